This design comes from an exercise in tuning for small area and a short achievable clock period on the open sky130 flow, not from production work. Only simulation tests tie the RTL to the original design; equivalence was not proved. The runs stand in the order in which they began. Some may have run side by side, so a run need not build on the results above it, and the first need not be the original design. The series may have gaps, and a smaller design here may also do less where the tests do not look. No activity file was given, so power comes from the tool's default toggle rates.

<file path="design/flow/config.mk">
export PLATFORM = sky130hd
export DESIGN_NAME = Processor
export DESIGN_NICKNAME = Processor
export VERILOG_FILES = /design/flow/design.v
export SDC_FILE = /design/flow/constraint.sdc
export NUM_CORES = 4
export LEC_CHECK = 0
export CAP_MARGIN = 20
export CORE_MARGIN = 2
export CORE_UTILIZATION = 40
export PLACE_DENSITY = 0.6
export SLEW_MARGIN = 20
</file>
<file path="design/flow/constraint.sdc">
create_clock -name core_clock -period 12.0 [get_ports {clock}]
set_input_delay 2.4000 -clock core_clock [delete_from_list [all_inputs] [get_ports {clock}]]
set_output_delay 2.4000 -clock core_clock [all_outputs]
set_load 0.01 [all_outputs]
</file>
<file path="design/flow/design.v">
module ArithmeticLogicUnit (
	input clock,
	input [5:0] funct,
	input [31:0] RSvalue,  
	input [31:0] RTvalue,  
	input [31:0] immediate,  
	output reg [31:0] RDvalue  
);
	localparam [5:0] ADD = 6'd0, ADDI = 6'd1, SUB = 6'd2, SUBI = 6'd3, AND = 6'd4, ANDI = 6'd5,
							OR = 6'd6, ORI = 6'd7, XOR = 6'd8, NOR = 6'd9, NOT = 6'd10,
							SLT = 6'd11, SLE = 6'd12, SGT = 6'd13, SGE = 6'd14, EQ = 6'd15,
							NEQ = 6'd16, MULT = 6'd17, DIV = 6'd18;
	always@ (*) begin
		case (funct)
			ADD: RDvalue = RSvalue + RTvalue;  
			ADDI: RDvalue = RSvalue + immediate;  
			SUB: RDvalue = RSvalue - RTvalue;  
			SUBI: RDvalue = RSvalue - immediate;  
			AND: RDvalue = RSvalue & RTvalue;  
			ANDI: RDvalue = RSvalue & immediate;  
			OR: RDvalue = RSvalue | RTvalue;  
			ORI: RDvalue = RSvalue | immediate;  
			XOR: RDvalue = RSvalue ^ RTvalue;  
			NOR: RDvalue = ~(RSvalue | RTvalue);  
			NOT: RDvalue = ~RSvalue;  
			SLT: begin  
				if (RSvalue < RTvalue) RDvalue = 32'd1;
				else RDvalue = 32'd0;
			end
			SLE: begin  
				if (RSvalue <= RTvalue) RDvalue = 32'd1;
				else RDvalue = 32'd0;
			end
			SGT: begin  
				if (RSvalue > RTvalue) RDvalue = 32'd1;
				else RDvalue = 32'd0;
			end
			SGE: begin  
				if (RSvalue >= RTvalue) RDvalue = 32'd1;
				else RDvalue = 32'd0;
			end
			EQ: begin  
				if (RSvalue == RTvalue) RDvalue = 32'd1;
				else RDvalue = 32'd0;
			end
			NEQ: begin  
				if (RSvalue != RTvalue) RDvalue = 32'd1;
				else RDvalue = 32'd0;
			end
			default: RDvalue = 32'd0;
		endcase
	end	
endmodule
module RegisterFile (
	input clock,
	input reset,
	input flagRF,  
	input [4:0] addrRW,  
	input [4:0] addrRD,  
	input [4:0] addrRS,  
	input [4:0] addrRT,  
	input [31:0] data,   
	output [31:0] readRW,   
	output [31:0] readRD,   
	output [31:0] readRS,   
	output [31:0] readRT,   
	output [31:0] regOUT,   
	output [31:0] regDest,  
	output [31:0] regData   
);
	reg [31:0] registers[31:0];  
	assign readRW = (addrRW == 5'd0) ? 32'd0 : registers[addrRW];
	assign readRD = (addrRD == 5'd0) ? 32'd0 : registers[addrRD];
	assign readRS = (addrRS == 5'd0) ? 32'd0 : registers[addrRS];
	assign readRT = (addrRT == 5'd0) ? 32'd0 : registers[addrRT];
	assign regOUT = registers[6];
	assign regDest = registers[1];
	assign regData = registers[2];
	always@ (posedge clock) begin
		if (flagRF == 1) begin  
			if(addrRW != 5'd0)
				registers[addrRW] <= data;
		end
	end	
endmodule
module ProgramCounter
#(parameter ADDR_WIDTH=12)
(
	input clock,
	input reset,
	input [2:0] flagPC,
	input [(ADDR_WIDTH-1):0] newAddress,
	output reg [(ADDR_WIDTH-1):0] address
);
	localparam [2:0] INCREASE = 3'd1, JUMP = 3'd2, DELAY = 3'd3;
	wire [31:0] delay;
	reg [31:0] count;
	assign delay = 32'd750000;
	always@ (posedge clock) begin
		if (reset == 1) begin 	 
			address <= 12'd0;
			count <= 32'd0;
		end
		else begin
			case(flagPC)
				INCREASE: address <= address + 12'd1;
				JUMP: address <= newAddress;
				DELAY: begin
					if(count < delay) count <= count + 32'd1;
					else begin
						count <= 32'd0;
						address <= address + 12'd1;
					end		
				end
			endcase	
		end
	end
endmodule
module ControlUnit (
	input reset,  
	input interruption,  
	input flagJB,  
	input flagCS,  
	input [5:0] opcode,  
	output reg LED,  
	output reg flagMI,  
	output reg flagMD,  
	output reg flagJR,  
	output reg flagLSR,  
	output reg flagRF,  
	output reg flagAddrRF,  
	output reg flagHALT,  
	output reg flagExecProc,  
	output reg flagHD,  
	output reg flagNumProg,  
	output reg [1:0] flagBQ,  
	output reg [1:0] flagSetValue,  
	output reg [2:0] flagPC,  
	output reg [2:0] flagMuxRF,  
	output reg flagSend,  
	output reg flagSOControl,  
	output reg flagReceive
);
	localparam [5:0] ALU = 6'd0, LW = 6'd1, LI = 6'd2, LR = 6'd3, SW = 6'd4, SR = 6'd5,
							BEQ = 6'd6, BNQ = 6'd7, JMP = 6'd8, JR = 6'd9, NOP = 6'd10,
							HLT = 6'd11, IN = 6'd12, OUT = 6'd13, DELAY = 6'd14,
							HD_TRANSFER_MI = 6'd15, SAVE_RF_HD = 6'd16, REC_RF_HD = 6'd17,
							SAVE_RF_HD_IND = 6'd18, REC_RF_HD_IND = 6'd19, SET_MULTIPROG = 6'd20,
							SET_QUANTUM = 6'd21, SET_ADDR_CS = 6'd22, SET_NUM_PROG = 6'd23,
							EXEC_PROCESS = 6'd24, GET_PC_PROCESS = 6'd25,
							SEND = 6'd26, RECEIVE = 6'd27, SEND_SO = 6'd28, RECEIVE_SO = 6'd29;
	always@(*) begin
		if((reset == 1) || (interruption == 1) || (flagCS == 1))
			flagSOControl = 0;
		else if((opcode == SEND) || (opcode == RECEIVE))
			flagSOControl = 1;
		else
			flagSOControl = 0;
	end
	always@(*) begin
		if((reset == 1) || (interruption == 1) || (flagCS == 1))
			flagSend = 0;
		else if(opcode == SEND_SO)
			flagSend = 1;
		else
			flagSend = 0;
	end
	always@(*) begin
		if((reset == 1) || (interruption == 1) || (flagCS == 1))
			flagReceive = 0;
		else if(opcode == RECEIVE_SO)
			flagReceive = 1;
		else
			flagReceive = 0;
	end
	always@(*) begin
		if((reset == 1) || (interruption == 1) || (flagCS == 1))
			flagMI = 0;
		else if(opcode == HD_TRANSFER_MI)
			flagMI = 1;
		else
			flagMI = 0;
	end
	always@(*) begin
		if((reset == 1) || (interruption == 1) || (flagCS == 1))
			flagHD = 0;
		else if((opcode == SAVE_RF_HD) || (opcode == SAVE_RF_HD_IND))
			flagHD = 1;
		else
			flagHD = 0;
	end
	always@(*) begin
		if((reset == 1) || (interruption == 1) || (flagCS == 1))
			flagHALT = 0;
		else if(opcode == HLT)
			flagHALT = 1;
		else
			flagHALT = 0;
	end
	always@(*) begin
		if((reset == 1) || (interruption == 1) || (flagCS == 1))
			flagExecProc = 0;
		else if(opcode == EXEC_PROCESS)
			flagExecProc = 1;
		else
			flagExecProc = 0;
	end
	always@(*) begin
		if((reset == 1) || (interruption == 1) || (flagCS == 1))
			flagSetValue = 2'd0;
		else if(opcode == SET_QUANTUM)
			flagSetValue = 2'd1;
		else if(opcode == SET_MULTIPROG)
			flagSetValue = 2'd2;
		else if(opcode == SET_ADDR_CS)
			flagSetValue = 2'd3;
		else
			flagSetValue = 2'd0;
	end
	always@(*) begin
		if((reset == 1) || (interruption == 1) || (flagCS == 1))
			flagNumProg = 0;
		else if(opcode == SET_NUM_PROG)
			flagNumProg = 1;
		else
			flagNumProg = 0;
	end
	always@ (*) begin
		if((reset == 1) || (interruption == 1)) begin
			LED = 0;
			flagMD = 0;
			flagJR = 0;
			flagLSR = 0;
			flagRF = 0;
			flagAddrRF = 0;
			flagPC = 3'd0;
			flagBQ = 2'd0;
			flagMuxRF = 3'd0;
		end
		else if(flagCS == 1) begin
			LED = 0;
			flagMD = 0;
			flagJR = 0;
			flagLSR = 0;
			flagRF = 0;
			flagAddrRF = 0;
			flagPC = 3'd2;
			flagBQ = 2'd0;
			flagMuxRF = 3'd0;
		end
		else begin
			case (opcode)
				ALU: begin  
					LED = 0;
					flagMD = 0;
					flagJR = 0;
					flagLSR = 0;
					flagRF = 1;
					flagAddrRF = 0;
					flagPC = 3'd1;
					flagBQ = 2'd0;
					flagMuxRF = 3'd1;
				end
				LW: begin  
					LED = 0;
					flagMD = 0;
					flagJR = 0;
					flagLSR = 0;
					flagRF = 1;
					flagAddrRF = 0;
					flagPC = 3'd1;
					flagBQ = 2'd0;
					flagMuxRF = 3'd2;
				end
				LI: begin  
					LED = 0;
					flagMD = 0;
					flagJR = 0;
					flagLSR = 0;
					flagRF = 1;
					flagAddrRF = 0;
					flagPC = 3'd1;
					flagBQ = 2'd0;
					flagMuxRF = 3'd4;
				end
				LR: begin  
					LED = 0;
					flagMD = 0;
					flagJR = 0;
					flagLSR = 1;
					flagRF = 1;
					flagAddrRF = 0;
					flagPC = 3'd1;
					flagBQ = 2'd0;
					flagMuxRF = 3'd2;
				end
				SW: begin  
					LED = 0;
					flagMD = 1;
					flagJR = 0;
					flagLSR = 0;
					flagRF = 0;
					flagAddrRF = 0;
					flagPC = 3'd1;
					flagBQ = 2'd0;
					flagMuxRF = 3'd0;
				end
				SR: begin  
					LED = 0;
					flagMD = 1;
					flagJR = 0;
					flagLSR = 1;
					flagRF = 0;
					flagAddrRF = 0;
					flagPC = 3'd1;
					flagBQ = 2'd0;
					flagMuxRF = 3'd0;
				end
				BEQ: begin  
					LED = 0;
					flagMD = 0;
					flagJR = 0;
					flagLSR = 0;
					flagRF = 0;
					flagAddrRF = 0;
					flagBQ = 2'd1;
					flagMuxRF = 3'd0;
					if(flagJB == 1)
						flagPC = 3'd2;
					else flagPC = 3'd1;
				end
				BNQ: begin  
					LED = 0;
					flagMD = 0;
					flagJR = 0;
					flagLSR = 0;
					flagRF = 0;
					flagAddrRF = 0;
					flagBQ = 2'd2;
					flagMuxRF = 3'd0;
					if(flagJB == 1)
						flagPC = 3'd2;
					else flagPC = 3'd1;
				end
				JMP: begin  
					LED = 0;
					flagMD = 0;
					flagJR = 0;
					flagLSR = 0;
					flagRF = 0;
					flagAddrRF = 0;
					flagPC = 3'd2;
					flagBQ = 2'd0;
					flagMuxRF = 3'd0;
				end
				JR: begin  
					LED = 0;
					flagMD = 0;
					flagJR = 1;
					flagLSR = 0;
					flagRF = 0;
					flagAddrRF = 0;
					flagPC = 3'd2;
					flagBQ = 2'd0;
					flagMuxRF = 3'd0;
				end
				NOP: begin  
					LED = 0;
					flagMD = 0;
					flagJR = 0;
					flagLSR = 0;
					flagRF = 0;
					flagAddrRF = 0;
					flagPC = 3'd1;
					flagBQ = 2'd0;
					flagMuxRF = 3'd0;
				end
				HLT: begin  
					LED = 1;
					flagMD = 0;
					flagJR = 0;
					flagLSR = 0;
					flagRF = 0;
					flagAddrRF = 0;
					flagPC = 3'd2;
					flagBQ = 2'd0;
					flagMuxRF = 3'd0;
				end
				IN: begin  
					LED = 1;
					flagMD = 0;
					flagJR = 0;
					flagLSR = 0;
					flagRF = 1;
					flagAddrRF = 0;
					flagPC = 3'd1;
					flagBQ = 2'd0;
					flagMuxRF = 3'd3;
				end
				OUT: begin  
					LED = 0;
					flagMD = 0;
					flagJR = 0;
					flagLSR = 0;
					flagRF = 0;
					flagAddrRF = 0;
					flagPC = 3'd1;
					flagBQ = 2'd0;
					flagMuxRF = 3'd0;
				end
				DELAY: begin
					LED = 0;
					flagMD = 0;
					flagJR = 0;
					flagLSR = 0;
					flagRF = 0;
					flagAddrRF = 0;
					flagPC = 3'd3;
					flagBQ = 2'd0;
					flagMuxRF = 3'd0;
				end
				HD_TRANSFER_MI: begin
					LED = 0;
					flagMD = 0;
					flagJR = 0;
					flagLSR = 0;
					flagRF = 0;
					flagAddrRF = 0;
					flagPC = 3'd1;
					flagBQ = 2'd0;
					flagMuxRF = 3'd0;
				end
				SAVE_RF_HD: begin
					LED = 0;
					flagMD = 0;
					flagJR = 0;
					flagLSR = 0;
					flagRF = 0;
					flagAddrRF = 0;
					flagPC = 3'd1;
					flagBQ = 2'd0;
					flagMuxRF = 3'd0;
				end
				REC_RF_HD: begin
					LED = 0;
					flagMD = 0;
					flagJR = 0;
					flagLSR = 0;
					flagRF = 1;
					flagAddrRF = 0;
					flagPC = 3'd1;
					flagBQ = 2'd0;
					flagMuxRF = 3'd6;
				end
				SAVE_RF_HD_IND: begin
					LED = 0;
					flagMD = 0;
					flagJR = 0;
					flagLSR = 0;
					flagRF = 0;
					flagAddrRF = 1;
					flagPC = 3'd1;
					flagBQ = 2'd0;
					flagMuxRF = 3'd0;
				end
				REC_RF_HD_IND: begin
					LED = 0;
					flagMD = 0;
					flagJR = 0;
					flagLSR = 0;
					flagRF = 1;
					flagAddrRF = 1;
					flagPC = 3'd1;
					flagBQ = 2'd0;
					flagMuxRF = 3'd6;
				end
				SET_MULTIPROG: begin
					LED = 0;
					flagMD = 0;
					flagJR = 0;
					flagLSR = 0;
					flagRF = 0;
					flagAddrRF = 0;
					flagPC = 3'd1;
					flagBQ = 2'd0;
					flagMuxRF = 3'd0;
				end
				SET_QUANTUM: begin
					LED = 0;
					flagMD = 0;
					flagJR = 0;
					flagLSR = 0;
					flagRF = 0;
					flagAddrRF = 0;
					flagPC = 3'd1;
					flagBQ = 2'd0;
					flagMuxRF = 3'd0;
				end
				SET_ADDR_CS: begin
					LED = 0;
					flagMD = 0;
					flagJR = 0;
					flagLSR = 0;
					flagRF = 0;
					flagAddrRF = 0;
					flagPC = 3'd1;
					flagBQ = 2'd0;
					flagMuxRF = 3'd0;
				end
				SET_NUM_PROG: begin
					LED = 0;
					flagMD = 0;
					flagJR = 0;
					flagLSR = 0;
					flagRF = 0;
					flagAddrRF = 0;
					flagPC = 3'd1;
					flagBQ = 2'd0;
					flagMuxRF = 3'd0;
				end
				EXEC_PROCESS: begin
					LED = 0;
					flagMD = 0;
					flagJR = 1;
					flagLSR = 0;
					flagRF = 0;
					flagAddrRF = 0;
					flagPC = 3'd2;
					flagBQ = 2'd0;
					flagMuxRF = 3'd0;
				end
				GET_PC_PROCESS: begin
					LED = 0;
					flagMD = 0;
					flagJR = 0;
					flagLSR = 0;
					flagRF = 1;
					flagAddrRF = 0;
					flagPC = 3'd1;
					flagBQ = 2'd0;
					flagMuxRF = 3'd5;
				end
				SEND: begin
					LED = 0;
					flagMD = 0;
					flagJR = 0;
					flagLSR = 0;
					flagRF = 0;
					flagAddrRF = 0;
					flagPC = 3'd0;
					flagBQ = 2'd0;
					flagMuxRF = 3'd0;
				end
				RECEIVE: begin
					LED = 0;
					flagMD = 0;
					flagJR = 0;
					flagLSR = 0;
					flagRF = 0;
					flagAddrRF = 0;
					flagPC = 3'd0;
					flagBQ = 2'd0;
					flagMuxRF = 3'd0;
				end
				SEND_SO: begin
					LED = 0;
					flagMD = 0;
					flagJR = 0;
					flagLSR = 0;
					flagRF = 0;
					flagAddrRF = 0;
					flagPC = 3'd1;
					flagBQ = 2'd0;
					flagMuxRF = 3'd0;
				end
				RECEIVE_SO: begin
					LED = 0;
					flagMD = 0;
					flagJR = 0;
					flagLSR = 0;
					flagRF = 1;
					flagAddrRF = 0;
					flagPC = 3'd1;
					flagBQ = 2'd0;
					flagMuxRF = 3'd7;
				end
				default: begin
					LED = 0;
					flagMD = 0;
					flagJR = 0;
					flagLSR = 0;
					flagRF = 0;
					flagAddrRF = 0;
					flagPC = 3'd0;
					flagBQ = 2'd0;
					flagMuxRF = 3'd0;
				end
			endcase
		end
	end
endmodule
module Datapath (
	input reset,
	input clock,
	input flagJR,  
	input flagLSR,  
	input flagRF,  
	input flagAddrRF,  
	input flagHALT,  
	input flagExecProc,  
	input [1:0] flagBQ,  
	input [1:0] flagSetValue,  
	input [2:0] flagPC,  
	input [2:0] flagMuxRF,  
	input [31:0] dataReadMD,  
	input [31:0] instruction,  
	input [31:0] IN,  
	input [31:0] dataHD,
	output reg flagJB,  
	output reg flagCS,  
	output reg [1:0] flagShift,  
	output [5:0] opcode,  
	output [11:0] addressMI,  
	output reg [11:0] addressMD,  
	output [15:0] outTest,  
	output [31:0] RWvalue,  
	output [31:0] RDvalue,
	output [31:0] RSvalue,
	output [31:0] RTvalue,
	output [31:0] OUT_LCD,  
	input [31:0] netDataArduino,
	output [31:0] netDest,
	output [31:0] netData
);
	wire [4:0] RD, RS, RT, addrRW;  
	wire [5:0] funct;  
	wire [9:0] imed_op;  
	wire [20:0] imed_load;  
	wire [31:0] resultALU;  
	reg multProg;  
	reg [11:0] newAddress;  
	reg [11:0] addrCS;  
	reg [11:0] processPC;  
	reg [31:0] quantum;  
	reg [31:0] imed_op_ext;  
	reg [31:0] imed_load_ext;  
	reg [31:0] data;  
	reg [31:0] contQ;  
	RegisterFile RegisterFile1 (
		.clock(clock),
		.reset(reset),
		.flagRF(flagRF),
		.addrRW(addrRW),
		.addrRD(RD),
		.addrRS(RS),
		.addrRT(RT),
		.data(data),
		.readRW(RWvalue),
		.readRD(RDvalue),
		.readRS(RSvalue),
		.readRT(RTvalue),
		.regOUT(OUT_LCD),
		.regDest(netDest),
		.regData(netData)
	);
	ProgramCounter ProgramCounter1 (
		.clock(clock),
		.reset(reset),
		.flagPC(flagPC),
		.newAddress(newAddress),
		.address(addressMI)
	);
	ArithmeticLogicUnit ArithmeticLogicUni1 (
		.clock(clock),
		.funct(funct),
		.RDvalue(resultALU),
		.RSvalue (RSvalue),
		.RTvalue(RTvalue),
		.immediate(imed_op_ext)
	);
	assign outTest = {10'd0, opcode};
	assign addrRW = (flagAddrRF == 1)? RDvalue[4:0] : RD;
	assign opcode = instruction [31:26];  
	assign RD = instruction [25:21];  
	assign RS = instruction [20:16];  
	assign RT = instruction [15:11];  
	assign funct = instruction [5:0];  
	assign imed_op = instruction [15:6];  
	assign imed_load = instruction[20:0];  
	always@ (posedge clock) begin
		if (reset == 1) begin 	 
			quantum <= 32'd500000;
			multProg <= 0;
			addrCS <= 12'd0;
			processPC <= 12'd0;
		end
		else begin
			if(flagSetValue == 2'd1)  
				quantum <= RDvalue;
			else if(flagSetValue == 2'd2)  
				multProg <= imed_load_ext[0];
			else if(flagSetValue == 2'd3)  
				addrCS <= RDvalue[11:0];
			if((flagCS == 1) || (flagHALT == 1))
				processPC <= addressMI;
		end
	end
	always@(*) begin
		if((flagHALT == 1) || (flagCS == 1))  
			flagShift = 2'd1;
		else if(flagExecProc == 1)  
			flagShift = 2'd2;
		else  
			flagShift = 2'd0;
	end
	always@ (posedge clock) begin
		if(reset == 1)
			contQ <= 32'd0;
		else if((multProg == 1) && (flagCS == 0)) begin  
			if((flagHALT == 1) || (flagPC == 3'd3))  
				contQ <= 32'd0;
			else if(contQ < quantum)  
				contQ <= contQ + 32'd1;
			else contQ <= 32'd0;
		end
		else contQ <= 32'd0;
	end
	always@(*) begin
		if(contQ == quantum)  
			flagCS = 1;  
		else flagCS = 0;
	end
	always@ (*) begin
		if(imed_op[9] == 1) imed_op_ext = {20'hfffff, 2'b11, imed_op};
		else imed_op_ext = {22'd0, imed_op};
		if(imed_load[20] == 1) imed_load_ext = {11'b11111111111, imed_load};
		else imed_load_ext = {11'd0, imed_load};
	end
	always@ (*) begin
		if (flagHALT == 1) begin  
			if(multProg == 1) newAddress = addrCS;
			else newAddress = 12'd0;
		end
		else if(flagCS == 1)  
			newAddress = addrCS;
		else if (flagJR == 1)  
			newAddress = RDvalue [11:0];
		else  
			newAddress = instruction [11:0];
	end
	always@ (*) begin	
		if(flagBQ == 2'd1) begin  
			if(RDvalue == RSvalue)
				flagJB = 1;  
			else flagJB = 0;  
		end
		else if (flagBQ == 2'd2) begin  
			if(RDvalue != RSvalue) 
				flagJB = 1;  
			else flagJB = 0;  
		end
		else flagJB = 0;  
	end
	always@ (*) begin
		if(flagLSR == 1)  
			addressMD = RSvalue [11:0];  
		else addressMD = instruction [11:0];  
	end
	always@ (*) begin
		if(flagMuxRF == 3'd1) data = resultALU;  
		else if(flagMuxRF == 3'd2) data = dataReadMD;  
		else if(flagMuxRF == 3'd3) data = IN;  
		else if(flagMuxRF == 3'd4) data = imed_load_ext;  
		else if(flagMuxRF == 3'd5) data = {20'd0, processPC};  
		else if(flagMuxRF == 3'd6) data = dataHD;
		else if(flagMuxRF == 3'd7) data = netDataArduino;
		else data = 32'd0;
	end
endmodule
module Processor (
	input reset,  
	input clock,  
	input interruption,  
	input [31:0] dataReadMD,  
	input [31:0] instruction,  
	input [31:0] IN_Data,  
	input [31:0] dataHD,  
	output flagMI,  
	output LED,  
	output flagMD,  
	output flagHALT,  
	output flagHD,  
	output flagNumProg,  
	output flagSend,
	output [1:0] flagShift,  
	output [11:0] addressMD,  
	output [11:0] addressMI,  
	output [15:0] outTest,  
	output [31:0] RWvalue,  
	output [31:0] RDvalue,
	output [31:0] RSvalue,
	output [31:0] RTvalue,
	output [31:0] outLCD,  
	input [31:0] netDataArduino,
	output flagSOControl,
	output flagReceive,
	output reg [1:0] addrSOControl,
	output [31:0] netDest,
	output [31:0] netData
);
	wire flagJR, flagLSR, flagRF, flagJB, flagAddrRF, flagSO;
	wire flagExecProc;
	wire flagCS;
	wire [1:0] flagBQ;
	wire [1:0] flagSetValue;
	wire [2:0] flagPC, flagMuxRF;
	wire [5:0] opcode;  
	Datapath Datapath1 (
		.reset(reset),
		.clock(clock),
		.flagJR(flagJR),
		.flagLSR(flagLSR),
		.flagRF(flagRF),
		.flagAddrRF(flagAddrRF),
		.flagHALT(flagHALT),
		.flagExecProc(flagExecProc),
		.flagBQ(flagBQ),
		.flagSetValue(flagSetValue),
		.flagPC(flagPC),
		.flagMuxRF(flagMuxRF),
		.dataReadMD(dataReadMD),
		.instruction(instruction),
		.IN(IN_Data),
		.dataHD(dataHD),
		.flagJB(flagJB),
		.flagCS(flagCS),
		.flagShift(flagShift),
		.opcode(opcode),
		.addressMI(addressMI),
		.addressMD(addressMD),
		.outTest(outTest),
		.RWvalue(RWvalue),
		.RDvalue(RDvalue),
		.RSvalue(RSvalue),
		.RTvalue(RTvalue),
		.OUT_LCD(outLCD),
		.netDataArduino(netDataArduino),
		.netDest(netDest),
		.netData(netData)
	);
	ControlUnit ControlUnit1 (
		.reset(reset),
		.interruption(interruption),
		.flagJB(flagJB),
		.flagCS(flagCS),
		.opcode(opcode),  
		.LED(LED),
		.flagMI(flagMI),
		.flagMD(flagMD),
		.flagJR(flagJR),
		.flagLSR(flagLSR),
		.flagRF(flagRF),
		.flagAddrRF(flagAddrRF),
		.flagHALT(flagHALT),
		.flagExecProc(flagExecProc),
		.flagHD(flagHD),
		.flagNumProg(flagNumProg),
		.flagBQ(flagBQ),
		.flagSetValue(flagSetValue),
		.flagPC(flagPC),
		.flagMuxRF(flagMuxRF),
		.flagSend(flagSend),
		.flagSOControl(flagSOControl),
		.flagReceive(flagReceive)
	);
	always@(posedge clock) begin
		if(reset == 1)
			addrSOControl <= 2'd0;
		else if(opcode == 6'd26) 
			addrSOControl <= 2'd0;  
		else if(opcode == 6'd27) 
			addrSOControl <= 2'd1;  
	end
endmodule
</file>
<file path="design/flow/run.sh">
#!/bin/bash
# synth_recipe.tcl (not shown) runs the flow's synth.tcl, then flattens the netlist and writes it again
# the make line also repeats each setting of config.mk as NAME=value (left out here)
make -C /OpenROAD-flow-scripts/flow DESIGN_CONFIG=/design/flow/config.mk WORK_HOME=/design/flow/orfs CLKGATE_MAP_FILE= SYNTH_SCRIPT=/design/flow/synth_recipe.tcl finish
</file>
==> results of run 1 <==
## tightest hold or removal path: cells and delay by family (launching register included)
family	cells	cell delay (ps)
AO/OA/AOI/OAI	1	50
flip-flops	1	310
AND/OR/NAND/NOR	1	50
## power groups by stage
stage | clock network, mW | registers (mW) | logic (mW)
2_1_floorplan | 0 | 4.42 | 1.11
3_3_place_gp | 0 | 4.42 | 1.95
3_5_place_dp | 0 | 4.42 | 1.95
4_1_cts | 4.05 | 4.34 | 1.96
5_1_grt | 4.20 | 4.33 | 2.08
6_report | 4.06 | 4.34 | 2.04
## per-stage QoR
step / cell area (sq um) / utilization / total power [mW]
finish: 93000 / 0.466 / 10.4
detailed placement: 88700 / 0.444 / 6.37
floorplan: 80500 / - / 5.53
CTS: 92900 / 0.465 / 10.4
global route: 92900 / 0.465 / 10.6
global placement: 88600 / 0.444 / 6.37
## flip-flops by register name, indices dropped and copies added, names as in the netlist
signal / flops
addrSOControl: 1
Datapath1.processPC: 12
Datapath1.quantum: 32
Datapath1.ProgramCounter1.address: 12
Datapath1.contQ: 32
Datapath1.RegisterFile1.registers: 1024
Datapath1.multProg: 1
Datapath1.addrCS: 12
Datapath1.ProgramCounter1.count: 32
## per-layer routing
layer,GRT usage,up-vias
met3,0.163,1727
li1,-,28400
met1,0.448,35300
met5,0,-
met2,0.535,6590
met4,0.287,26
## cell type report
class | count | area (sq um)
diodes | 26 | 65.1
flip-flops and latches | 1158 | 33400
repair buffers | 785 | 7310
clock buffers | 161 | 3550
inverters | 149 | 566
well taps | 2656 | 3320
fillers | 17900 | 107000
clock inverters | 72 | 631
multi-input cells | 5265 | 44100
## worst paths after layout
kind,slack (ps),end,from,cells after the start
worst max-delay path,690,RWvalue[20],instruction[24],16
worst min-delay path,450,Datapath1.processPC[5]$_SDFFE_PP0N_,Datapath1.processPC[5]$_SDFFE_PP0N_,2
worst max register to register,4250,Datapath1.RegisterFile1.registers[7][29]$_DFFE_PP_,Datapath1.RegisterFile1.registers[6][8]$_DFFE_PP_,22
worst min register to register,450,Datapath1.processPC[5]$_SDFFE_PP0N_,Datapath1.processPC[5]$_SDFFE_PP0N_,2
## Yosys cell counts, types with 16 or more instances
cell type	number	area [sq um]
mux2_2	71	800
nor3_1	68	340
xor2_1	62	543
clkbuf_1	339	1270
ha_1	142	1780
o22ai_1	57	357
o21ai_0	188	941
edfxtp_1	1024	30700
nor2b_1	44	275
mux2i_1	224	2240
buf_6	38	428
nand2_1	1313	4930
or3_1	16	100
a31oi_1	60	375
a21oi_1	450	2250
a21o_1	27	203
a211oi_1	58	435
buf_2	129	646
nor2_1	352	1320
or4_1	35	263
inv_1	142	533
nor4_1	50	313
o2111ai_1	21	184
nand4_1	39	244
o21bai_1	27	203
buf_1	55	206
a22oi_1	95	713
mux4_2	750	16900
buf_4	48	360
xnor2_1	91	797
a221oi_1	77	674
nand2b_1	26	163
and3_1	83	519
dfxtp_1	134	2680
o221ai_1	36	315
o211ai_1	52	390
nand3_1	450	2250
a22o_1	30	263
## logic make-up after synthesis
family | Yosys count | synth area share
DFF | 1158 | 0.416
xor gates and xnor gates | 153 | 0.0167
other | 1 | 0.0000467
and+or+nand+nor | 2552 | 0.142
buffers and inverters | 768 | 0.0455
adders and majority gates | 144 | 0.0226
AOI/OAI and AO/OA | 1327 | 0.108
muxes | 1046 | 0.249
==> impl_metrics.toml, run 1 <==
[power]
p_clk_frac = 0.389
comb_power_share = 0.196
ir_worst_vdd_mv = 0.126
power_density_mw_per_mm2 = 112
p_sw_frac = 0.299
p_switching_mw = 3.11
p_leak_nw = 33.3
seqPwrFrac = 0.416
intPower_mw = 7.32

[yosys]
syn_inst = 7149
synth.distinct_cells = 100
ys.warnings.count = 6
synthFlopType = "edfxtp_1"
async_reset_ff_frac = 0
ys_seq_area_frac = 0.416
avgSynthCellArea_sq_um = 11.2
synthesis.area_sq_mm = 0.0803
synth_edf_count = 1024
synth_seq_cells = 1158

[routing]
drt_iter0_markers = 11800
num_vias = 72100
antenna_left = 0
wl_met1_mm = 129
met3_wirelength_mm = 65.4
drc = 0
viasPerCell = 7.02
wl_per_cell_microns = 38.4
wl_mm = 395
dr.pass1.iters = 8
route.met2.wl_mm = 162
highest_layer = "met5"

[floorplan]
fp-row-count = 164
coreArea_sq_mm = 0.200
start_util = 0.402
die_y_microns = 452
io_pins = 440
die_width_microns = 452
dieArea_sq_mm = 0.204

[sta]
rsz0062_at_grt = "false"
fin_crit_ps = 11310
slew_headroom = 0.158
slew_violations = 0
maxClockFrequency_ghz = 0.0884
fin_tns_setup_ps = 0
timing.final.ws_setup_ps = 688
min_period_over_period = 0.943
hold_ws_ps = 450
worst_pin_slew_ps = 1260
finalClockSkew_ps = 49.8
setup_violations = 0
finalHoldViolations = 0

[critical_path]
crit_path_max_incr_delay_ps = 810
path_buf_inv = 6
cp_max_fo = 81
required_ps = 9600
crit_arrival_ps = 8910
critPathTopFamily = "buffers and inverters"
start_kind = "input port"
cp-end-kind = "primary output"
path_class = "in -> out"
crit_path_frequent_cell = "buf_4"
crit_path_cell_trace = "clkdlybuf4s50_1 > or4_1 > nor2_1 > buf_4 > nor2_4 > a22o_1 > mux2_8 > buf_12 > buf_4 > nand2_1 > nand3_1 > a21oi_1 > or4_1 > nor4_1 > buf_4 > clkdlybuf4s50_1"
cp_slowest_cell = "clkdlybuf4s50_1"

[global_routing]
grt_pass1_vias = 67700
grt_use_total = 0.376
grt_overflow_total = 0
antenna_found_initial = 29
grt_start_max_net_pins = 178
grt_pass1_wl_mm = 541

[clock_tree]
cts_resized = 0
clockRootBuffer = "clkbuf_16"
max-clock-path-buffers = 3
postCtsSetupBuffers = 0
cts_hold_buf = 0
clock-sinks = 1158
clk_latency_ps = 840
h-tree-depth = 4
tritoncts = "done"
numCtsBuffers = 131
clk_pin_slew_ps = 60

[run_status]
status = "no timing/DRC/antenna violations"

[placement]
gp_congestion = 0.996
numPortBuffers = 428
pre_cts_ws_ps = 888
hpwl_mm = 267
placedCellCount = 10000

[final_layout]
final-instance-count-excl-fill = 10300
final_nets = 7797
area_delta_synth_final_pct = 15.8
layout.cells.most_common = "nand2_1"
drive_above_1_share = 0.204
final_cell_mix = "nand2_1 (1311), edfxtp_1 (1024), mux4_2 (750)"

[flow_run]
drv_cap = 0

[hold_path]
worst_hold_path_type = "reg -> reg"
==> inputs of run 2 (changes only) <==
==> design/flow/design.v (replaced) <==
module ArithmeticLogicUnit (
	input [5:0] funct,
	input [31:0] RSvalue,
	input [31:0] RTvalue,
	input [31:0] immediate,
	output reg [31:0] result
);
	wire useImm = (funct == 6'd1) | (funct == 6'd3) | (funct == 6'd5) | (funct == 6'd7);
	wire isSub = (funct == 6'd2) | (funct == 6'd3) | (funct == 6'd11) | (funct == 6'd12) |
	             (funct == 6'd13) | (funct == 6'd14);
	wire [31:0] B = useImm ? immediate : RTvalue;
	wire [31:0] b = B ^ {32{isSub}};
	wire [31:0] a = RSvalue;
	wire [31:0] g0, p0, carry, sum;
	AluAnd32 gen (.x(a), .z(b), .y(g0));
	AluXor32 prop (.x(a), .z(b), .y(p0));
	AluCarry cla (.g(g0), .p(p0), .cin(isSub), .c(carry));
	AluXor32 add (.x(p0), .z({carry[30:0], isSub}), .y(sum));
	wire ge = carry[31];
	wire eqST = (RSvalue == RTvalue);
	always @(*) begin
		case (funct)
			6'd0, 6'd1, 6'd2, 6'd3: result = sum;
			6'd4, 6'd5: result = g0;
			6'd6, 6'd7: result = g0 | p0;
			6'd8:  result = p0;
			6'd9:  result = ~(g0 | p0);
			6'd10: result = ~a;
			6'd11: result = {31'd0, ~ge};
			6'd12: result = {31'd0, ~ge | eqST};
			6'd13: result = {31'd0, ge & ~eqST};
			6'd14: result = {31'd0, ge};
			6'd15: result = {31'd0, eqST};
			6'd16: result = {31'd0, ~eqST};
			default: result = 32'd0;
		endcase
	end
endmodule
module AluAnd32 (input [31:0] x, input [31:0] z, output [31:0] y);
	assign y = x & z;
endmodule
module AluXor32 (input [31:0] x, input [31:0] z, output [31:0] y);
	assign y = x ^ z;
endmodule
module AluCarry (
	input [31:0] g,
	input [31:0] p,
	input cin,
	output [31:0] c
);
	wire [31:0] G [0:5];
	wire [31:0] P [0:5];
	assign G[0] = {g[31:1], g[0] | (p[0] & cin)};
	assign P[0] = p;
	genvar l, i;
	generate
		for (l = 0; l < 5; l = l + 1) begin : LVL
			for (i = 0; i < 32; i = i + 1) begin : BIT
				if (i >= (1 << l)) begin : C
					assign G[l+1][i] = G[l][i] | (P[l][i] & G[l][i - (1 << l)]);
					assign P[l+1][i] = P[l][i] & P[l][i - (1 << l)];
				end else begin : N
					assign G[l+1][i] = G[l][i];
					assign P[l+1][i] = P[l][i];
				end
			end
		end
	endgenerate
	assign c = G[5];
endmodule
module RegisterFile (
	input [30:0] sel,
	input [31*32-1:0] regs,
	output [31:0] value
);
	genvar b, g;
	generate
		for (b = 0; b < 32; b = b + 1) begin : BIT
			wire [10:0] n;
			for (g = 0; g < 10; g = g + 1) begin : GRP
				Aoi222 aoi (
					.a1(sel[3*g]),     .b1(regs[(3*g)*32 + b]),
					.a2(sel[3*g + 1]), .b2(regs[(3*g + 1)*32 + b]),
					.a3(sel[3*g + 2]), .b3(regs[(3*g + 2)*32 + b]),
					.y(n[g]));
			end
			wire [2:0] m;
			Nand2 last (.a(sel[30]), .b(regs[30*32 + b]), .y(n[10]));
			And4 m0 (.a(n[0]), .b(n[1]), .c(n[2]), .d(n[3]), .y(m[0]));
			And4 m1 (.a(n[4]), .b(n[5]), .c(n[6]), .d(n[7]), .y(m[1]));
			And3 m2 (.a(n[8]), .b(n[9]), .c(n[10]), .y(m[2]));
			Nand3 fin (.a(m[0]), .b(m[1]), .c(m[2]), .y(value[b]));
		end
	endgenerate
endmodule
module RfReadFast #(parameter W = 32) (
	input [30:0] sel,
	input [31*W-1:0] regs,
	output [W-1:0] value
);
	genvar b, k;
	generate
		for (b = 0; b < W; b = b + 1) begin : BIT
			wire [15:0] n;
			wire [3:0] m;
			wire [1:0] o;
			for (k = 0; k < 15; k = k + 1) begin : P
				Aoi22 aoi (
					.a1(sel[2*k]),     .b1(regs[(2*k)*W + b]),
					.a2(sel[2*k + 1]), .b2(regs[(2*k + 1)*W + b]),
					.y(n[k]));
			end
			Nand2 last (.a(sel[30]), .b(regs[30*W + b]), .y(n[15]));
			for (k = 0; k < 4; k = k + 1) begin : Q
				Nand4 nd (.a(n[4*k]), .b(n[4*k + 1]), .c(n[4*k + 2]), .d(n[4*k + 3]), .y(m[k]));
			end
			Nor2 o0 (.a(m[0]), .b(m[1]), .y(o[0]));
			Nor2 o1 (.a(m[2]), .b(m[3]), .y(o[1]));
			Nand2 fin (.a(o[0]), .b(o[1]), .y(value[b]));
		end
	endgenerate
endmodule
module RfDecode (
	input [4:0] addr,
	output [30:0] sel
);
	wire [3:0] lo;
	wire [7:0] hi;
	genvar j;
	generate
		for (j = 0; j < 4; j = j + 1) begin : LO
			assign lo[j] = (addr[1:0] == j);
		end
		for (j = 0; j < 8; j = j + 1) begin : HI
			assign hi[j] = (addr[4:2] == j);
		end
		for (j = 1; j < 32; j = j + 1) begin : SEL
			assign sel[j-1] = hi[j >> 2] & lo[j & 3];
		end
	endgenerate
endmodule
module Aoi222 (input a1, b1, a2, b2, a3, b3, output y);
	assign y = ~((a1 & b1) | (a2 & b2) | (a3 & b3));
endmodule
module Aoi22 (input a1, b1, a2, b2, output y);
	assign y = ~((a1 & b1) | (a2 & b2));
endmodule
module Nand4 (input a, b, c, d, output y);
	assign y = ~(a & b & c & d);
endmodule
module Nor2 (input a, b, output y);
	assign y = ~(a | b);
endmodule
module Nand2 (input a, b, output y);
	assign y = ~(a & b);
endmodule
module Nand3 (input a, b, c, output y);
	assign y = ~(a & b & c);
endmodule
module And4 (input a, b, c, d, output y);
	assign y = a & b & c & d;
endmodule
module And3 (input a, b, c, output y);
	assign y = a & b & c;
endmodule
module Processor (
	input reset,
	input clock,
	input interruption,
	input [31:0] dataReadMD,
	input [31:0] instruction,
	input [31:0] IN_Data,
	input [31:0] dataHD,
	output flagMI,
	output LED,
	output flagMD,
	output flagHALT,
	output flagHD,
	output flagNumProg,
	output flagSend,
	output [1:0] flagShift,
	output [11:0] addressMD,
	output [11:0] addressMI,
	output [15:0] outTest,
	output [31:0] RWvalue,
	output [31:0] RDvalue,
	output [31:0] RSvalue,
	output [31:0] RTvalue,
	output [31:0] outLCD,
	input [31:0] netDataArduino,
	output flagSOControl,
	output flagReceive,
	output reg [1:0] addrSOControl,
	output [31:0] netDest,
	output [31:0] netData
);
	wire [5:0] opcode = instruction[31:26];
	wire [4:0] RD = instruction[25:21];
	wire [4:0] RS = instruction[20:16];
	wire [4:0] RT = instruction[15:11];
	wire [5:0] funct = instruction[5:0];
	reg [11:0] pc;
	reg [19:0] count;
	reg [31:0] quantum;
	reg [31:0] contQ;
	reg multProg;
	reg [11:0] addrCS;
	reg [11:0] processPC;
	wire flagCS = (contQ == quantum);
	wire en = ~reset & ~interruption & ~flagCS;
	wire op_alu  = opcode == 6'd0;
	wire op_lw   = opcode == 6'd1;
	wire op_li   = opcode == 6'd2;
	wire op_lr   = opcode == 6'd3;
	wire op_sw   = opcode == 6'd4;
	wire op_sr   = opcode == 6'd5;
	wire op_beq  = opcode == 6'd6;
	wire op_bnq  = opcode == 6'd7;
	wire op_jmp  = opcode == 6'd8;
	wire op_jr   = opcode == 6'd9;
	wire op_hlt  = opcode == 6'd11;
	wire op_in   = opcode == 6'd12;
	wire op_dly  = opcode == 6'd14;
	wire op_hdmi = opcode == 6'd15;
	wire op_svhd = opcode == 6'd16;
	wire op_rchd = opcode == 6'd17;
	wire op_svhi = opcode == 6'd18;
	wire op_rchi = opcode == 6'd19;
	wire op_smp  = opcode == 6'd20;
	wire op_sq   = opcode == 6'd21;
	wire op_scs  = opcode == 6'd22;
	wire op_snp  = opcode == 6'd23;
	wire op_exec = opcode == 6'd24;
	wire op_gpc  = opcode == 6'd25;
	wire op_send = opcode == 6'd26;
	wire op_recv = opcode == 6'd27;
	wire op_sso  = opcode == 6'd28;
	wire op_rso  = opcode == 6'd29;
	assign flagMI        = en & op_hdmi;
	assign flagHD        = en & (op_svhd | op_svhi);
	assign flagHALT      = en & op_hlt;
	assign flagNumProg   = en & op_snp;
	assign flagSOControl = en & (op_send | op_recv);
	assign flagSend      = en & op_sso;
	assign flagReceive   = en & op_rso;
	assign LED           = en & (op_hlt | op_in);
	assign flagMD        = en & (op_sw | op_sr);
	wire flagExecProc    = en & op_exec;
	wire flagJR          = op_jr | op_exec;
	wire flagLSR         = en & (op_lr | op_sr);
	wire flagAddrRF      = en & (op_svhi | op_rchi);
	wire flagRF          = en & (op_alu | op_lw | op_li | op_lr | op_in | op_rchd |
	                             op_rchi | op_gpc | op_rso);
	assign flagShift = {flagExecProc, flagHALT | flagCS};
	assign outTest = {10'd0, opcode};
	assign addressMI = pc;
	wire [32*32-1:0] rfv;
	assign rfv[31:0] = 32'd0;
	wire [4:0] rdLow;
	wire [30:0] selA;
	wire [31*5-1:0] lowBits;
	genvar ga;
	generate
		for (ga = 1; ga < 32; ga = ga + 1) begin : LOWB
			assign lowBits[(ga-1)*5 +: 5] = rfv[ga*32 +: 5];
		end
	endgenerate
	RfDecode decA (.addr(RD), .sel(selA));
	RfReadFast #(.W(5)) readA (.sel(selA), .regs(lowBits), .value(rdLow));
	wire [4:0] addrRW = flagAddrRF ? rdLow : RD;
	reg [31:0] wdata;
	wire [31:0] wen;
	genvar gi;
	generate
		for (gi = 1; gi < 32; gi = gi + 1) begin : R
			reg [31:0] q;
			assign wen[gi] = flagRF & (addrRW == gi);
			always @(posedge clock)
				if (wen[gi]) q <= wdata;
			assign rfv[gi*32 +: 32] = q;
		end
	endgenerate
	assign wen[0] = 1'b0;
	wire [30:0] selD, selS, selT, selW;
	RfDecode decD (.addr(RD), .sel(selD));
	RfDecode decS (.addr(RS), .sel(selS));
	RfDecode decT (.addr(RT), .sel(selT));
	RfDecode decW (.addr(rdLow), .sel(selW));
	RegisterFile readD (.sel(selD), .regs(rfv[32*32-1:32]), .value(RDvalue));
	RegisterFile readS (.sel(selS), .regs(rfv[32*32-1:32]), .value(RSvalue));
	RegisterFile readT (.sel(selT), .regs(rfv[32*32-1:32]), .value(RTvalue));
	wire [31:0] rdInd;
	RfReadFast #(.W(32)) readW (.sel(selW), .regs(rfv[32*32-1:32]), .value(rdInd));
	assign RWvalue = flagAddrRF ? rdInd : RDvalue;
	assign outLCD  = rfv[6*32 +: 32];
	assign netDest = rfv[1*32 +: 32];
	assign netData = rfv[2*32 +: 32];
	assign addressMD = flagLSR ? RSvalue[11:0] : instruction[11:0];
	wire [31:0] imm = {{22{instruction[15]}}, instruction[15:6]};
	wire [31:0] aluR;
	ArithmeticLogicUnit alu (.funct(funct), .RSvalue(RSvalue), .RTvalue(RTvalue),
		.immediate(imm), .result(aluR));
	always @(*) begin
		case (opcode)
			6'd0: wdata = aluR;
			6'd1, 6'd3: wdata = dataReadMD;
			6'd12: wdata = IN_Data;
			6'd2: wdata = {{11{instruction[20]}}, instruction[20:0]};
			6'd25: wdata = {20'd0, processPC};
			6'd17, 6'd19: wdata = dataHD;
			default: wdata = netDataArduino;
		endcase
	end
	always @(posedge clock) begin
		if (reset) begin
			quantum <= 32'd500000;
			multProg <= 1'b0;
			addrCS <= 12'd0;
			processPC <= 12'd0;
		end else begin
			if (en & op_sq) quantum <= RDvalue;
			if (en & op_smp) multProg <= instruction[0];
			if (en & op_scs) addrCS <= RDvalue[11:0];
			if (flagCS | flagHALT) processPC <= pc;
		end
	end
	wire kill = reset | interruption;
	always @(posedge clock) begin
		if (reset)
			contQ <= 32'd0;
		else if (multProg & ~flagCS & ~(~interruption & (op_hlt | op_dly)) & (contQ < quantum))
			contQ <= contQ + 32'd1;
		else
			contQ <= 32'd0;
	end
	wire eqDS = (RDvalue == RSvalue);
	wire taken = (op_beq & eqDS) | (op_bnq & ~eqDS);
	wire pcJump = flagCS | op_jmp | op_jr | op_hlt | op_exec | taken;
	wire pcInc = op_alu | op_lw | op_li | op_lr | op_sw | op_sr | (opcode == 6'd10) |
	             op_in | (opcode == 6'd13) | op_hdmi | op_svhd | op_rchd | op_svhi | op_rchi |
	             op_smp | op_sq | op_scs | op_snp | op_gpc | op_sso | op_rso |
	             ((op_beq | op_bnq) & ~taken);
	reg [11:0] newAddress;
	always @(*) begin
		if (flagCS) newAddress = addrCS;
		else if (op_hlt) newAddress = multProg ? addrCS : 12'd0;
		else if (flagJR) newAddress = RDvalue[11:0];
		else newAddress = instruction[11:0];
	end
	wire dlyDone = (count == 20'd750000);
	always @(posedge clock) begin
		if (reset) begin
			pc <= 12'd0;
			count <= 20'd0;
		end else if (~interruption) begin
			if (pcJump) pc <= newAddress;
			else if (pcInc | (op_dly & dlyDone)) pc <= pc + 12'd1;
			if (~flagCS & op_dly) count <= dlyDone ? 20'd0 : count + 20'd1;
		end
	end
	always @(posedge clock) begin
		if (reset)
			addrSOControl <= 2'd0;
		else if (op_send)
			addrSOControl <= 2'd0;
		else if (op_recv)
			addrSOControl <= 2'd1;
	end
endmodule
==> design/flow/flow/run.sh (new file) <==
#!/bin/bash
# Layout flow: the standard ORFS flow (standard synthesis unchanged), with
# port buffers built from sky130_fd_sc_hd__buf_2 instead of the default choice,
# and sizing allowed to change a cell's footprint. The make output is logged
# to flow_make.log here; each ORFS step keeps its own log under orfs/logs/.
set -euo pipefail
bash standard.sh MATCH_CELL_FOOTPRINT=0 \
  "BUFFER_PORTS_ARGS=-buffer_cell sky130_fd_sc_hd__buf_2" \
  finish > flow_make.log 2>&1
==> design/flow/standard.sh (new file) <==
#!/bin/bash
# synth_recipe.tcl (not shown) runs the flow's synth.tcl, then flattens the netlist and writes it again
# the make line also repeats each setting of config.mk as NAME=value (left out here)
make -C /OpenROAD-flow-scripts/flow DESIGN_CONFIG=/design/flow/config.mk WORK_HOME=/design/flow/orfs CLKGATE_MAP_FILE= SYNTH_SCRIPT=/design/flow/synth_recipe.tcl "${@:-finish}"
--- a/design/flow/config.mk
+++ b/design/flow/config.mk
@@ -8,5 +8,11 @@
 export CAP_MARGIN = 20
+export CELL_PAD_IN_SITES_DETAIL_PLACEMENT = 1
+export CELL_PAD_IN_SITES_GLOBAL_PLACEMENT = 1
 export CORE_MARGIN = 2
-export CORE_UTILIZATION = 40
-export PLACE_DENSITY = 0.6
+export CORE_UTILIZATION = 30
+export CTS_BUF_LIST = sky130_fd_sc_hd__clkbuf_8
+export PLACE_DENSITY = 0.45
+export SETUP_SLACK_MARGIN = 4
 export SLEW_MARGIN = 20
+export SYNTH_HIERARCHICAL = 1
+export SYNTH_MINIMUM_KEEP_SIZE = 0
removed: design/flow/run.sh
==> impl_metrics.toml, run 2 <==
[routing]
drc = 0
dr.pass1.iters = 15
num_vias = 67700
wl_per_cell_microns = 46.6
viasPerCell = 7.18
wl_mm = 439
antenna_left = 0
drt_iter0_markers = 16000

[global_routing]
grt_start_max_net_pins = 52
grt_overflow_total = 0
grt_use_total = 0.384
grt_pass1_vias = 63700
grt_pass1_wl_mm = 576
antenna_found_initial = 32

[placement]
hpwl_mm = 303
gp_congestion = 0.993
numPortBuffers = 428
pre_cts_ws_ps = 1870

[critical_path]
cp_max_fo = 32
crit_arrival_ps = 5970
path_class = "in -> out"
cp-end-kind = "primary output"
start_kind = "input port"
required_ps = 9600

[clock_tree]
numCtsBuffers = 207
tritoncts = "done"
clock-sinks = 1114
clk_pin_slew_ps = 60
h-tree-depth = 4
clockRootBuffer = "clkbuf_8"
cts_hold_buf = 0
max-clock-path-buffers = 3
clk_latency_ps = 1020

[final_layout]
final_cell_mix = "edfxtp_1 (992), a222oi_1 (970), a22oi_2 (555)"
register_area_sq_mm = 0.0322
final_nets = 6611
area_delta_synth_final_pct = 30.3
nFillCells = 22700
largest_register = "R.q"
largest_reg_flops = 992
reg_top3 = "R.q: 992 flops, contQ: 32 flops, quantum: 32 flops"
multi_input_area_sq_mm = 0.0343
layout.cells.most_common = "edfxtp_1"
drive_above_1_share = 0.374

[yosys]
ys.warnings.count = 9
synth.distinct_cells = 80
avgSynthCellArea_sq_um = 12.4
synthesis.area_sq_mm = 0.0645
async_reset_ff_frac = 0
netlist_top_cells_area = "edfxtp_1 (46%), a222oi_1 (15%), a22oi_2 (11%), dfxtp_1 (3.8%), and4_1 (2.6%)"
synthFlopType = "edfxtp_1"
synth.top_cell.area_share = 0.462
ys_seq_area_frac = 0.500
synth.most_common_cell = "edfxtp_1"
synth_top_cells_by_count = "edfxtp_1 (992), a222oi_1 (970), a22oi_2 (555)"
syn_inst = 5193
synth_edf_count = 992
synth_seq_cells = 1114
yosysTopAreaCell = "edfxtp_1"

[floorplan]
start_util = 0.301
dieArea_sq_mm = 0.219
die_width_microns = 468
io_pins = 440
fp-row-count = 170
coreArea_sq_mm = 0.214
die_y_microns = 468

[sta]
min_period_over_period = 0.698
fin_tns_setup_ps = 0
worst_pin_slew_ps = 1160
maxClockFrequency_ghz = 0.119
finalHoldViolations = 0
setup_violations = 0
fin_crit_ps = 8370
slew_violations = 0
slew_headroom = 0.224
timing.final.ws_setup_ps = 3630
finalClockSkew_ps = 57.9
rsz0062_at_grt = "true"

[hold_path]
worst_hold_path_type = "reg -> reg"

[power]
p_leak_nw = 26.8
power_density_mw_per_mm2 = 129
ir_worst_vdd_mv = 0.119

[run_status]
status = "no timing/DRC/antenna violations"

[flow_run]
drv_cap = 0
[run 2: cell types whose count changed after synthesis, moves of 297 or more]
| cell | before | now |
|---|---|---|
| a22oi_2 | 1 | 555 |
| a21oi_1 | 450 | 52 |
| nand3_1 | 450 | 153 |
| mux4_2 | 750 | 0 |
| nand2_1 | 1313 | 404 |
| a222oi_1 | 0 | 970 |
[run 2: worst paths after layout]
path | startpoint | end | slack, ps | cells after the start
hold reg to reg | addrCS[7]$_SDFFE_PP0P_ | addrCS[7]$_SDFFE_PP0P_ | 470 | 2
hold / removal | addrCS[7]$_SDFFE_PP0P_ | addrCS[7]$_SDFFE_PP0P_ | 470 | 2
setup reg to reg | R[1].q[1]$_DFFE_PP_ | R[11].q[19]$_DFFE_PP_ | 5920 | 19
setup / recovery | instruction[24] | RWvalue[13] | 3630 | 11
[run 2: kinds of logic (layout without fill, tap and decap cells)]
kind of cell	after synthesis	in the layout	share of synthesized area
other	1	22	0.0000582
AND/OR/NAND/NOR	1645	1662	0.136
XOR/XNOR	211	211	0.0287
flip-flops	1114	1114	0.500
adder cells (fa/ha/maj)	36	36	0.00699
multiplexers	113	113	0.0184
buffers and inverters	195	1561	0.0133
AO/OA/AOI/OAI	1878	1878	0.297
[run 2: routing by layer]
metal	track usage	wire length [microns]	share of wire
met1	0.517	174000	0.40
met4	0.232	33100	0.075
met3	0.111	54900	0.12
met2	0.541	177000	0.40
met5	0	138	0.00031
[run 2: through the flow]
step / total power, mW / std cells / hold WS [ps] / utilization / instance area, sq um
2_1_floorplan: 5.32 / 5203 / 434 / - / 64800
3_3_place_gp: 6.41 / 8689 / 447 / 0.343 / 73400
3_5_place_dp: 6.42 / 8693 / 457 / 0.343 / 73500
4_1_cts: 10.7 / 9334 / 467 / 0.385 / 82600
5_1_grt: 11.1 / 9428 / 491 / 0.392 / 84000
6_report: 10.8 / 9435 / 467 / 0.392 / 84000
[run 2: worst max-delay path, cell delays in order]
cell	delay [ps]
buf_12	110
buf_4	120
buf_4	130
nand3b_1	520
nor2_2	50
buf_4	310
a222oi_1	490
and4_1	550
nand3_1	550
mux2_4	520
buf_6	140
[run 2: cell type report]
type / count / area share
Antenna cell: 11 / 0.000328
Clock buffer: 210 / 0.0344
Clock inverter: 173 / 0.0171
Inverter: 69 / 0.00308
Multi-Input combinational cell: 3911 / 0.408
Sequential cell: 1114 / 0.384
Tap cell: 2838 / 0.0423
Timing Repair Buffer: 1109 / 0.111
[run 2: modules after synthesis, one instance, submodules excluded, a selection]
module	cells inside	flops+latches	times used
RfDecode	46	0	5
Aoi222	1	0	960
AluAnd32	32	0	1
ArithmeticLogicUnit	292	0	1
AluXor32	32	0	2
And3	1	0	96
Nor2	1	0	74
Processor	2146	1114	1
AluCarry	138	0	1
And4	1	0	192
[run 2: repair_timing]
action,CTS,global route
gates cloned,34,1
endpoints found under the setup margin,740,535
buffers inserted,224,88
pin swaps,254,149
resized for setup,478,125
[run 2: where the power goes]
group | internal, mW | total (mW) | switching [mW]
Sequential | 4.26 | 4.27 | 0.00707
Combinational | 0.775 | 2.52 | 1.74
Clock | 2.16 | 4.04 | 1.88
==> inputs of run 3 (changes only) <==
--- a/design/flow/design.v
+++ b/design/flow/design.v
@@ -5,3 +5,5 @@
 	input [31:0] immediate,
-	output reg [31:0] result
+	input opAlu,               
+	input [31:0] otherData,    
+	output [31:0] wdata
 );
@@ -10,2 +12,3 @@
 	             (funct == 6'd13) | (funct == 6'd14);
+	wire isArith = (funct[5:2] == 4'd0);
 	wire [31:0] B = useImm ? immediate : RTvalue;
@@ -13,3 +16,3 @@
 	wire [31:0] a = RSvalue;
-	wire [31:0] g0, p0, carry, sum;
+	wire [31:0] g0, p0, carry;
 	AluAnd32 gen (.x(a), .z(b), .y(g0));
@@ -17,22 +20,31 @@
 	AluCarry cla (.g(g0), .p(p0), .cin(isSub), .c(carry));
-	AluXor32 add (.x(p0), .z({carry[30:0], isSub}), .y(sum));
-	wire ge = carry[31];
 	wire eqST = (RSvalue == RTvalue);
+	reg [31:0] logicRes;
 	always @(*) begin
 		case (funct)
-			6'd0, 6'd1, 6'd2, 6'd3: result = sum;
-			6'd4, 6'd5: result = g0;
-			6'd6, 6'd7: result = g0 | p0;
-			6'd8:  result = p0;
-			6'd9:  result = ~(g0 | p0);
-			6'd10: result = ~a;
-			6'd11: result = {31'd0, ~ge};
-			6'd12: result = {31'd0, ~ge | eqST};
-			6'd13: result = {31'd0, ge & ~eqST};
-			6'd14: result = {31'd0, ge};
-			6'd15: result = {31'd0, eqST};
-			6'd16: result = {31'd0, ~eqST};
-			default: result = 32'd0;
+			6'd4, 6'd5: logicRes = g0;
+			6'd6, 6'd7: logicRes = g0 | p0;
+			6'd8:  logicRes = p0;
+			6'd9:  logicRes = ~(g0 | p0);
+			6'd10: logicRes = ~a;
+			default: logicRes = 32'd0;
 		endcase
 	end
+	wire sum0 = p0[0] ^ isSub;
+	wire cmpGe = (funct == 6'd14) | ((funct == 6'd13) & ~eqST) | ((funct == 6'd12) & eqST) |
+	             ((funct == 6'd15) & eqST) | ((funct == 6'd16) & ~eqST);
+	wire cmpLt = (funct == 6'd11) | (funct == 6'd12) | ((funct == 6'd15) & eqST) |
+	             ((funct == 6'd16) & ~eqST);
+	wire r0ge = isArith ? sum0 : (cmpGe | logicRes[0]);
+	wire r0lt = isArith ? sum0 : (cmpLt | logicRes[0]);
+	Mux2 fin0 (.s(carry[31]), .a1(opAlu ? r0ge : otherData[0]), .a0(opAlu ? r0lt : otherData[0]),
+		.y(wdata[0]));
+	genvar i;
+	generate
+		for (i = 1; i < 32; i = i + 1) begin : W
+			wire x1 = opAlu ? (isArith ? ~p0[i] : logicRes[i]) : otherData[i];
+			wire x0 = opAlu ? (isArith ? p0[i] : logicRes[i]) : otherData[i];
+			Mux2 fin (.s(carry[i-1]), .a1(x1), .a0(x0), .y(wdata[i]));
+		end
+	endgenerate
 endmodule
@@ -95,26 +107,57 @@
 endmodule
-module RfReadFast #(parameter W = 32) (
-	input [30:0] sel,
-	input [31*W-1:0] regs,
-	output [W-1:0] value
+module RfDecode (
+	input [4:0] addr,
+	output [30:0] sel
 );
-	genvar b, k;
+	wire [3:0] lo;
+	wire [7:0] hi;
+	genvar j;
 	generate
-		for (b = 0; b < W; b = b + 1) begin : BIT
-			wire [15:0] n;
-			wire [3:0] m;
-			wire [1:0] o;
-			for (k = 0; k < 15; k = k + 1) begin : P
-				Aoi22 aoi (
-					.a1(sel[2*k]),     .b1(regs[(2*k)*W + b]),
-					.a2(sel[2*k + 1]), .b2(regs[(2*k + 1)*W + b]),
-					.y(n[k]));
-			end
-			Nand2 last (.a(sel[30]), .b(regs[30*W + b]), .y(n[15]));
-			for (k = 0; k < 4; k = k + 1) begin : Q
-				Nand4 nd (.a(n[4*k]), .b(n[4*k + 1]), .c(n[4*k + 2]), .d(n[4*k + 3]), .y(m[k]));
+		for (j = 0; j < 4; j = j + 1) begin : LO
+			assign lo[j] = (addr[1:0] == j);
+		end
+		for (j = 0; j < 8; j = j + 1) begin : HI
+			assign hi[j] = (addr[4:2] == j);
+		end
+		for (j = 1; j < 32; j = j + 1) begin : SEL
+			assign sel[j-1] = hi[j >> 2] & lo[j & 3];
+		end
+	endgenerate
+endmodule
+module RfAddrRead (
+	input [4:0] addr,
+	input [31*5-1:0] regs,
+	output [4:0] value
+);
+	wire [7:0] hi;
+	wire [3:0] lo;
+	genvar j, b, l, k;
+	generate
+		for (j = 0; j < 8; j = j + 1) begin : HI
+			assign hi[j] = (addr[4:2] == j);
+		end
+		for (j = 0; j < 4; j = j + 1) begin : LO
+			assign lo[j] = (addr[1:0] == j);
+		end
+		for (b = 0; b < 5; b = b + 1) begin : BIT
+			wire [3:0] inner;
+			for (l = 0; l < 4; l = l + 1) begin : L
+				wire [7:0] r;
+				for (k = 0; k < 8; k = k + 1) begin : R
+					if (4*k + l == 0) begin : Z
+						assign r[k] = 1'b0;
+					end else begin : V
+						assign r[k] = regs[(4*k + l - 1)*5 + b];
+					end
+				end
+				wire [3:0] n;
+				for (k = 0; k < 4; k = k + 1) begin : P
+					Aoi22 aoi (.a1(hi[2*k]), .b1(r[2*k]), .a2(hi[2*k + 1]), .b2(r[2*k + 1]), .y(n[k]));
+				end
+				Nand4 nd (.a(n[0]), .b(n[1]), .c(n[2]), .d(n[3]), .y(inner[l]));
 			end
-			Nor2 o0 (.a(m[0]), .b(m[1]), .y(o[0]));
-			Nor2 o1 (.a(m[2]), .b(m[3]), .y(o[1]));
-			Nand2 fin (.a(o[0]), .b(o[1]), .y(value[b]));
+			wire [1:0] m;
+			Aoi22 o0 (.a1(lo[0]), .b1(inner[0]), .a2(lo[1]), .b2(inner[1]), .y(m[0]));
+			Aoi22 o1 (.a1(lo[2]), .b1(inner[2]), .a2(lo[3]), .b2(inner[3]), .y(m[1]));
+			Nand2 fin (.a(m[0]), .b(m[1]), .y(value[b]));
 		end
@@ -122,5 +165,8 @@
 endmodule
-module RfDecode (
+module RfReadInd (
 	input [4:0] addr,
-	output [30:0] sel
+	input en,
+	input [31*32-1:0] regs,
+	input [31:0] bypass,
+	output [31:0] value
 );
@@ -128,6 +174,7 @@
 	wire [7:0] hi;
-	genvar j;
+	wire [30:0] sel;
+	genvar j, b, k;
 	generate
 		for (j = 0; j < 4; j = j + 1) begin : LO
-			assign lo[j] = (addr[1:0] == j);
+			assign lo[j] = en & (addr[1:0] == j);
 		end
@@ -139,2 +186,22 @@
 		end
+		for (b = 0; b < 32; b = b + 1) begin : BIT
+			wire [15:0] n;
+			wire [3:0] m;
+			wire [1:0] o;
+			wire nb;
+			for (k = 0; k < 15; k = k + 1) begin : P
+				Aoi22 aoi (
+					.a1(sel[2*k]),     .b1(regs[(2*k)*32 + b]),
+					.a2(sel[2*k + 1]), .b2(regs[(2*k + 1)*32 + b]),
+					.y(n[k]));
+			end
+			Nand2 last (.a(sel[30]), .b(regs[30*32 + b]), .y(n[15]));
+			for (k = 0; k < 4; k = k + 1) begin : Q
+				Nand4 nd (.a(n[4*k]), .b(n[4*k + 1]), .c(n[4*k + 2]), .d(n[4*k + 3]), .y(m[k]));
+			end
+			Nor2 o0 (.a(m[0]), .b(m[1]), .y(o[0]));
+			Nor2 o1 (.a(m[2]), .b(m[3]), .y(o[1]));
+			Nand2 byp (.a(~en), .b(bypass[b]), .y(nb));
+			Nand3 fin (.a(o[0]), .b(o[1]), .c(nb), .y(value[b]));
+		end
 	endgenerate
@@ -165,2 +232,5 @@
 endmodule
+module Mux2 (input s, a1, a0, output y);
+	assign y = s ? a1 : a0;
+endmodule
 module Processor (
@@ -259,3 +329,2 @@
 	wire [4:0] rdLow;
-	wire [30:0] selA;
 	wire [31*5-1:0] lowBits;
@@ -267,6 +336,5 @@
 	endgenerate
-	RfDecode decA (.addr(RD), .sel(selA));
-	RfReadFast #(.W(5)) readA (.sel(selA), .regs(lowBits), .value(rdLow));
+	RfAddrRead readA (.addr(RD), .regs(lowBits), .value(rdLow));
 	wire [4:0] addrRW = flagAddrRF ? rdLow : RD;
-	reg [31:0] wdata;
+	wire [31:0] wdata;
 	wire [31:0] wen;
@@ -283,3 +351,3 @@
 	assign wen[0] = 1'b0;
-	wire [30:0] selD, selS, selT, selW;
+	wire [30:0] selD, selS, selT;
 	RfDecode decD (.addr(RD), .sel(selD));
@@ -287,3 +355,2 @@
 	RfDecode decT (.addr(RT), .sel(selT));
-	RfDecode decW (.addr(rdLow), .sel(selW));
 	RegisterFile readD (.sel(selD), .regs(rfv[32*32-1:32]), .value(RDvalue));
@@ -291,5 +358,4 @@
 	RegisterFile readT (.sel(selT), .regs(rfv[32*32-1:32]), .value(RTvalue));
-	wire [31:0] rdInd;
-	RfReadFast #(.W(32)) readW (.sel(selW), .regs(rfv[32*32-1:32]), .value(rdInd));
-	assign RWvalue = flagAddrRF ? rdInd : RDvalue;
+	RfReadInd readW (.addr(rdLow), .en(flagAddrRF), .regs(rfv[32*32-1:32]), .bypass(RDvalue),
+		.value(RWvalue));
 	assign outLCD  = rfv[6*32 +: 32];
@@ -299,16 +365,15 @@
 	wire [31:0] imm = {{22{instruction[15]}}, instruction[15:6]};
-	wire [31:0] aluR;
-	ArithmeticLogicUnit alu (.funct(funct), .RSvalue(RSvalue), .RTvalue(RTvalue),
-		.immediate(imm), .result(aluR));
+	reg [31:0] otherData;
 	always @(*) begin
 		case (opcode)
-			6'd0: wdata = aluR;
-			6'd1, 6'd3: wdata = dataReadMD;
-			6'd12: wdata = IN_Data;
-			6'd2: wdata = {{11{instruction[20]}}, instruction[20:0]};
-			6'd25: wdata = {20'd0, processPC};
-			6'd17, 6'd19: wdata = dataHD;
-			default: wdata = netDataArduino;
+			6'd1, 6'd3: otherData = dataReadMD;
+			6'd12: otherData = IN_Data;
+			6'd2: otherData = {{11{instruction[20]}}, instruction[20:0]};
+			6'd25: otherData = {20'd0, processPC};
+			6'd17, 6'd19: otherData = dataHD;
+			default: otherData = netDataArduino;
 		endcase
 	end
+	ArithmeticLogicUnit alu (.funct(funct), .RSvalue(RSvalue), .RTvalue(RTvalue),
+		.immediate(imm), .opAlu(op_alu), .otherData(otherData), .wdata(wdata));
 	always @(posedge clock) begin
==> impl_metrics.toml, run 3 <==
[sta]
worst_pin_slew_ps = 1110
rsz0062_at_grt = "true"
min_period_over_period = 0.683
slew_headroom = 0.260
fin_crit_ps = 8200
fin_tns_setup_ps = 0
timing.final.ws_setup_ps = 3800
setup_violations = 0
finalHoldViolations = 0
slew_violations = 0
finalClockSkew_ps = 73.5
maxClockFrequency_ghz = 0.122

[critical_path]
cp_max_fo = 31
cp-end-kind = "flip-flop"
start_kind = "input port"
required_ps = 12610
path_class = "in -> reg"
r2r_slack_ps = 6050
crit_arrival_ps = 8810

[yosys]
netlist_top_cells_area = "edfxtp_1 (45%), a222oi_1 (15%), a22oi_2 (11%), dfxtp_1 (3.7%), and4_1 (2.6%)"
synth.distinct_cells = 90
synth_top_cells_by_count = "edfxtp_1 (992), a222oi_1 (984), a22oi_2 (570)"
syn_inst = 5284
yosysTopAreaCell = "edfxtp_1"
avgSynthCellArea_sq_um = 12.4
ys.warnings.count = 9
synthesis.area_sq_mm = 0.0656
async_reset_ff_frac = 0
synthFlopType = "edfxtp_1"
synth.top_cell.area_share = 0.454
synth.most_common_cell = "edfxtp_1"
synth_edf_count = 992
ys_seq_area_frac = 0.491
synth_seq_cells = 1114

[floorplan]
coreArea_sq_mm = 0.217
die_y_microns = 472
io_pins = 440
start_util = 0.302
die_width_microns = 472
dieArea_sq_mm = 0.223
fp-row-count = 171

[placement]
numPortBuffers = 428
pre_cts_ws_ps = 2200
gp_congestion = 0.988
hpwl_mm = 299

[clock_tree]
max-clock-path-buffers = 3
numCtsBuffers = 213
clockRootBuffer = "clkbuf_8"
tritoncts = "done"
clk_latency_ps = 1030
cts_hold_buf = 0
h-tree-depth = 4
clock-sinks = 1114
clk_pin_slew_ps = 50

[routing]
wl_per_cell_microns = 46.4
viasPerCell = 7.21
antenna_left = 0
drc = 0
num_vias = 67500
wl_mm = 435
drt_iter0_markers = 15100
dr.pass1.iters = 14

[final_layout]
final_nets = 6525
largest_register = "R.q"
reg_top3 = "R.q: 992 flops, contQ: 32 flops, quantum: 32 flops"
nFillCells = 23100
final_cell_mix = "edfxtp_1 (992), a222oi_1 (984), a22oi_2 (570)"
layout.cells.most_common = "edfxtp_1"
area_delta_synth_final_pct = 25.5
drive_above_1_share = 0.342
largest_reg_flops = 992

[global_routing]
grt_overflow_total = 0
grt_pass1_wl_mm = 570
grt_start_max_net_pins = 78
grt_use_total = 0.370
antenna_found_initial = 13
grt_pass1_vias = 63600

[flow_run]
drv_cap = 0

[power]
power_density_mw_per_mm2 = 126
p_leak_nw = 25.7
ir_worst_vdd_mv = 0.111

[run_status]
status = "no timing/DRC/antenna violations"

[hold_path]
worst_hold_path_type = "reg -> reg"
==> run 3: cell types whose count changed after synthesis, sizes merged, moves of 36 or more <==
cell   previous run  this run
o22a              0        50
xnor2            22        58
nor2            395       345
xor2            189       120
o32ai            41         2
nand2           404       358
==> run 3: path summary, 6_finish.rpt <==
check / from / to / depth (start not counted)
worst min register to register: quantum[6]$_SDFFE_PP0P_ / quantum[6]$_SDFFE_PP0P_ / 2
worst min-delay path: quantum[6]$_SDFFE_PP0P_ / quantum[6]$_SDFFE_PP0P_ / 2
worst max register to register: R[7].q[3]$_DFFE_PP_ / R[7].q[0]$_DFFE_PP_ / 14
worst max-delay path: instruction[15] / R[7].q[0]$_DFFE_PP_ / 17
==> run 3: modules after synthesis (local to each module, per instance), excerpt <==
module | times used | cells inside | area [sq um] | flops+latches
AluXor32 | 1 | 32 | 280 | 0
AluCarry | 1 | 138 | 817 | 0
And4 | 192 | 1 | 8.76 | 0
Aoi222 | 960 | 1 | 10.0 | 0
Nor2 | 64 | 1 | 3.75 | 0
AluAnd32 | 1 | 32 | 200 | 0
Processor | 1 | 2092 | 38400 | 1114
ArithmeticLogicUnit | 1 | 437 | 3030 | 0
Mux2 | 32 | 1 | 15.0 | 0
RfReadInd | 1 | 47 | 234 | 0
Aoi22 | 570 | 1 | 12.5 | 0
Nand4 | 148 | 1 | 6.26 | 0
Nand2 | 165 | 1 | 3.75 | 0
Nand3 | 128 | 1 | 5.00 | 0
RfAddrRead | 1 | 13 | 91.3 | 0
==> run 3: metal layers <==
layer,GRT usage,vias to the layer above,part of all wire
li1,-,26200,-
met1,0.501,34700,0.40
met2,0.534,5501,0.41
met3,0.0766,1049,0.11
met4,0.240,0,0.078
met5,0,-,0
==> run 3: layout make-up <==
cell class / instances / area (sq um) / share of cell area
diodes: 15 / 37.5 / 0.000456
clock buffers: 218 / 3000 / 0.0364
clock inverters: 169 / 1160 / 0.0141
inverters: 59 / 221 / 0.00269
multi-input cells: 3993 / 34800 / 0.422
flip-flops and latches: 1114 / 32200 / 0.391
well taps: 2854 / 3570 / 0.0434
repair buffers: 945 / 7350 / 0.0892
==> run 3: repair_timing <==
item,in CTS,in global routing
gates resized for setup,233,128
cloned,16,8
endpoints found under the setup margin,554,464
buffers inserted,174,52
pin swaps,112,104
==> run 3: through the flow <==
stage / instances / hold slack, ps / area, sq um / util / total power, mW
CTS: 9292 / 488 / 81000 / 0.373 / 10.3
detailed placement: 8715 / 475 / 74000 / 0.340 / 6.39
floorplan: 5298 / 440 / 66000 / - / 5.42
global route: 9353 / 501 / 82300 / 0.379 / 10.6
global placement: 8715 / 470 / 74000 / 0.340 / 6.38
finish: 9367 / 486 / 82400 / 0.379 / 10.4
==> run 3: worst max-delay path, stage by stage <==
cell and delay [ps]:
buf_2 320, nand2b_4 460, nor2_4 180, buf_4 340, a222oi_1 560, and4_1 500
nand3_1 560, mux2i_1 360, xor2_1 240, xor2_1 620, nand2_1 280, nor2_1 170
o21ai_1 270, a31oi_1 350, nor2_2 140, o21ai_2 340, mux2_4 520
==> run 3: power by group <==
part	leakage, nW	switching [mW]	internal [mW]
registers	9.91	0.00646	4.46
clock network	2.29	1.86	2.03
logic	13.5	1.47	0.530
total	25.7	3.34	7.02
==> run 3: cells by family after synthesis <==
kind of cell / share of synthesized area
AOI/OAI and AO/OA: 0.301
xor gates and xnor gates: 0.0238
adders and majority gates: 0.00686
buffers and inverters: 0.0137
DFF: 0.491
muxes: 0.0225
other: 0.000114
and+or+nand+nor: 0.141
==> inputs of run 4 (changes only) <==
==> design/flow/design.v: back to that of run 2 <==
--- a/design/flow/config.mk
+++ b/design/flow/config.mk
@@ -11,5 +11,5 @@
 export CORE_MARGIN = 2
-export CORE_UTILIZATION = 30
+export CORE_UTILIZATION = 33
 export CTS_BUF_LIST = sky130_fd_sc_hd__clkbuf_8
-export PLACE_DENSITY = 0.45
+export PLACE_DENSITY = 0.5
 export SETUP_SLACK_MARGIN = 4
==> impl_metrics.toml, run 4 <==
[run_status]
status = "no timing/DRC/antenna violations"

[yosys]
synth_top_cells_by_count = "edfxtp_1 (992), a222oi_1 (970), a22oi_2 (555)"
ys_seq_area_frac = 0.500
synth.top_cell.area_share = 0.462
synth.distinct_cells = 80
netlist_top_cells_area = "edfxtp_1 (46%), a222oi_1 (15%), a22oi_2 (11%), dfxtp_1 (3.8%), and4_1 (2.6%)"
synth.most_common_cell = "edfxtp_1"
async_reset_ff_frac = 0
synth_seq_cells = 1114
ys.warnings.count = 9
avgSynthCellArea_sq_um = 12.4
syn_inst = 5193
synthFlopType = "edfxtp_1"
synthesis.area_sq_mm = 0.0645
yosysTopAreaCell = "edfxtp_1"
synth_edf_count = 992

[sta]
maxClockFrequency_ghz = 0.118
fin_crit_ps = 8470
timing.final.ws_setup_ps = 3530
slew_violations = 0
fin_tns_setup_ps = 0
worst_pin_slew_ps = 1110
finalClockSkew_ps = 90.6
finalHoldViolations = 0
min_period_over_period = 0.706
slew_headroom = 0.260
hold_ws_ps = 460
rsz0062_at_grt = "true"
setup_violations = 0

[routing]
wl_mm = 429
drc = 0
antenna_left = 0
num_vias = 67300
drt_iter0_markers = 16200
viasPerCell = 7.44
dr.pass1.iters = 22
wl_per_cell_microns = 47.4

[clock_tree]
h-tree-depth = 4
clk_latency_ps = 1040
cts_hold_buf = 0
clockRootBuffer = "clkbuf_8"
clock-sinks = 1114
max-clock-path-buffers = 3
tritoncts = "done"
clk_pin_slew_ps = 60
numCtsBuffers = 205

[final_layout]
fin_util = 0.423
layout.cells.most_common = "edfxtp_1"
stdcell_area_sq_mm = 0.0822
final-instance-count-excl-fill = 9052
area_delta_synth_final_pct = 27.6
largest_register = "R.q"
drive_above_1_share = 0.359
reg_top3 = "R.q: 992 flops, contQ: 32 flops, quantum: 32 flops"
largest_reg_flops = 992
final_cell_mix = "edfxtp_1 (992), a222oi_1 (970), a22oi_2 (555)"
final_nets = 6530

[critical_path]
cp_slowest_cell = "nand4_1"
cp-end-kind = "primary output"
crit_arrival_ps = 6070
crit_path_frequent_cell = "nor2_4"
crit_path_cell_trace = "buf_12 > or3b_4 > nor2_4 > a22oi_2 > nand4_1 > nor2_4 > nand2_4 > or3b_4 > nor2_4 > buf_12 > buf_8 > a22oi_2 > nand4_1 > nor2_2 > nand2_1 > mux2_4 > buf_6"
path_class = "in -> out"
crit_path_max_incr_delay_ps = 480
start_kind = "input port"
cp_max_fo = 6
required_ps = 9600

[global_routing]
grt_overflow_total = 0
antenna_found_initial = 29
grt_pass1_vias = 63400
grt_use_total = 0.412
grt_start_max_net_pins = 52
grt_pass1_wl_mm = 564

[placement]
placedCellCount = 8344
hpwl_mm = 286
gp_congestion = 0.992
placed_area_sq_mm = 0.0726
pre_cts_ws_ps = 1900
numPortBuffers = 428

[power]
ir_worst_vdd_mv = 0.114
p_sw_frac = 0.343
comb_power_share = 0.240
p_leak_nw = 26.2
seqPwrFrac = 0.410
p_switching_mw = 3.57
p_clk_frac = 0.350
power_density_mw_per_mm2 = 127
total_power_mw = 10.4
intPower_mw = 6.84

[hold_path]
worst_hold_path_type = "reg -> reg"

[floorplan]
coreArea_sq_mm = 0.195
dieArea_sq_mm = 0.199
start_util = 0.331
die_y_microns = 446
io_pins = 440
fp-row-count = 162
die_width_microns = 446

[flow_run]
drv_cap = 0
==> run 4: cell count changes in the layout (fill, tap and decap cells not counted), sizes merged, moves of 36 or more <==
cell | before | now
o32ai | 2 | 41
o22a | 50 | 0
buf | 935 | 1011
nand2 | 358 | 407
xor2 | 120 | 189
nor2 | 353 | 404
xnor2 | 58 | 22
==> run 4: final timing paths <==
check | cells past startpoint | end | slack (ps) | startpoint
setup / recovery | 17 | RWvalue[31] | 3530 | instruction[24]
hold / removal | 2 | addrSOControl[0]$_SDFFE_PP0N_ | 460 | addrSOControl[0]$_SDFFE_PP0N_
setup reg to reg | 19 | R[6].q[19]$_DFFE_PP_ | 5970 | R[4].q[4]$_DFFE_PP_
hold reg to reg | 2 | addrSOControl[0]$_SDFFE_PP0N_ | 460 | addrSOControl[0]$_SDFFE_PP0N_
==> run 4: worst max-delay path, delay by kind of cell <==
family	cells	cell delay [ps]
AO/OA/AOI/OAI	2	330
buffers and inverters	4	530
multiplexers	1	310
AND/OR/NAND/NOR	10	2430
==> run 4: layout make-up <==
cell class / instances / area, sq um
fillers: 20500 / 112000
flip-flops and latches: 1114 / 32200
well taps: 2542 / 3180
clock inverters: 162 / 937
repair buffers: 1034 / 8790
diodes: 9 / 22.5
clock buffers: 215 / 2960
multi-input cells: 3907 / 33900
inverters: 69 / 259
==> run 4: kinds of logic (layout without fill, tap and decap cells) <==
family	after synthesis	in the layout	synth area share
muxes	113	113	0.0184
DFF	1114	1114	0.500
xor gates and xnor gates	211	211	0.0287
buffers and inverters	195	1480	0.0133
and+or+nand+nor	1645	1658	0.136
other	1	20	0.0000582
AOI/OAI and AO/OA	1878	1878	0.297
adders and majority gates	36	36	0.00699
==> run 4: what timing repair did <==
item / CTS / global route
endpoints found under the setup margin: 691 / 597
resized for setup: 447 / 95
cloned: 34 / 4
pin swaps: 245 / 135
buffers inserted: 222 / 56
==> run 4: modules after synthesis, one instance, submodules excluded, excerpt <==
module	area [sq um]	flip-flops and latches	copies in the design	cells inside
Nand2	3.75	0	170	1
RfDecode	218	0	5	46
AluXor32	280	0	2	32
Processor	38600	1114	1	2146
Aoi222	10.0	0	960	1
And4	8.76	0	192	1
Aoi22	12.5	0	555	1
==> run 4: per-layer routing <==
layer,vias up,GRT usage,wire length [microns]
li1,25900,-,-
met1,34600,0.543,164000
met2,5655,0.572,171000
met3,1173,0.130,58100
met4,10,0.276,35500
met5,-,0.00440,165
==> run 4: power groups by stage <==
stage          logic [mW]  clock network, mW  registers (mW)
3_3_place_gp         2.02                  0            4.35
4_1_cts              2.32               3.70            4.27
6_report             2.50               3.64            4.27
3_5_place_dp         2.03                  0            4.35
5_1_grt              2.50               3.85            4.27
2_1_floorplan       0.967                  0            4.35
==> inputs of run 5 (changes only) <==
==> design/flow/design.v: back to that of run 3 <==
==> impl_metrics.toml, run 5 <==
[placement]
gp_congestion = 0.993
hpwl_mm = 294
numPortBuffers = 428

[final_layout]
reg_top3 = "R.q: 992 flops, contQ: 32 flops, quantum: 32 flops"
final_cell_mix = "edfxtp_1 (992), a222oi_1 (984), a22oi_2 (570)"
area_delta_synth_final_pct = 24.6
largest_reg_flops = 992
nFillCells = 21100
drive_above_1_share = 0.340
multi_input_area_sq_mm = 0.0347
final_nets = 6506
register_area_sq_mm = 0.0322
layout.cells.most_common = "edfxtp_1"
largest_register = "R.q"

[critical_path]
start_kind = "input port"
required_ps = 9600
path_class = "in -> out"
cp-end-kind = "primary output"
crit_arrival_ps = 5930
cp_max_fo = 8

[power]
comb_power_share = 0.192
p_clk_frac = 0.371
seqPwrFrac = 0.437
p_switching_mw = 3.32
p_sw_frac = 0.324
power_density_mw_per_mm2 = 125
p_leak_nw = 25.6
ir_worst_vdd_mv = 0.119
intPower_mw = 6.91

[sta]
slew_violations = 0
fin_tns_setup_ps = 0
slew_headroom = 0.172
rsz0062_at_grt = "true"
finalHoldViolations = 0
min_period_over_period = 0.694
hold_ws_ps = 479
worst_pin_slew_ps = 1230
finalClockSkew_ps = 66.1
fin_crit_ps = 8330
setup_violations = 0
maxClockFrequency_ghz = 0.120

[hold_path]
worst_hold_path_type = "reg -> reg"

[run_status]
status = "no timing/DRC/antenna violations"

[routing]
drt_iter0_markers = 15000
wl_mm = 418
dr.pass1.iters = 15
num_vias = 67300
drc = 0
antenna_left = 0
wl_per_cell_microns = 45.8
viasPerCell = 7.37

[yosys]
synth.distinct_cells = 90
async_reset_ff_frac = 0
ys_seq_area_frac = 0.491
synth_seq_cells = 1114
synth.top_cell.area_share = 0.454
avgSynthCellArea_sq_um = 12.4
syn_inst = 5284
synthFlopType = "edfxtp_1"
yosysTopAreaCell = "edfxtp_1"
netlist_top_cells_area = "edfxtp_1 (45%), a222oi_1 (15%), a22oi_2 (11%), dfxtp_1 (3.7%), and4_1 (2.6%)"
ys.warnings.count = 9
synth.most_common_cell = "edfxtp_1"
synth_top_cells_by_count = "edfxtp_1 (992), a222oi_1 (984), a22oi_2 (570)"
synthesis.area_sq_mm = 0.0656
synth_edf_count = 992

[global_routing]
antenna_found_initial = 15
grt_pass1_vias = 63500
grt_pass1_wl_mm = 554
grt_use_total = 0.392
grt_start_max_net_pins = 65
grt_overflow_total = 0

[clock_tree]
max-clock-path-buffers = 3
clockRootBuffer = "clkbuf_8"
numCtsBuffers = 210
clock-sinks = 1114
tritoncts = "done"
clk_latency_ps = 1030
h-tree-depth = 4
cts_hold_buf = 0
clk_pin_slew_ps = 60

[floorplan]
io_pins = 440
fp-row-count = 163
die_y_microns = 450
coreArea_sq_mm = 0.197
dieArea_sq_mm = 0.202
start_util = 0.332
die_width_microns = 450

[flow_run]
drv_cap = 0
-- run 5: through the flow --
step | power [mW] | instance area (sq um) | util | instances | setup slack [ps]
2_1_floorplan | 5.42 | 66000 | - | 5298 | 4160
3_3_place_gp | 6.33 | 73700 | 0.373 | 8497 | 2140
3_5_place_dp | 6.35 | 73700 | 0.373 | 8497 | 2100
4_1_cts | 10.2 | 80600 | 0.408 | 9063 | 3910
5_1_grt | 10.5 | 81800 | 0.414 | 9127 | 3750
6_report | 10.2 | 81800 | 0.414 | 9131 | 3670
-- run 5: area by class of cell --
| type | count | area share |
|---|---|---|
| Multi-Input combinational cell | 3994 | 0.424 |
| Sequential cell | 1114 | 0.394 |
| Timing Repair Buffer | 928 | 0.0885 |
| Tap cell | 2640 | 0.0404 |
| Clock buffer | 222 | 0.0374 |
| Clock inverter | 168 | 0.0126 |
| Inverter | 59 | 0.00271 |
| Antenna cell | 6 | 0.000184 |
-- run 5: power by group through the flow --
stage / combinational [mW] / clock (mW) / sequential, mW
2_1_floorplan: 0.878 / 0 / 4.54
3_3_place_gp: 1.78 / 0 / 4.55
3_5_place_dp: 1.80 / 0 / 4.55
4_1_cts: 1.87 / 3.84 / 4.47
5_1_grt: 2.01 / 4.00 / 4.47
6_report: 1.96 / 3.80 / 4.47
-- run 5: logic make-up after synthesis --
group	after synthesis	share of synthesized area
flip-flops	1114	0.491
buffers and inverters	202	0.0137
AND/OR/NAND/NOR	1691	0.141
other	2	0.000114
XOR/XNOR	178	0.0238
multiplexers	128	0.0225
AO/OA/AOI/OAI	1933	0.301
adder cells (fa/ha/maj)	36	0.00686
-- run 5: worst paths after layout --
check	start	slack [ps]	to	depth (start not counted)
setup / recovery	instruction[23]	3670	RWvalue[15]	17
hold / removal	quantum[14]$_SDFFE_PP0P_	480	quantum[14]$_SDFFE_PP0P_	2
setup reg to reg	R[13].q[2]$_DFFE_PP_	5970	R[8].q[0]$_DFFE_PP_	9
hold reg to reg	quantum[14]$_SDFFE_PP0P_	480	quantum[14]$_SDFFE_PP0P_	2
-- run 5: metal layers --
layer | GRT usage | vias up | wire length [microns] | share of wire
met5 | 0 | - | 33 | 0.000079
met4 | 0.270 | 6 | 36200 | 0.087
met3 | 0.0824 | 1157 | 46400 | 0.11
met2 | 0.574 | 5481 | 175000 | 0.42
met1 | 0.516 | 34400 | 161000 | 0.38
li1 | - | 26200 | - | -
-- run 5: modules after synthesis (local to each module, per instance), excerpt --
module | flip-flops and latches | area [sq um] | cells inside | copies in the design
Mux2 | 0 | 15.0 | 1 | 32
RfAddrRead | 0 | 91.3 | 13 | 1
AluAnd32 | 0 | 200 | 32 | 1
AluXor32 | 0 | 280 | 32 | 1
Nand3 | 0 | 5.00 | 1 | 128
RfReadInd | 0 | 234 | 47 | 1
ArithmeticLogicUnit | 0 | 3030 | 437 | 1
And4 | 0 | 8.76 | 1 | 192
Processor | 1114 | 38400 | 2092 | 1
Nand2 | 0 | 3.75 | 1 | 165
Nand4 | 0 | 6.26 | 1 | 148
Aoi222 | 0 | 10.0 | 1 | 960
Aoi22 | 0 | 12.5 | 1 | 570
AluCarry | 0 | 817 | 138 | 1
-- run 5: repair_timing --
item / 4_1_cts / 5_1_grt
resized for setup: 219 / 95
setup buffers: 158 / 56
cloned: 18 / 6
endpoints found under the setup margin: 442 / 509
pin swaps: 86 / 88
-- run 5: worst max-delay path: stages --
cell and delay, ps:
buf_16 120, nor3b_4 170, buf_12 140, a22oi_2 350
nand4_1 180, a22oi_2 250, nand2_4 110, nand4b_1 160
buf_6 140, nor2_4 40, buf_12 150, buf_8 140
a22oi_2 530, nand4_1 450, nor2_4 300, nand3_4 120
buf_6 140

separate check: timing with driven ports:
No port has a modelled driver above. Below, the same layouts with a new extraction and two added sets of constraints.
Step 1 sets driving cells, clkbuf_16 on the clock port and buf_2 on the other inputs (assumed; they add their load-dependent delay and slew).
Step 2 also shifts input and output timing later by t, the mid clock arrival at the registers, as if the neighbouring blocks saw the same clock.
a / b / c = no drivers / after step 1 / after step 2; a / b = the first two.
run	shift t [ns]	setup WS [ns]	worst hold slack (ns)	clock arrival spread, ns	worst data-port slew with drivers (ns)
run 1	0.906	0.688 / 0.433 / 0.433	0.450 / 0.450 / 0.450	0.050 / 0.050	0.26
run 2	1.081	3.628 / 3.519 / 2.972	0.467 / 0.467 / 0.467	0.058 / 0.058	0.18
run 3	1.081	3.800 / 3.765 / 2.790	0.486 / 0.486 / 0.486	0.074 / 0.074	0.18
run 4	1.103	3.528 / 3.387 / 2.814	0.460 / 0.460 / 0.460	0.091 / 0.091	0.18
run 5	1.093	3.673 / 3.522 / 2.848	0.479 / 0.479 / 0.479	0.066 / 0.066	0.18
After both steps every run listed still meets setup and hold. For run 3, which loses most, drivers alone change the setup slack by -0.035 ns; drivers and shift together by -1.010 ns.
